Source: an optimization exercise on an open RTL-to-GDS flow (aim: a short achievable clock period and few clock cycles). Production flows keep margins and buffers that such runs may drop. At most, simulation tests tie the RTL to the original design; equivalence was not proved. Runs are listed by start time; runs that overlapped did not see each other's results, and the first one shown may already differ from the original design. Not every run is shown, and edits may drop behaviour that the tests do not exercise. Only the layout flow was run in runs 2 to 4; the RTL was not checked for function there. Power is estimated from default activity; no workload was simulated.

==> flow/run.sh <==
#!/bin/bash
# synth_recipe.tcl (not shown) runs the flow's synth.tcl, then flattens the netlist and writes it again
# the make line also repeats each setting of config.mk as NAME=value (left out here)
make -C /OpenROAD-flow-scripts/flow DESIGN_CONFIG=/design/flow/config.mk WORK_HOME=/design/flow/orfs CLKGATE_MAP_FILE= SYNTH_SCRIPT=/design/flow/synth_recipe.tcl finish
==> flow/config.mk <==
export PLATFORM = sky130hd
export DESIGN_NAME = TopLevel
export DESIGN_NICKNAME = TopLevel
export VERILOG_FILES = /design/flow/design.v
export SDC_FILE = /design/flow/constraint.sdc
export NUM_CORES = 4
export LEC_CHECK = 0
export CAP_MARGIN = 20
export CORE_MARGIN = 2
export CORE_UTILIZATION = 40
export SLEW_MARGIN = 20
==> flow/constraint.sdc <==
create_clock -name core_clock -period 11.0 [get_ports {clk}]
set_input_delay 2.2000 -clock core_clock [delete_from_list [all_inputs] [get_ports {clk}]]
set_output_delay 2.2000 -clock core_clock [all_outputs]
set_load 0.01 [all_outputs]
==> flow/design.v <==
module MUX(sw, input0, input1, out);
    parameter n = 32;
    input sw;
    input [n-1:0] input0, input1;
    output [n-1:0] out;
    assign out = (~sw)? input0:input1;
endmodule  
module adder(in0,in1,out);
parameter n = 32;
input [n-1:0] in0,in1; 
output [n-1:0] out;
assign out = in0 + in1;
endmodule
module register ( clk, rst, ld,r_in,r_out);
	parameter n = 32;
	input clk, rst, ld;
    	input [n-1:0] r_in;
   	 output reg [n-1:0] r_out;
	always@(posedge clk, negedge rst)begin
		if(~rst)
			r_out <= 0;
		else if(ld == 1'b1)
				r_out <= r_in;
	end
 endmodule
module registerf (flush, clk, rst, ld,r_in,r_out);
	parameter n = 32;
	input flush, clk, rst, ld;
    	input [n-1:0] r_in;
   	 output reg [n-1:0] r_out;
	always@(posedge clk, negedge rst)begin
		if(~rst)
			r_out <= 0;
        else if(flush)
			r_out <= 0;
		else if(ld == 1'b1)
				r_out <= r_in;
	end
 endmodule
module PCReg (
    input freeze,clk,rst,
    input [31:0] in,
    output [31:0] out
);
    register #(32) pcreg (clk, rst, ~freeze,in, out);
endmodule
module IF(
	input rst, clk, freeze, Branch_taken,
	input [31:0] BranchAddress,
	output [31:0] PC, Instruction,
	output [31:0] imem_addr,
	input [31:0] imem_rdata
);
	wire [31:0] pcin, pcout;
	MUX #(32) m1(Branch_taken,PC,BranchAddress,pcin);
	PCReg p1(freeze & ~Branch_taken,clk,rst,pcin,pcout);
	adder a1 (32'd4,pcout,PC);
	assign imem_addr = pcout;
	assign Instruction = imem_rdata;
endmodule
module IF_Reg(
	input rst, clk, freeze,flush,
	input [31:0] PC_in, Instruction_in,
	output [31:0] PC, Instruction
);
registerf instr(flush,clk, rst,~freeze,Instruction_in, Instruction);
registerf regif(flush,clk, rst, ~freeze,PC_in, PC);
endmodule
module register_file(read_reg1,read_reg2,read_data1,read_data2,write_reg,write_data,regwrite,clk);
input [3:0] read_reg1,read_reg2,write_reg;
input [31:0]write_data;
input regwrite,clk;
output [31:0]read_data1,read_data2;
reg [31:0]R[15:0];
wire wr = regwrite & (write_reg != 4'b0);
assign read_data1=(wr && write_reg==read_reg1)? write_data : R[read_reg1];
assign read_data2=(wr && write_reg==read_reg2)? write_data : R[read_reg2];
always@ (posedge clk)begin 
    R[0]<=32'b0;
    if(wr)
        R[write_reg]<=write_data;
end
endmodule
module ControlUnit (input S_in, 
    input [1:0] mode, 
    input [3:0] Op_code, 
    output reg [3:0] Execute_Command, 
    output reg mem_read, mem_write, WB_enable, B, S_out); 
parameter [3:0]  MOV = 4'b1101, MVN = 4'b1111, ADD = 4'b0100, 
                 ADC = 4'b0101, SUB = 4'b0010, SBC = 4'b0110, 
                 AND = 4'b0000, ORR = 4'b1100, EOR = 4'b0001, 
                 CMP = 4'b1010, TST = 4'b1000, LDR = 4'b0100, 
                 STR = 4'b0100, NOP = 4'b0000; 
always @(Op_code, mode, S_in) begin 
   {Execute_Command, mem_read, mem_write, WB_enable, B} = 8'b0;S_out = S_in; 
    case (mode) 
        2'b00: begin
             case (Op_code) 
                MOV: begin Execute_Command = 4'b0001; WB_enable = 1'b1; S_out = S_in;end 
                MVN: begin Execute_Command = 4'b1001; WB_enable = 1'b1; S_out = S_in;end 
                ADD: begin Execute_Command = 4'b0010; WB_enable = 1'b1; S_out = S_in;end
                ADC: begin Execute_Command = 4'b0011; WB_enable = 1'b1; S_out = S_in;end
                SUB: begin Execute_Command = 4'b0100; WB_enable = 1'b1; S_out = S_in;end
                SBC: begin Execute_Command = 4'b0101; WB_enable = 1'b1; S_out = S_in;end
                AND: begin Execute_Command = 4'b0110; WB_enable = 1'b1; S_out = S_in;end
                ORR: begin Execute_Command = 4'b0111; WB_enable = 1'b1; S_out = S_in;end
                EOR: begin Execute_Command = 4'b1000; WB_enable = 1'b1; S_out = S_in;end
                CMP: begin Execute_Command = 4'b0100; S_out = 1'b1; end
                TST: begin Execute_Command = 4'b0110; S_out = 1'b1; end 
                default: begin {Execute_Command, mem_read, mem_write, WB_enable, B} = 8'b0; S_out = S_in; end
            endcase
        end
        2'b01: begin
            S_out = 1'b0;
            if (Op_code == LDR) begin
                if (S_in) begin mem_read = 1'b1; Execute_Command = 4'b0010; WB_enable = 1'b1; end
                else begin mem_write = 1'b1; Execute_Command = 4'b0010; end
            end
        end 
        2'b10: begin B = 1'b1; S_out = 1'b0; end
        2'b11: begin S_out = 1'b0; end 
    endcase
end
endmodule
module ConditionCheck(input [3:0] Cond, input Z, C , N, V, output reg CondFlag);  
parameter [3:0] EQ = 4'b0000,NE=4'b0001,CS_HS=4'b0010,
                CC_LO=4'b0011,MI=4'b0100,PL=4'b0101,
                VS=4'b0110, VC=4'b0111 , HI=4'b1000,
                LS=4'b1001,GE=4'b1010,LT=4'b1011,
                GT=4'b1100,LE=4'b1101,AL=4'b1110, NOP=4'b1111;
always @(Cond,Z,C,N,V) begin 
    case (Cond) 
    EQ: CondFlag = Z ? 1'b1 : 1'b0;
    NE: CondFlag = ~Z ? 1'b1 : 1'b0; 
    CS_HS: CondFlag = C ? 1'b1 : 1'b0; 
    CC_LO: CondFlag = ~C ? 1'b1 : 1'b0; 
    MI: CondFlag = N ? 1'b1 : 1'b0; 
    PL: CondFlag = ~N ? 1'b1 : 1'b0; 
    VS: CondFlag = V ? 1'b1 : 1'b0; 
    VC: CondFlag= ~V ? 1'b1 : 1'b0; 
    HI: CondFlag= (C&~Z) ? 1'b1 : 1'b0; 
    LS: CondFlag= (~C|Z) ? 1'b1 : 1'b0; 
    GE: CondFlag= ((N&V)|(~N&~V)) ? 1'b1 : 1'b0; 
    LT: CondFlag= ((N&~V)|(~N&V)) ? 1'b1 : 1'b0; 
    GT: CondFlag= ((~Z&(N|V))|(~N&~V)) ? 1'b1 : 1'b0; 
    LE: CondFlag= ((Z|(N&~V))|(~N&V)) ? 1'b1 : 1'b0; 
    AL: CondFlag=1'b1; NOP: CondFlag=1'b0; 
    default:CondFlag=1'b0; 
    endcase 
end 
endmodule
module ID (
	input clk,rst,
	input [31:0] Instruction,
	input [31:0] Result_WB,
	input WB_enable_rf,
	input [3:0] Dest_WB,
	input hazard,
	input [3:0] SR,
	input [31:0] PC_in,
	output [31:0] PC,
	output WB_enable,mem_read,mem_write,B,S_out,
	output [3:0] Execute_Command,
	output [31:0] Val_Rn, Value_Rm,
	output imm,
	output [11:0] Shift_operand,
	output [23:0] Signed_imm_24,
	output [3:0] Dest,
	output [3:0] src1,src2,
	output Two_src,
	output [3:0] Op_code
);
wire [3:0] Cond=Instruction[31:28], read_reg1,read_reg2;
wire CondFlag;
wire S_in;
wire mux1_sl = (~CondFlag) | hazard;
wire WB_enable_c,mem_read_c,mem_write_c,B_c,S_out_c;
wire [3:0] Execute_Command_c;
wire [3:0] mux2_out;
wire [1:0] mode;
assign mode = Instruction[27:26];
assign imm = Instruction[25];
assign Op_code = Instruction[24:21];
assign S_in = Instruction [20];
assign read_reg1 = Instruction[19:16];
assign Dest = Instruction[15:12];
assign Shift_operand = Instruction[11:0];
assign read_reg2 = Instruction[3:0];
assign Signed_imm_24 = Instruction[23:0];
assign PC=PC_in;
assign Two_src = ~imm | mem_write_c;
assign src1 = read_reg1;
assign src2 = mux2_out;
register_file rf(read_reg1,mux2_out,Val_Rn,Value_Rm,Dest_WB,Result_WB,WB_enable_rf,clk);
ControlUnit cu(S_in, mode, Op_code, Execute_Command_c, mem_read_c, mem_write_c, WB_enable_c, B_c, S_out_c);
ConditionCheck cch(Cond, SR[1], SR[2] , SR[0], SR[3], CondFlag);
MUX #(9) mx1(mux1_sl,{WB_enable_c,mem_read_c,mem_write_c,Execute_Command_c,B_c,S_out_c},9'b0,{WB_enable,mem_read,mem_write,Execute_Command,B,S_out});
MUX #(4) mx2(mem_write_c, read_reg2, Dest, mux2_out);
endmodule
module ID_Reg (
	input c_in,flush,clk,rst,  
	input [31:0] PC_in,
	input [31:0] Val_Rn_in, Val_Rm_in,
	input [3:0] op_code_in, Execute_Command_in,
	input Two_src_in, imm_in , WB_enable_in ,mem_read_in,mem_write_in,B_in,S_in,
	input [3:0] src1_in,src2_in,Dest_in,
	input [23:0] Signed_imm_24_in,
	input [11:0] Shift_operand_in,
	output [11:0] Shift_operand_out,
	output [23:0] Signed_imm_24_out,
	output [3:0] src1_out,src2_out,Dest_out,
	output c_in_out, Two_src_out, imm_out,  WB_enable_out ,mem_read_out ,mem_write_out ,B_out ,S_out ,
	output [3:0] op_code_out , Execute_Command_out,
	output [31:0] PC,
	output [31:0] Val_Rn_out, Val_Rm_out
);
registerf pc_id(flush,clk, rst, 1'b1, PC_in,PC);
registerf Val_Rn_id(flush,clk, rst, 1'b1, Val_Rn_in,Val_Rn_out);
registerf Val_Rm_id(flush,clk, rst, 1'b1, Val_Rm_in,Val_Rm_out);
registerf #(4) opcode_id(flush,clk, rst, 1'b1, op_code_in,op_code_out);
registerf #(4) Execute_Command_id(flush,clk, rst, 1'b1, Execute_Command_in,Execute_Command_out);
registerf #(8) onebits(flush,clk, rst, 1'b1 , {c_in,Two_src_in, imm_in , WB_enable_in ,mem_read_in,mem_write_in,B_in,S_in},{c_in_out,Two_src_out, imm_out,  WB_enable_out ,mem_read_out ,mem_write_out ,B_out ,S_out});
registerf #(4) src1_id(flush,clk, rst, 1'b1, src1_in,src1_out);
registerf #(4) src2_id(flush,clk, rst, 1'b1, src2_in,src2_out);
registerf #(4) Dest_id(flush,clk, rst, 1'b1, Dest_in,Dest_out);
registerf #(24) Signed_imm_24_id(flush,clk, rst, 1'b1, Signed_imm_24_in,Signed_imm_24_out);
registerf #(12) Shift_operand_id(flush,clk, rst, 1'b1, Shift_operand_in,Shift_operand_out);
endmodule
module HazzardUnit(input [3:0] MEM_Dest, EXE_Dest, Src1, Src2, input MEM_WB_En, EXE_WB_En, Two_src, output reg hazzard); 
    always @(MEM_Dest, EXE_Dest, Src1, Src2, MEM_WB_En, EXE_WB_En, Two_src) begin 
        if ((Src1 == EXE_Dest) && (EXE_WB_En)) hazzard = 1;
        else if ((Src1 == MEM_Dest) && (MEM_WB_En)) hazzard = 1;
        else if ((Src2 == EXE_Dest) && (EXE_WB_En) && (Two_src)) hazzard = 1;
        else if ((Src2 == MEM_Dest) && (MEM_WB_En) && (Two_src)) hazzard = 1;
        else hazzard = 0;
end 
endmodule
module Val2_Generate(
                    input rw_en,
                    input I,
                    input signed [31:0] Val_RM,
                    input [11:0] imm,
                    input [11:0] shift_operand,
                    output reg [31:0] Val2
);
    always @(rw_en, Val_RM, imm, shift_operand, I) begin
        if (rw_en) begin
            Val2 = {20'b0, shift_operand};
        end
        else if(I)begin
            case(shift_operand[11:8])
            4'd0: Val2 = {24'd0, shift_operand[7:0]};
            4'd1: Val2 = {shift_operand[1:0], 24'd0, shift_operand[7:2]};
            4'd2: Val2 = {shift_operand[3:0], 24'd0, shift_operand[7:4]};
            4'd3: Val2 = {shift_operand[5:0], 24'd0, shift_operand[7:6]};
            4'd4: Val2 = {shift_operand[7:0], 24'd0};
            4'd5: Val2 = {2'd0, shift_operand[7:0], 22'd0};
            4'd6: Val2 = {4'd0, shift_operand[7:0], 20'd0};
            4'd7: Val2 = {6'd0,shift_operand[7:0], 18'd0};
            4'd8: Val2 = {8'd0, shift_operand[7:0], 16'd0};
            4'd9: Val2 = {10'd0, shift_operand[7:0], 14'd0};
            4'd10: Val2 = {12'd0, shift_operand[7:0], 12'd0};
            4'd11: Val2 = {14'd0, shift_operand[7:0], 10'd0};
            4'd12: Val2 = {16'd0, shift_operand[7:0], 8'd0};
            4'd13: Val2 = {18'd0, shift_operand[7:0], 6'd0};
            4'd14: Val2 = {20'd0, shift_operand[7:0], 4'd0};
            4'd15: Val2 = {22'd0, shift_operand[7:0], 2'd0};
            endcase
         end
        else begin 
            case (shift_operand[6:5])
                2'b00: Val2 = Val_RM << shift_operand[11:7];
                2'b01: Val2 = Val_RM >> shift_operand[11:7];
                2'b10: Val2 = Val_RM >>> shift_operand[11:7];
                2'b11: Val2 = (Val_RM >> shift_operand[11:7]) | (Val_RM << (6'd32 - shift_operand[11:7]));
            endcase
        end
    end
endmodule
module ALU (input [3:0] ALU_cmd,input [31:0] Val1,Val2,input C_in, output reg [31:0] ALU_out, output reg N_out, output reg Z_out, output reg C_out, output reg V_out);
parameter [3:0] MOV=4'b0001,MVN=4'b1001,ADD=4'b0010,ADC=4'b0011,SUB=4'b0100,AND=4'b0110,SBC=4'b0101,
                ORR=4'b0111,EOR=4'b1000,CMP=4'b0100,TST=4'b0110,LDR=4'b0010,STR=4'b0010;
always @(ALU_cmd,Val1,Val2,C_in) begin
    C_out = C_in;
    case (ALU_cmd)
    MOV:  ALU_out = Val2;
    MVN:  ALU_out = ~Val2;
    ADD:  {C_out, ALU_out} = Val1+Val2;
    ADC:  {C_out, ALU_out} = Val1+Val2+C_in;
    SUB:  {C_out, ALU_out} = Val1-Val2;
    SBC:  {C_out, ALU_out} = Val1-Val2-(!C_in);
    AND:  ALU_out = Val1&Val2;
    ORR:  ALU_out = Val1|Val2;
    EOR:  ALU_out = Val1^Val2;
        default: begin ALU_out=32'b0; C_out=1'b0; end
    endcase
    V_out = ALU_out[31]^C_out;
    N_out = ALU_out[31];
    if (ALU_out == 32'b0 & C_out == 0)
        Z_out = 1;
    else
        Z_out =0;
end
endmodule
module EXE(input mem_write, mem_read,I,C_in,
	   input [3:0] ALU_cmd,
	   input signed [31:0] Val_RM,
	   input [31:0] Val1,
	   input [23:0] signed_imm_24,
	   input [11:0] shift_operand,
	   input [31:0] PC,
           output N_out,Z_out,C_out,V_out,
	   output [31:0] Branch_address,
	   output [31:0] ALU_out
);
wire rw_en;
wire [31:0] Val2;
wire [11:0] imm;
assign rw_en = mem_write | mem_read;
assign imm = signed_imm_24[23:12];
Val2_Generate v2g(rw_en,I,Val_RM,imm,shift_operand,Val2);
ALU alu(ALU_cmd,Val1,Val2,C_in,ALU_out,N_out,Z_out,C_out,V_out);
adder #(32) add(PC,{signed_imm_24[23], signed_imm_24[23],
                    signed_imm_24[23], signed_imm_24[23],
                    signed_imm_24[23], signed_imm_24[23],
                    signed_imm_24, 2'b00},Branch_address);
endmodule
module StatusReg(clk, rst, ld,r_in,r_out);
  input clk, rst, ld;
  input [3:0] r_in;
  output reg [3:0] r_out;
  always@(posedge clk, negedge rst)begin
    if(~rst)
r_out <= 0;
    else if(ld == 1'b1)
r_out <= r_in;
    end
 endmodule
module EXE_Reg(
	input clk,rst , WB_en_in , MEM_R_EN_in , MEM_W_EN_in,
	input [31:0] ALU_result_in , ST_val_in, 
	input [3:0] Dest_in,
	output WB_en_out,  MEM_R_EN_out , MEM_W_EN_out,
	output [31:0] ALU_result_out , ST_val_out, 
	output [3:0] Dest_out
);
	register ALU_result_exe(clk, rst, 1'b1, ALU_result_in,ALU_result_out);
	register ST_val_exe(clk, rst, 1'b1, ST_val_in,ST_val_out);
	register #(4) dest_exe(clk, rst, 1'b1, Dest_in,Dest_out);
	register #(3) onebits_exe (clk, rst, 1'b1,  {WB_en_in , MEM_R_EN_in , MEM_W_EN_in},{WB_en_out,  MEM_R_EN_out , MEM_W_EN_out});
endmodule
module MEM(
	input clk,rst ,wb_in , MEM_R_EN , MEM_W_EN , 
	input [31:0] alu_res , Value_Rm,
	input [3:0] Dest,
	output wb_in_out , MEM_R_EN_out , 
	output [31:0] alu_res_out , mem_res,
	output [3:0] Dest_out,
	output [31:0] dmem_addr, dmem_wdata,
	output dmem_we, dmem_re,
	input [31:0] dmem_rdata
);
	assign Dest_out = Dest;
	assign alu_res_out = alu_res;
	assign MEM_R_EN_out = MEM_R_EN;
	assign wb_in_out = wb_in;
	assign dmem_addr = alu_res;
	assign dmem_wdata = Value_Rm;
	assign dmem_we = MEM_W_EN;
	assign dmem_re = MEM_R_EN;
	assign mem_res = MEM_R_EN ? dmem_rdata : 32'b0;
endmodule
module MEM_Reg(
	input clk,rst,
	input WB_en_in , MEM_R_EN_in ,
	input [31:0] ALU_result_in , MEM_Result_in , 
	input [3:0] Dest_in,
	output WB_en_out , MEM_R_EN_out ,
	output [31:0] ALU_result_out , MEM_Result_out , 
	output [3:0] Dest_out
);
	register ALU_result_mem(clk, rst, 1'b1, ALU_result_in,ALU_result_out);
	register MEM_Result_mem(clk, rst, 1'b1, MEM_Result_in,MEM_Result_out);
	register #(4) dest_exe(clk, rst, 1'b1, Dest_in,Dest_out);
	register #(2) onebits_exe (clk, rst, 1'b1,  {WB_en_in , MEM_R_EN_in },{WB_en_out,  MEM_R_EN_out }); 
endmodule
module WB(
	input MEM_R_EN, 
	input Wb_en,
	input [3:0] Dest,
	input [31:0] ALU_result, MEM_Result,
	output [31:0] out,
	output [3:0] WB_Dest,
	output Wb_Wb_en
);
	MUX #(32) mx_wb (MEM_R_EN,ALU_result,MEM_Result,out);
	assign WB_Dest = Dest;
	assign Wb_Wb_en = Wb_en;
endmodule
module TopLevel(
	input rst,clk,
	output [31:0] imem_addr,
	input [31:0] imem_rdata,
	output [31:0] dmem_addr, dmem_wdata,
	output dmem_we, dmem_re,
	input [31:0] dmem_rdata,
	output wb_en,
	output [3:0] wb_dest,
	output [31:0] wb_data
);
    wire   WB_enable_rf, hazard;
	wire [31:0] BranchAddress;
	wire [31:0] PC_IF, Instruction_IF, PC_IFReg,PC_IDReg, PC_ID,Val_Rn, Value_Rm, Instruction_ID;
	wire [31:0] Result_WB;
	wire [3:0] Dest_WB ,SR, SR_cur;
	wire WB_enable,mem_read,mem_write,B,S_out,imm,Two_src;
	wire [3:0] Execute_Command,Dest,src1,src2;
	wire [11:0] Shift_operand;
	wire [23:0] Signed_imm_24;
	wire [3:0] op_code_in;
	wire [11:0] Shift_operand_idreg;
	wire [23:0] Signed_imm_24_idreg;
	wire [3:0] src1_idreg,src2_idreg,Dest_idreg;
	wire c_in_idreg, Two_src_idreg, imm_idreg,  WB_enable_idreg ,mem_read_idreg ,mem_write_idreg ,B_idreg ,S_idreg ;
	wire [3:0] op_code_idreg , Execute_Command_idreg;
	wire [31:0] Val_Rn_idreg, Val_Rm_idreg;
	wire N_out, Z_out, C_out, V_out;
	wire [31:0] ALU_result_exe;
	wire WB_en_exereg, MEM_R_EN_exereg, MEM_W_EN_exereg;
	wire [31:0] ALU_result_exereg, ST_val_exereg;
	wire [3:0] Dest_exereg;
	wire WB_en_mem, MEM_R_EN_mem;
	wire [31:0] ALU_result_mem, MEM_Result_mem;
	wire [3:0] Dest_mem;
	wire WB_en_memreg, MEM_R_EN_memreg;
	wire [31:0] ALU_result_memreg, MEM_Result_memreg;
	wire [3:0] Dest_memreg;
	assign SR_cur = S_idreg ? {V_out,C_out,Z_out,N_out} : SR;
	IF if_inst(rst, clk, hazard, B_idreg, BranchAddress, PC_IF, Instruction_IF, imem_addr, imem_rdata);
	IF_Reg ifreg(rst, clk, hazard, B_idreg, PC_IF, Instruction_IF, PC_IFReg, Instruction_ID);
	ID id(clk, rst, Instruction_ID, Result_WB,WB_enable_rf,Dest_WB,hazard,SR_cur,PC_IFReg,PC_ID,WB_enable,
        mem_read,mem_write,B,S_out,Execute_Command,Val_Rn, Value_Rm,imm,Shift_operand, Signed_imm_24,Dest, src1,src2,Two_src,op_code_in);	
    ID_Reg idreg(SR_cur[2],B_idreg,clk, rst, PC_ID, Val_Rn, Value_Rm, op_code_in, Execute_Command, Two_src, imm , WB_enable , mem_read, mem_write, B, S_out, src1, src2, Dest, Signed_imm_24, Shift_operand, Shift_operand_idreg, Signed_imm_24_idreg, src1_idreg, src2_idreg, Dest_idreg, c_in_idreg,Two_src_idreg, imm_idreg,  WB_enable_idreg ,mem_read_idreg ,mem_write_idreg ,B_idreg ,S_idreg , op_code_idreg , Execute_Command_idreg, PC_IDReg, Val_Rn_idreg, Val_Rm_idreg);
    HazzardUnit haz(Dest_exereg, Dest_idreg, src1, src2, WB_en_exereg, WB_enable_idreg, Two_src, hazard);
    EXE exe(mem_write_idreg,mem_read_idreg,imm_idreg,c_in_idreg,Execute_Command_idreg,Val_Rm_idreg,Val_Rn_idreg,Signed_imm_24_idreg,
		Shift_operand_idreg,PC_IDReg,N_out,Z_out,C_out,V_out,BranchAddress,ALU_result_exe);
	StatusReg sr(clk, rst, S_idreg,{V_out,C_out,Z_out,N_out},SR);
    EXE_Reg exereg(clk , rst , WB_enable_idreg , mem_read_idreg , mem_write_idreg, ALU_result_exe , Val_Rm_idreg, Dest_idreg, WB_en_exereg, MEM_R_EN_exereg , MEM_W_EN_exereg, ALU_result_exereg , ST_val_exereg, Dest_exereg);
    MEM mem(clk,rst, WB_en_exereg , MEM_R_EN_exereg , MEM_W_EN_exereg , ALU_result_exereg , ST_val_exereg, Dest_exereg, WB_en_mem , MEM_R_EN_mem , ALU_result_mem , MEM_Result_mem, Dest_mem,
        dmem_addr, dmem_wdata, dmem_we, dmem_re, dmem_rdata);
    MEM_Reg memreg(clk,rst, WB_en_mem , MEM_R_EN_mem , ALU_result_mem , MEM_Result_mem ,  Dest_mem, WB_en_memreg , MEM_R_EN_memreg , ALU_result_memreg , MEM_Result_memreg , Dest_memreg);
    WB writeback(MEM_R_EN_memreg, WB_en_memreg, Dest_memreg, ALU_result_memreg, MEM_Result_memreg, Result_WB, Dest_WB, WB_enable_rf);
	assign wb_en = WB_enable_rf & (Dest_WB != 4'b0);
	assign wb_dest = Dest_WB;
	assign wb_data = Result_WB;
endmodule
==> results of run 1 <==
==> sequential cells by signal (all words and copies together) (netlist names), 32 cells and up <==
register and count:
exereg.ALU_result_exe.r_out 32, ifreg.regif.r_out 32, ifreg.instr.r_out 32, memreg.ALU_result_mem.r_out 32, if_inst.p1.pcreg.r_out 32, id.rf.R 512, memreg.MEM_Result_mem.r_out 32, exereg.ST_val_exe.r_out 32
idreg.pc_id.r_out 32, idreg.Val_Rn_id.r_out 32, idreg.Val_Rm_id.r_out 32
==> worst max path at each step <==
stage | from | to | slack [ns] | cells after the start
2_1_floorplan | idreg.Signed_imm_24_id.r_out[8]$_DFF_PN0_ | idreg.onebits.r_out[1]$_DFF_PN0_ | 1.88 | 33
3_3_place_gp | idreg.Signed_imm_24_id.r_out[9]$_DFF_PN0_ | idreg.onebits.r_out[1]$_DFF_PN0_ | 0.39 | 24
3_5_place_dp | idreg.Signed_imm_24_id.r_out[8]$_DFF_PN0_ | idreg.onebits.r_out[1]$_DFF_PN0_ | 0.34 | 25
4_1_cts | idreg.Signed_imm_24_id.r_out[8]$_DFF_PN0_ | idreg.onebits.r_out[1]$_DFF_PN0_ | 0.29 | 25
5_1_grt | idreg.Signed_imm_24_id.r_out[8]$_DFF_PN0_ | idreg.onebits.r_out[1]$_DFF_PN0_ | 0.13 | 27
6_report | idreg.Signed_imm_24_id.r_out[8]$_DFF_PN0_ | idreg.onebits.r_out[1]$_DFF_PN0_ | 0.37 | 25
==> cells by family after synthesis <==
logic type / Yosys count / synth area share [%]
compound gates: 1055 / 13.3
buf+inv: 533 / 3.96
flops: 884 / 43.8
simple gates: 1408 / 12.8
fa+ha+maj: 135 / 3.07
xor+xnor: 197 / 3.12
mux: 640 / 20.0
other cells: 1 / 0.00675
==> cell type report <==
type / count / area (sq um)
Sequential cell: 884 / 24400
Clock inverter: 56 / 692
Fill cell: 12500 / 74100
Clock buffer: 128 / 2700
Tap cell: 1794 / 2240
Antenna cell: 2 / 5.00
Inverter: 138 / 518
Multi-Input combinational cell: 3467 / 29400
Timing Repair Buffer: 400 / 3600
==> metal layers <==
metal	global-route usage, %	wire length, microns
met1	42.3	91600
met2	49.0	103000
met3	7.15	20700
met4	14.1	11300
met5	0	61
==> layout by cell type, fill, tap and decap left out, types with 42 or more instances in the layout <==
cell type / instances
xor2_1: 74
nand2_1: 338
mux2i_1: 184
mux2_2: 85
a211oi_1: 105
nand3_1: 92
xnor2_1: 121
edfxtp_1: 480
mux4_2: 366
clkbuf_16: 100
a21oi_1: 218
nor3_1: 77
nand2b_1: 42
and3_1: 47
a22oi_1: 43
nor2_1: 379
clkdlybuf4s50_1: 199
ha_1: 131
inv_1: 132
o21ai_0: 161
buf_4: 193
dfrtp_1: 360
nor2b_1: 85
o211ai_1: 58
and2_1: 88
==> metrics by stage <==
stage	utilization, %	setup WS [ns]	area, sq um	std cells
detailed placement	43.7	0.341	60100	6683
floorplan	-	1.88	55700	4884
global placement	43.7	0.393	60100	6683
CTS	46.1	0.292	63500	6867
finish	46.2	0.372	63500	6869
global route	46.2	0.134	63500	6867
==> worst max-delay path, stage by stage, from the launching register on <==
cell and delay, ns:
dfrtp_4 0.80, buf_4 0.47, nand2b_1 0.49, o22ai_1 0.14
nor2_1 0.34, o22ai_1 0.22, or3_1 0.40, a211o_1 0.44
inv_1 0.17, ha_1 0.30, o21bai_1 0.30, nor4b_2 0.68
nor2_1 0.23, a221o_1 0.46, nor3_2 0.38, a21oi_1 0.12
or4_4 0.56, or4b_1 0.59, nor4_2 0.52, or4b_1 0.57
nor4_1 0.58, nand4b_1 0.30, or3_4 0.43, and4b_1 0.20
or3b_1 0.57, nor4b_4 0.27
==> results.ini, run 1 <==
[clock_tree]
cts_root_buf = clkbuf_16
cts_sinks = 884
holdBufCountCts = 0
worstSkewPairLatency_ns = 0.73
htree_levels = 3
cts_resized = 0
cts_tree = built
cts_buffers = 97
post_cts_buffers = 0
clk_pin_slew_worst_paths_ns = 0.06
clockBufferDepth = 3

[routing]
first_pass_iters = 6
drt-wirelength-per-cell_microns = 33.0
viasPerCell = 6.52
ant_nets = 0
remaining_drc_errors = 0
routed_wl_microns = 227000
drtIter0Drc = 5838
vias = 44800

[floorplan]
io_pins = 201
initial_core_util_pct = 40.4
die_h_microns = 377
dieArea_sq_mm = 0.142
rows = 136
die_w_microns = 377
core_sq_mm = 0.138

[worst_setup_path]
start_kind = register
critPathRequiredTime_ns = 11.64
critPathMaxFanout = 36
path_class = register to register
reg2reg_to = idreg.onebits.r_out[1]$_DFF_PN0_
reg2reg_depth = 25
cp_data_arrival_time_ns = 11.27
cp-end-kind = register
rr_startpoint = idreg.Signed_imm_24_id.r_out[8]$_DFF_PN0_
regToRegSetupSlack_ns = 0.37

[synthesis]
syn_inst = 4853
synth.most_common_cell = edfxtp_1
synth-edff-count = 480
synth_area_sq_mm = 0.0556
yosys-top-cells-count = edfxtp_1 (480), nor2_1 (394), dfrtp_1 (372), mux4_2 (366), nand2_1 (340)
avgSynthCellArea_sq_um = 11.5
synth.distinct_cells = 116
async_flop_share_pct = 42.1
yosys_warnings = 17
yosysTopAreaCell = edfxtp_1
synth.area.top_cells = edfxtp_1 (26%), dfrtp_1 (17%), mux4_2 (15%)
synth_flop_cell = edfxtp_1
netlist.area_leader.share_pct = 25.9
ys_seq_elements = 884
yosysSeqAreaShare_pct = 43.8

[timing]
slew_headroom_pct = 20.1
finalSetupViolCount = 0
finalHoldViolations = 0
drv_slew = 0
period_needed_ns = 10.63
timing.hold.ws_ns = 0.374
finClkSkew_ns = 0.0434
tns_ns = 0
post-route-period-util_pct = 96.6
rsz0062_at_grt = no
tightest_slew_ns = 1.18
fmax_mhz = 94.1

[global_route]
grt_use_total_pct = 31.6
grt_max_degree = 211
grt_pass1_vias = 44000
antenna_found_initial = 14
overflow = 0
grt_first_pass_wirelength_microns = 325000

[placement]
post-dp-hpwl_microns = 159000
portBuffers = 200
gp_congestion = 1.05

[hold_path]
hold_path_class = register to register
hold_depth = 0
hold_end = memreg.ALU_result_mem.r_out[4]$_DFF_PN0_
worstHoldStart = exereg.ALU_result_exe.r_out[4]$_DFF_PN0_

[finish]
finalNetCount = 5188
area_growth_pct = 14.3
drive_gt1_share_pct = 18.6

[run_status]
status = no timing/DRC/antenna violations

[job]
drv_cap = 0

Testbench counts, summed over its fixed seeds: cycles 30,468.
Power of run 1 is not shown: the default activity estimate is doubtful for this run.
==> run 2: changes to the inputs <==
==> flow/design.v (replaced) <==
module TopLevel(
	input rst,clk,
	output [31:0] imem_addr,
	input [31:0] imem_rdata,
	output [31:0] dmem_addr, dmem_wdata,
	output dmem_we, dmem_re,
	input [31:0] dmem_rdata,
	output wb_en,
	output [3:0] wb_dest,
	output [31:0] wb_data
);
	function condpass(input [3:0] c, input n, input z, input cf, input v);
		case (c)
			4'b0000: condpass = z;
			4'b0001: condpass = ~z;
			4'b0010: condpass = cf;
			4'b0011: condpass = ~cf;
			4'b0100: condpass = n;
			4'b0101: condpass = ~n;
			4'b0110: condpass = v;
			4'b0111: condpass = ~v;
			4'b1000: condpass = cf & ~z;
			4'b1001: condpass = ~cf | z;
			4'b1010: condpass = n == v;
			4'b1011: condpass = n != v;
			4'b1100: condpass = (~z & (n | v)) | (~n & ~v);
			4'b1101: condpass = z | (n != v);
			4'b1110: condpass = 1'b1;
			default: condpass = 1'b0;
		endcase
	endfunction
	reg [31:0] pc;
	reg        d_valid;
	reg [31:0] d_ir, d_pcp4;
	reg        de_valid;        
	reg [3:0]  de_cond;
	reg        de_wr, de_ld, de_st, de_setf, de_br, de_pred;
	reg [3:0]  de_rd;
	reg [31:0] de_A, de_B, de_sd, de_alt;
	reg        de_fwdA, de_fwdB, de_fwdS;
	reg        de_sub, de_cin_c, de_cin_1;
	reg        de_r_add, de_r_and, de_r_orr, de_r_eor, de_r_mov, de_r_mvn;
	reg        de_c_add, de_c_keep;
	reg        fN, fZ, fC, fV;
	reg        em_wen, em_load, em_store;
	reg [3:0]  em_rd;
	reg [31:0] em_result, em_sd;
	reg        wb_en_r;
	reg [3:0]  wb_dest_r;
	reg [31:0] wb_data_r;
	reg [31:0] R [1:15];
	wire condE = condpass(de_cond, fN, fZ, fC, fV);
	wire doE = de_valid & condE;
	wire [31:0] A = de_fwdA ? em_result : de_A;
	wire [31:0] B = de_fwdB ? em_result : de_B;
	wire [31:0] SD = de_fwdS ? em_result : de_sd;
	wire cin = de_cin_c ? fC : de_cin_1;
	wire [32:0] sum = {1'b0, A} + {1'b0, B ^ {32{de_sub}}} + {32'b0, cin};
	wire [31:0] res = ({32{de_r_add}} & sum[31:0]) |
	                  ({32{de_r_and}} & (A & B)) |
	                  ({32{de_r_orr}} & (A | B)) |
	                  ({32{de_r_eor}} & (A ^ B)) |
	                  ({32{de_r_mov}} & B) |
	                  ({32{de_r_mvn}} & ~B);
	wire coutE = (de_c_add & (sum[32] ^ de_sub)) | (de_c_keep & fC);
	wire nE = res[31];
	wire zE = (res == 32'b0) & ~coutE;
	wire vE = nE ^ coutE;
	wire mispredict = de_valid & de_br & (condE != de_pred);
	wire [3:0] cond = d_ir[31:28];
	wire [1:0] mode = d_ir[27:26];
	wire       I    = d_ir[25];
	wire [3:0] op   = d_ir[24:21];
	wire       S    = d_ir[20];
	wire [3:0] rn   = d_ir[19:16];
	wire [3:0] rd   = d_ir[15:12];
	wire [3:0] rm   = d_ir[3:0];
	wire [4:0] shamt = d_ir[11:7];
	wire [1:0] shtyp = d_ir[6:5];
	wire dp = mode == 2'b00;
	wire o_mov = op == 4'b1101, o_mvn = op == 4'b1111, o_add = op == 4'b0100, o_adc = op == 4'b0101;
	wire o_sub = op == 4'b0010, o_sbc = op == 4'b0110, o_and = op == 4'b0000, o_orr = op == 4'b1100;
	wire o_eor = op == 4'b0001, o_cmp = op == 4'b1010, o_tst = op == 4'b1000;
	wire o_wr  = o_mov | o_mvn | o_add | o_adc | o_sub | o_sbc | o_and | o_orr | o_eor;
	wire o_two = o_add | o_adc | o_sub | o_sbc | o_and | o_orr | o_eor | o_cmp | o_tst;
	wire mem  = mode == 2'b01 && op == 4'b0100;
	wire ld   = mem & S;
	wire st   = mem & ~S;
	wire br   = mode == 2'b10;
	wire wr_d   = ((dp & o_wr) | ld) & (rd != 4'b0);
	wire setf_d = dp & (S | o_cmp | o_tst);
	wire use_rn = ((dp & o_two) | mem) & (rn != 4'b0);
	wire use_rm = dp & (o_wr | o_two) & ~I & (rm != 4'b0);
	wire use_sd = st & (rd != 4'b0);
	wire shifted = shamt != 5'b0;
	wire e_wr = doE & de_wr;
	wire e_ld = doE & de_ld;
	wire hitE_rn = e_wr & (de_rd == rn);
	wire hitE_rm = e_wr & (de_rd == rm);
	wire hitE_rd = e_wr & (de_rd == rd);
	wire hitM_rn = em_wen & (em_rd == rn);
	wire hitM_rm = em_wen & (em_rd == rm);
	wire hitM_rd = em_wen & (em_rd == rd);
	wire stall = d_valid & (
		(e_ld & ((use_rn & hitE_rn) | (use_rm & hitE_rm) | (use_sd & hitE_rd))) |
		(use_rm & shifted & (hitE_rm | (hitM_rm & em_load))));
	wire [31:0] mval = em_load ? dmem_rdata : em_result;
	wire [31:0] rf_rn = (rn == 4'b0) ? 32'b0 : R[rn];
	wire [31:0] rf_rm = (rm == 4'b0) ? 32'b0 : R[rm];
	wire [31:0] rf_rd = (rd == 4'b0) ? 32'b0 : R[rd];
	wire [31:0] a_val  = hitM_rn ? mval : rf_rn;
	wire [31:0] sd_val = hitM_rd ? mval : rf_rd;
	wire [31:0] rm_base = (hitM_rm & ~em_load) ? em_result : rf_rm;
	reg [31:0] sh_val;
	always @(*) begin
		case (shtyp)
			2'b00: sh_val = rm_base << shamt;
			2'b01: sh_val = rm_base >> shamt;
			2'b10: sh_val = $signed(rm_base) >>> shamt;
			default: sh_val = (rm_base >> shamt) | (rm_base << (6'd32 - {1'b0, shamt}));
		endcase
	end
	wire [63:0] rot2 = {24'b0, d_ir[7:0], 24'b0, d_ir[7:0]} >> {d_ir[11:8], 1'b0};
	wire [31:0] b_val = mem ? {20'b0, d_ir[11:0]} :
	                    I ? rot2[31:0] :
	                    (hitM_rm & em_load) ? dmem_rdata : sh_val;
	wire flags_final = ~(de_valid & de_setf);
	wire condD = condpass(cond, fN, fZ, fC, fV);
	wire pred = flags_final ? condD : ((cond == 4'b1110) | ((cond != 4'b1111) & d_ir[23]));
	wire [31:0] target = d_pcp4 + {{6{d_ir[23]}}, d_ir[23:0], 2'b00};
	wire redirect = d_valid & br & pred;
	assign imem_addr = pc;
	wire [31:0] pc_p4 = pc + 32'd4;
	always @(posedge clk or negedge rst) begin
		if (~rst) begin
			pc <= 32'b0;
			d_valid <= 1'b0;
		end else if (mispredict) begin
			pc <= de_alt;
			d_valid <= 1'b0;
		end else if (redirect) begin
			pc <= target;
			d_valid <= 1'b0;
		end else if (~stall) begin
			pc <= pc_p4;
			d_valid <= 1'b1;
		end
	end
	always @(posedge clk) begin
		if (~stall | mispredict | redirect) begin
			d_ir <= imem_rdata;
			d_pcp4 <= pc_p4;
		end
	end
	always @(posedge clk or negedge rst) begin
		if (~rst) begin
			de_valid <= 1'b0;
		end else begin
			de_valid <= d_valid & ~stall & ~mispredict & (dp | mem | br) & (cond != 4'b1111);
		end
	end
	always @(posedge clk) begin
		de_cond <= cond;
		de_wr <= wr_d;
		de_ld <= ld;
		de_st <= st;
		de_setf <= setf_d;
		de_br <= br;
		de_pred <= pred;
		de_rd <= rd;
		de_A <= a_val;
		de_B <= b_val;
		de_sd <= sd_val;
		de_alt <= pred ? d_pcp4 : target;
		de_fwdA <= use_rn & hitE_rn;
		de_fwdB <= use_rm & hitE_rm;
		de_fwdS <= use_sd & hitE_rd;
		de_sub <= dp & (o_sub | o_sbc | o_cmp);
		de_cin_c <= dp & (o_adc | o_sbc);
		de_cin_1 <= dp & (o_sub | o_cmp);
		de_r_add <= mem | (dp & (o_add | o_adc | o_sub | o_sbc | o_cmp));
		de_r_and <= dp & (o_and | o_tst);
		de_r_orr <= dp & o_orr;
		de_r_eor <= dp & o_eor;
		de_r_mov <= dp & o_mov;
		de_r_mvn <= dp & o_mvn;
		de_c_add <= dp & (o_add | o_adc | o_sub | o_sbc | o_cmp);
		de_c_keep <= dp & (o_mov | o_mvn | o_and | o_orr | o_eor | o_tst);
	end
	always @(posedge clk or negedge rst) begin
		if (~rst) begin
			em_wen <= 1'b0;
			em_load <= 1'b0;
			em_store <= 1'b0;
			fN <= 1'b0; fZ <= 1'b0; fC <= 1'b0; fV <= 1'b0;
		end else begin
			em_wen <= doE & de_wr;
			em_load <= doE & de_ld;
			em_store <= doE & de_st;
			if (doE & de_setf) begin
				fN <= nE; fZ <= zE; fC <= coutE; fV <= vE;
			end
		end
	end
	always @(posedge clk) begin
		em_rd <= de_rd;
		em_result <= res;
		em_sd <= SD;
	end
	assign dmem_addr = em_result;
	assign dmem_wdata = em_sd;
	assign dmem_we = em_store;
	assign dmem_re = em_load;
	always @(posedge clk) begin
		if (em_wen) R[em_rd] <= mval;
	end
	always @(posedge clk or negedge rst) begin
		if (~rst) wb_en_r <= 1'b0;
		else wb_en_r <= em_wen;
	end
	always @(posedge clk) begin
		wb_dest_r <= em_rd;
		wb_data_r <= mval;
	end
	assign wb_en = wb_en_r;
	assign wb_dest = wb_dest_r;
	assign wb_data = wb_data_r;
endmodule
==> run 2 against run 1 <==
  * Still clean on timing, DRC and antenna
  * Non-clock buffer count is 55 lower
  * Register-to-register slack better by 4.9 ns
  * Synthesized cell count fell by 5.3%
  * Global-route usage rose by 1.7 points
  * Fmax grew 86%
  * First-iteration DRC count up 4.4%
  * Final area fell by 4.9%
  * Critical path depth decreased by 16
  * Worst hold slack got worse by 0.00052 ns
  * Highest routed layer unchanged
==> results.ini, run 2 <==
[finish]
layout_commonest_cell = edfxtp_1
largest_reg_flops = 480  ; -6.3%
area_growth_pct = 13.7
fillerInstances = 12100  ; -3.0%
layout_common_cells = edfxtp_1 (544), mux4_2 (379), nor2_1 (320), mux2i_1 (291), nand2_1 (291)
multiInputGateArea_sq_mm = 0.0282  ; -4.1%
finalInstanceArea_sq_mm = 0.0604  ; -4.9%
drive_gt1_share_pct = 18.7  ; +0.064 points
finalNetCount = 4886  ; -5.8%
regMostFlops = R
register_area_sq_mm = 0.0229  ; -6.2%

[timing]
rsz0062_at_grt = no
tns_ns = 0  ; unchanged
period_needed_ns = 5.71  ; -4.92 ns
finalHoldViolations = 0  ; unchanged
slew_headroom_pct = 18.1  ; -2.0 points
finalSetupViolCount = 0  ; unchanged
tightest_slew_ns = 1.23  ; +0.0443 ns
finClkSkew_ns = 0.0359  ; -0.00750 ns
post-route-period-util_pct = 51.9  ; -45 points
fmax_mhz = 175  ; +86%
drv_slew = 0  ; unchanged

[routing]
drtIter0Drc = 6094  ; +4.4%
first_pass_iters = 6  ; unchanged
ant_nets = 0  ; unchanged
remaining_drc_errors = 0  ; unchanged
routed_wl_microns = 230000  ; +1.2%
viasPerCell = 6.65  ; +1.9%
vias = 43400  ; -3.1%
drt-wirelength-per-cell_microns = 35.2  ; +6.5%

[synthesis]
ys_seq_elements = 858  ; -2.9%
synth.area.top_cells = edfxtp_1 (31%), mux4_2 (16%), dfxtp_1 (10%)
netlist.area_leader.share_pct = 30.7  ; +4.8 points
yosysTopAreaCell = edfxtp_1
synth.distinct_cells = 107  ; -7.8%
avgSynthCellArea_sq_um = 11.6  ; +1.0%
synth-edff-count = 544  ; +13%
yosys-top-cells-count = edfxtp_1 (544), mux4_2 (379), nor2_1 (338), mux2i_1 (291), nand2_1 (291)
async_flop_share_pct = 4.90  ; -37 points
synth_flop_cell = edfxtp_1
yosysSeqAreaShare_pct = 42.9  ; -0.90 points
synth_area_sq_mm = 0.0532  ; -4.3%
yosys_warnings = 1  ; -16
synth.most_common_cell = edfxtp_1
syn_inst = 4596  ; -5.3%

[worst_setup_path]
reg2reg_depth = 9  ; -64%
cp_data_arrival_time_ns = 6.32  ; -4.95 ns
regToRegSetupSlack_ns = 5.29  ; +4.92 ns
reg2reg_to = de_B[27]$_SDFF_PP0_
critPathMaxFanout = 89  ; +150%
start_kind = register
path_class = register to register
critPathRequiredTime_ns = 11.61  ; -0.03 ns
cp-end-kind = register

[floorplan]
die_h_microns = 369  ; -2.2%
core_sq_mm = 0.132  ; -4.3%
dieArea_sq_mm = 0.136  ; -4.3%
initial_core_util_pct = 40.4  ; about the same
die_w_microns = 369  ; -2.2%
io_pins = 201  ; unchanged
rows = 133  ; -2.2%

[power_and_ir_drop]
p_sw_mw = 3.50
power_density_mw_per_mm2 = 171
switching_share_pct = 33.9
p_total_mw = 10.3
leakage_nw = 21.9
vdd_drop_max_mv = 0.120
seqPwrFrac_pct = 39.9
power.share.clock_pct = 32.2
combPwrFrac_pct = 27.9
intPower_mw = 6.82

[global_route]
grt_use_total_pct = 33.3  ; +1.7 points
grt_max_degree = 91  ; -57%
antenna_found_initial = 14  ; unchanged
grt_use_met2_pct = 49.3  ; +0.36 points
use_met1_pct = 46.3  ; +4.0 points
overflow = 0  ; unchanged
top_usage_layer = met2
grt_first_pass_wirelength_microns = 323000  ; -0.79%
grtUsageMet3_pct = 8.55  ; +1.4 points
grt_pass1_vias = 41600  ; -5.5%

[clock_tree]
worstSkewPairLatency_ns = 0.75  ; +0.02 ns
holdBufCountCts = 0  ; unchanged
clk_pin_slew_worst_paths_ns = 0.06  ; about the same
cts_buffers = 97  ; unchanged
post_cts_buffers = 0  ; unchanged
cts_sinks = 858  ; -2.9%
cts_tree = built
cts_root_buf = clkbuf_16
clockBufferDepth = 3  ; unchanged
htree_levels = 3  ; unchanged
cts_resized = 0  ; unchanged

[placement]
place_area_sq_mm = 0.0572  ; -4.9%
post-dp-hpwl_microns = 161000  ; +1.4%
portBuffers = 200  ; unchanged
gp_congestion = 1.09  ; +3.5%

[run_status]
status = no timing/DRC/antenna violations

[hold_path]
worstHoldStart = d_pcp4[0]$_DFFE_PN_
hold_end = de_alt[0]$_DFF_P_
hold_path_class = register to register
hold_depth = 0  ; unchanged

[job]
drv_cap = 0  ; unchanged

-- run 2: changes by cell type after synthesis, sizes merged, moves of 76 or more --
| cell | previous run | this run |
|---|---|---|
| dfrtp | 372 | 42 |
| dfxtp | 32 | 272 |
| inv | 135 | 215 |
| mux2i | 188 | 292 |
| nor2b | 86 | 9 |
| o22ai | 30 | 106 |
-- run 2: cells by family after synthesis --
logic type | share of synthesized area, %
simple gates | 8.73
fa+ha+maj | 3.15
compound gates | 15.1
mux | 23.6
flops | 42.9
buf+inv | 4.48
xor+xnor | 2.04
-- run 2: area by class of cell --
type | count | share of cell area (%)
Tap cell | 1755 | 3.63
Clock inverter | 49 | 0.834
Sequential cell | 858 | 37.8
Multi-Input combinational cell | 3169 | 46.6
Inverter | 217 | 1.35
Antenna cell | 2 | 0.00828
Timing Repair Buffer | 345 | 5.15
Clock buffer | 134 | 4.57
-- run 2: stage by stage --
step | setup slack [ns] | hold WS [ns] | utilization (%) | std cells
CTS | 5.48 | 0.380 | 45.9 | 6527
global placement | 5.53 | 0.353 | 43.4 | 6343
detailed placement | 5.50 | 0.366 | 43.4 | 6344
floorplan | 6.47 | 0.326 | - | 4596
global route | 5.21 | 0.395 | 45.9 | 6527
finish | 5.29 | 0.373 | 45.9 | 6529
-- run 2: worst max path at each step --
stage / cells after the start / startpoint / to
after detailed placement: 16 / de_fwdB$_DFF_P_ / fZ$_DFFE_PN0P_
after global routing: 10 / register / de_B[28]$_SDFF_PP0_
final: 9 / register / de_B[27]$_SDFF_PP0_
after global placement: 10 / register / de_B[28]$_SDFF_PP0_
after CTS: 16 / de_fwdB$_DFF_P_ / fZ$_DFFE_PN0P_
after floorplan: 11 / d_ir[9]$_DFFE_PN_ / d_ir[0]$_DFFE_PN_
-- run 2: worst max-delay path, cell delays in order (launching register included) --
cell,delay [ns]
dfxtp_4,0.91
buf_12,0.58
mux2i_1,0.17
a211oi_1,0.40
o311ai_0,0.27
o221ai_1,0.93
o22ai_1,0.23
a221oi_1,0.91
a221oi_1,0.45
o32ai_1,0.52
-- run 2: power by group through the flow --
stage,logic [mW],clock network [mW],registers (mW)
after floorplan,1.78,0,4.05
after global placement,2.78,0,4.17
after detailed placement,2.80,0,4.17
after CTS,2.81,3.37,4.11
after global routing,3.08,3.49,4.15
final,2.88,3.32,4.11
-- run 2: per-layer routing --
| metal | vias up | routed length, microns |
|---|---|---|
| met2 | 2693 | 99700 |
| li1 | 18200 | - |
| met1 | 22000 | 95300 |
| met5 | - | 34 |
| met3 | 487 | 24300 |
| met4 | 6 | 10300 |
==> run 3: changes to the inputs <==
--- a/flow/design.v
+++ b/flow/design.v
@@ -31,7 +31,8 @@
 	endfunction
 	reg [31:0] pc;
 	reg        d_valid;
-	reg [31:0] d_ir, d_pcp4;
+	reg [31:0] d_ir, d_pcp4, d_tgt;
+	reg        d_fpred;      
 	reg        de_valid;        
 	reg [3:0]  de_cond;
 	reg        de_wr, de_ld, de_st, de_setf, de_br, de_pred;
@@ -64,7 +65,21 @@
 	                  ({32{de_r_mvn}} & ~B);
 	wire coutE = (de_c_add & (sum[32] ^ de_sub)) | (de_c_keep & fC);
 	wire nE = res[31];
-	wire zE = (res == 32'b0) & ~coutE;
+	wire [31:0] Bs = B ^ {32{de_sub}};
+	wire a0 = A == 32'b0;
+	wire b0 = B == 32'b0;
+	wire b1 = B == 32'hFFFFFFFF;
+	wire aeqb = A == B;
+	wire and0 = (A & B) == 32'b0;
+	wire [31:0] sx = A ^ Bs;
+	wire [31:0] so = A | Bs;
+	wire sum0 = sx == {so[30:0], cin};
+	wire allz = a0 & (Bs == 32'b0) & ~cin;
+	wire zadd = de_sub ? (sum0 & ~allz) : (sum0 & allz);
+	wire zE = (de_c_add & zadd) |
+	          (~fC & ((de_r_and & and0) | (de_r_orr & a0 & b0) | (de_r_eor & aeqb) |
+	                  (de_r_mov & b0) | (de_r_mvn & b1))) |
+	          ~(de_c_add | de_c_keep);
 	wire vE = nE ^ coutE;
 	wire mispredict = de_valid & de_br & (condE != de_pred);
 	wire [3:0] cond = d_ir[31:28];
@@ -124,13 +139,22 @@
 	wire [31:0] b_val = mem ? {20'b0, d_ir[11:0]} :
 	                    I ? rot2[31:0] :
 	                    (hitM_rm & em_load) ? dmem_rdata : sh_val;
-	wire flags_final = ~(de_valid & de_setf);
+	wire e_setf = doE & de_setf;
+	wire zD = e_setf ? zE : fZ;
 	wire condD = condpass(cond, fN, fZ, fC, fV);
-	wire pred = flags_final ? condD : ((cond == 4'b1110) | ((cond != 4'b1111) & d_ir[23]));
-	wire [31:0] target = d_pcp4 + {{6{d_ir[23]}}, d_ir[23:0], 2'b00};
-	wire redirect = d_valid & br & pred;
+	wire zcond = cond[3:1] == 3'b000;
+	wire known = ~e_setf | zcond;
+	wire takenD = e_setf ? (zD ^ cond[0]) : condD;
+	wire spred = (cond == 4'b1110) | ((cond != 4'b1111) & d_ir[23]);
+	wire pred = known ? takenD : spred;
+	wire redirect = d_valid & br & (pred != d_fpred);
+	wire [31:0] target = d_tgt;
 	assign imem_addr = pc;
 	wire [31:0] pc_p4 = pc + 32'd4;
+	wire [3:0] fc = imem_rdata[31:28];
+	wire f_br = imem_rdata[27:26] == 2'b10;
+	wire f_pred = f_br & ((fc == 4'b1110) | ((fc != 4'b1111) & imem_rdata[23]));
+	wire [31:0] f_tgt = pc_p4 + {{6{imem_rdata[23]}}, imem_rdata[23:0], 2'b00};
 	always @(posedge clk or negedge rst) begin
 		if (~rst) begin
 			pc <= 32'b0;
@@ -139,10 +163,10 @@
 			pc <= de_alt;
 			d_valid <= 1'b0;
 		end else if (redirect) begin
-			pc <= target;
+			pc <= pred ? target : d_pcp4;
 			d_valid <= 1'b0;
 		end else if (~stall) begin
-			pc <= pc_p4;
+			pc <= f_pred ? f_tgt : pc_p4;
 			d_valid <= 1'b1;
 		end
 	end
@@ -150,6 +174,8 @@
 		if (~stall | mispredict | redirect) begin
 			d_ir <= imem_rdata;
 			d_pcp4 <= pc_p4;
+			d_tgt <= f_tgt;
+			d_fpred <= f_pred;
 		end
 	end
 	always @(posedge clk or negedge rst) begin
==> flow/flow/run.sh (new file) <==
#!/bin/bash
# Standard synthesis and layout, with repair_timing asked to leave extra setup slack so that it
# optimises the design's paths below the clock period (the SDC is the standard flow's, unchanged).
set -euo pipefail
bash standard.sh finish SETUP_SLACK_MARGIN=7.5 > standard.log 2>&1
==> flow/standard.sh (new file) <==
#!/bin/bash
# synth_recipe.tcl (not shown) runs the flow's synth.tcl, then flattens the netlist and writes it again
# the make line also repeats each setting of config.mk as NAME=value (left out here)
make -C /OpenROAD-flow-scripts/flow DESIGN_CONFIG=/design/flow/config.mk WORK_HOME=/design/flow/orfs CLKGATE_MAP_FILE= SYNTH_SCRIPT=/design/flow/synth_recipe.tcl "${@:-finish}"
removed: flow/run.sh
==> run 3 against run 2 <==
  * Critical endpoint is now fN$_DFFE_PN0P_
  * Via count is 12% higher
  * Count of clock-buffer cells in the layout is 9 higher
  * Sequential share of layout area fell by 5.5 points
  * Synthesized cell count rose by 5.3%
  * Combinational power is 75% higher
  * Critical path type unchanged
  * Final cell count up 13%
  * Critical path depth grew 6
  * Worst setup slack improved by 1.1 ns
  * Fmax grew 23%
  * Die area grew 3.8%
  * Still clean on timing, DRC and antenna
  * Final area is 23% higher
  * Sequential power up 5.8%
==> results.ini, run 3 <==
[run_status]
status = no timing/DRC/antenna violations

[job]
drv_cap = 0  ; unchanged

[power_and_ir_drop]
vdd_drop_max_mv = 0.169  ; +41%
power_density_mw_per_mm2 = 175  ; +2.4%
leakage_nw = 28.0  ; +27%

[floorplan]
dieArea_sq_mm = 0.141  ; +3.8%
initial_core_util_pct = 40.2  ; -0.14 points
die_h_microns = 376  ; +1.9%
rows = 136  ; +2.3%
die_w_microns = 376  ; +1.9%
core_sq_mm = 0.137  ; +4.2%
io_pins = 201  ; unchanged

[synthesis]
synth.area.top_cells = edfxtp_1 (31%), mux4_2 (15%), dfxtp_1 (9.9%)
yosys_warnings = 1  ; unchanged
synth.distinct_cells = 88  ; -18%
yosysSeqAreaShare_pct = 43.0  ; +0.099 points
yosysTopAreaCell = edfxtp_1
syn_inst = 4841  ; +5.3%
synth-edff-count = 575  ; +5.7%
async_flop_share_pct = 4.72  ; -0.17 points
netlist.area_leader.share_pct = 31.3  ; +0.55 points
synth.most_common_cell = edfxtp_1
synth_flop_cell = edfxtp_1
yosys-top-cells-count = edfxtp_1 (575), mux4_2 (366), mux2i_1 (349), nor2_1 (334), nand2_1 (289)
ys_seq_elements = 889  ; +3.6%
synth_area_sq_mm = 0.0552  ; +3.8%
avgSynthCellArea_sq_um = 11.4  ; -1.4%

[routing]
viasPerCell = 6.59  ; -0.93%
vias = 48500  ; +12%
remaining_drc_errors = 0  ; unchanged
ant_nets = 0  ; unchanged
first_pass_iters = 8  ; +2
routed_wl_microns = 256000  ; +11%
drt-wirelength-per-cell_microns = 34.8  ; -1.2%
drtIter0Drc = 7458  ; +22%

[clock_tree]
cts_sinks = 889  ; +3.6%
cts_root_buf = clkbuf_16
clockBufferDepth = 3  ; unchanged
worstSkewPairLatency_ns = 0.77  ; +0.02 ns
holdBufCountCts = 0  ; unchanged
clk_pin_slew_worst_paths_ns = 0.07  ; about the same
cts_buffers = 100  ; +3.1%
htree_levels = 3  ; unchanged
cts_tree = built

[finish]
area_growth_pct = 34.1
finalNetCount = 5711  ; +17%
register_area_sq_mm = 0.0240  ; +4.8%
fillerInstances = 11400  ; -6.0%
layout_common_cells = edfxtp_1 (575), buf_4 (466), mux4_2 (366), nor2_1 (291), nand2_1 (274)
regMostFlops = R
multiInputGateArea_sq_mm = 0.0344  ; +22%
largest_reg_flops = 480  ; unchanged
fin_util_pct = 53.9  ; +8.1 points
drive_gt1_share_pct = 40.3  ; +22 points
layout_commonest_cell = edfxtp_1

[worst_setup_path]
cp-end-kind = register
path_class = register to register
crit_start = de_fwdA$_DFF_P_
critPathMaxFanout = 9  ; -90%
critPathRequiredTime_ns = 11.55  ; -0.06 ns
rr_startpoint = de_fwdA$_DFF_P_
cp_slowest_cell = or4b_4
critPathMaxStageDelay_ns = 0.56  ; -0.37 ns
worstPathCellList = buf_12, buf_8, mux2i_2, inv_1, ha_1, o21a_1, o21ai_1, o311ai_4, a221oi_2, o221ai_2, or4b_4, a31oi_4, xnor2_4, a211o_1, a21boi_0
cp_data_arrival_time_ns = 5.19  ; -1.13 ns
regToRegSetupSlack_ns = 6.36  ; +1.07 ns
start_kind = register

[timing]
tns_ns = 0  ; unchanged
finalSetupViolCount = 0  ; unchanged
timing.final.ws_setup_ns = 6.36  ; +1.07 ns
slew_headroom_pct = 16.4  ; -1.7 points
rsz0062_at_grt = yes
timing.hold.ws_ns = 0.395  ; +0.0216 ns
fmax_mhz = 216  ; +23%
drv_slew = 0  ; unchanged
post-route-period-util_pct = 42.2  ; -9.7 points
finalHoldViolations = 0  ; unchanged
finClkSkew_ns = 0.0760  ; +0.0401 ns
period_needed_ns = 4.64  ; -1.07 ns
tightest_slew_ns = 1.24  ; +0.0130 ns

[global_route]
grtUsageMet3_pct = 8.60  ; +0.043 points
grt_use_total_pct = 35.2  ; +1.9 points
grt_use_met2_pct = 51.3  ; +2.0 points
antenna_found_initial = 8  ; -6
top_usage_layer = met2
grt_pass1_vias = 45900  ; +10%
overflow = 0  ; unchanged
grt_max_degree = 95  ; +4.4%
grt_first_pass_wirelength_microns = 354000  ; +9.5%
use_met1_pct = 48.2  ; +1.9 points

[hold_path]
worstHoldStart = d_pcp4[1]$_DFFE_PP_
hold_path_class = register to register

[placement]
post-dp-hpwl_microns = 163000  ; +1.6%
gp_congestion = 1.03  ; -4.9%
portBuffers = 200  ; unchanged
place_worst_setup_slack_ns = 4.63  ; -0.868 ns

==> run 3: logic make-up (layout without fill, tap and decap cells) <==
family                     after synthesis  count (layout)  share of synthesized area (%)
AOI/OAI and AO/OA                     1048            1048                           12.5
xor gates and xnor gates               171             172                           2.73
adders and majority gates              163             163                           3.73
buffers and inverters                  583            1311                           4.22
DFF                                    889             889                           43.0
muxes                                  842             842                           23.9
other                                    0               1                              0
and+or+nand+nor                       1145            1145                           9.94
==> run 3: metal layers <==
| metal | vias up | wire length (microns) |
|---|---|---|
| met5 | - | 46 |
| met4 | 8 | 16800 |
| met3 | 723 | 30500 |
| met2 | 3450 | 109000 |
| met1 | 24300 | 99900 |
| li1 | 20000 | - |
==> run 3: repair_timing <==
| item | in CTS | in global routing |
|---|---|---|
| pin swaps | 169 | 157 |
| gates resized for setup | 1577 | 318 |
| setup buffers | 392 | 157 |
| cloned | 17 | 7 |
| setup endpoints to repair | 478 | 457 |
==> run 3: path summary, 6_finish.rpt <==
kind                                      to  cells after the start
max                           fN$_DFFE_PN0P_                     15
min                        de_alt[1]$_DFF_P_                      0
max reg2reg                   fN$_DFFE_PN0P_                     15
min reg2reg                de_alt[1]$_DFF_P_                      0
max in group asynchronous     fC$_DFFE_PN0P_                      2
min in group asynchronous  pc[3]$_DFFE_PN0P_                      2
==> run 3: where the power goes <==
part           switching (mW)  internal [mW]  leakage [nW]
Sequential              0.326           4.03          8.21
Clock                    1.52           2.04          1.70
Combinational            2.68           2.35          18.0
Total                    4.53           8.42          28.0
==> run 3: critical path: cells and delay by family (launching register included) <==
family / cells / cell delay (ns)
buffers and inverters: 3 / 0.48
muxes: 1 / 0.48
xor gates and xnor gates: 1 / 0.16
adders and majority gates: 1 / 0.32
AOI/OAI and AO/OA: 8 / 2.06
DFF: 1 / 0.38
and+or+nand+nor: 1 / 0.56
==> run 3: area by class of cell <==
| class | count | area share [%] |
|---|---|---|
| Timing Repair inverter | 1 | 0.0118 |
| Tap cell | 1794 | 3.03 |
| Timing Repair Buffer | 907 | 12.2 |
| Clock buffer | 143 | 3.95 |
| Clock inverter | 47 | 0.787 |
| Inverter | 213 | 1.11 |
| Sequential cell | 889 | 32.4 |
| Antenna cell | 1 | 0.00338 |
| Multi-Input combinational cell | 3370 | 46.5 |
==> run 3: metrics by stage <==
stage | instance area [sq um] | power (mW) | instances
finish | 74100 | 12.9 | 7365
global route | 74100 | 13.3 | 7364
CTS | 71100 | 12.4 | 7200
detailed placement | 59800 | 7.80 | 6601
global placement | 59800 | 7.79 | 6600
floorplan | 56000 | 6.52 | 4841
==> run 4: changes to the inputs <==
--- a/flow/design.v
+++ b/flow/design.v
@@ -1,3 +1,32 @@
+module ks_add #(parameter N = 32) (
+	input  [N-1:0] a, b,
+	input          cin,
+	output [N-1:0] s,
+	output         cout
+);
+	localparam L = $clog2(N);
+	wire [N-1:0] p0 = a ^ b;
+	wire [N-1:0] g [0:L];
+	wire [N-1:0] p [0:L];
+	assign g[0] = (a & b) | {{(N-1){1'b0}}, p0[0] & cin};
+	assign p[0] = p0;
+	genvar k, i;
+	generate
+		for (k = 0; k < L; k = k + 1) begin : lvl
+			for (i = 0; i < N; i = i + 1) begin : bt
+				if (i >= (1 << k)) begin : comb
+					assign g[k+1][i] = g[k][i] | (p[k][i] & g[k][i - (1 << k)]);
+					assign p[k+1][i] = p[k][i] & p[k][i - (1 << k)];
+				end else begin : thru
+					assign g[k+1][i] = g[k][i];
+					assign p[k+1][i] = p[k][i];
+				end
+			end
+		end
+	endgenerate
+	assign s = p0 ^ {g[L][N-2:0], cin};
+	assign cout = g[L][N-1];
+endmodule
 module TopLevel(
 	input rst,clk,
 	output [31:0] imem_addr,
@@ -29,15 +58,20 @@
 			default: condpass = 1'b0;
 		endcase
 	endfunction
+	function [15:1] onehot(input [3:0] r);
+		integer k;
+		for (k = 1; k < 16; k = k + 1) onehot[k] = r == k;
+	endfunction
 	reg [31:0] pc;
 	reg        d_valid;
 	reg [31:0] d_ir, d_pcp4, d_tgt;
 	reg        d_fpred;      
-	reg        de_valid;        
+	reg [15:1] d_rn_oh, d_rm_oh, d_rd_oh;
+	reg        de_valid;     
 	reg [3:0]  de_cond;
 	reg        de_wr, de_ld, de_st, de_setf, de_br, de_pred;
 	reg [3:0]  de_rd;
-	reg [31:0] de_A, de_B, de_sd, de_alt;
+	reg [31:0] de_A, de_B, de_sd, de_pcp4, de_tgt;
 	reg        de_fwdA, de_fwdB, de_fwdS;
 	reg        de_sub, de_cin_c, de_cin_1;
 	reg        de_r_add, de_r_and, de_r_orr, de_r_eor, de_r_mov, de_r_mvn;
@@ -56,16 +90,18 @@
 	wire [31:0] B = de_fwdB ? em_result : de_B;
 	wire [31:0] SD = de_fwdS ? em_result : de_sd;
 	wire cin = de_cin_c ? fC : de_cin_1;
-	wire [32:0] sum = {1'b0, A} + {1'b0, B ^ {32{de_sub}}} + {32'b0, cin};
-	wire [31:0] res = ({32{de_r_add}} & sum[31:0]) |
+	wire [31:0] Bs = B ^ {32{de_sub}};
+	wire [31:0] sum;
+	wire carry;
+	ks_add #(32) alu_add(.a(A), .b(Bs), .cin(cin), .s(sum), .cout(carry));
+	wire [31:0] res = ({32{de_r_add}} & sum) |
 	                  ({32{de_r_and}} & (A & B)) |
 	                  ({32{de_r_orr}} & (A | B)) |
 	                  ({32{de_r_eor}} & (A ^ B)) |
 	                  ({32{de_r_mov}} & B) |
 	                  ({32{de_r_mvn}} & ~B);
-	wire coutE = (de_c_add & (sum[32] ^ de_sub)) | (de_c_keep & fC);
+	wire coutE = (de_c_add & (carry ^ de_sub)) | (de_c_keep & fC);
 	wire nE = res[31];
-	wire [31:0] Bs = B ^ {32{de_sub}};
 	wire a0 = A == 32'b0;
 	wire b0 = B == 32'b0;
 	wire b1 = B == 32'hFFFFFFFF;
@@ -75,13 +111,14 @@
 	wire [31:0] so = A | Bs;
 	wire sum0 = sx == {so[30:0], cin};
 	wire allz = a0 & (Bs == 32'b0) & ~cin;
-	wire zadd = de_sub ? (sum0 & ~allz) : (sum0 & allz);
+	wire zadd = de_sub ? (sum0 & ~allz) : allz;
 	wire zE = (de_c_add & zadd) |
 	          (~fC & ((de_r_and & and0) | (de_r_orr & a0 & b0) | (de_r_eor & aeqb) |
 	                  (de_r_mov & b0) | (de_r_mvn & b1))) |
 	          ~(de_c_add | de_c_keep);
 	wire vE = nE ^ coutE;
 	wire mispredict = de_valid & de_br & (condE != de_pred);
+	wire [31:0] e_alt = de_pred ? de_pcp4 : de_tgt;
 	wire [3:0] cond = d_ir[31:28];
 	wire [1:0] mode = d_ir[27:26];
 	wire       I    = d_ir[25];
@@ -119,71 +156,74 @@
 	wire stall = d_valid & (
 		(e_ld & ((use_rn & hitE_rn) | (use_rm & hitE_rm) | (use_sd & hitE_rd))) |
 		(use_rm & shifted & (hitE_rm | (hitM_rm & em_load))));
+	reg [31:0] rf_rn, rf_rm, rf_rd;
+	integer k;
+	always @(*) begin
+		rf_rn = 32'b0; rf_rm = 32'b0; rf_rd = 32'b0;
+		for (k = 1; k < 16; k = k + 1) begin
+			rf_rn = rf_rn | ({32{d_rn_oh[k]}} & R[k]);
+			rf_rm = rf_rm | ({32{d_rm_oh[k]}} & R[k]);
+			rf_rd = rf_rd | ({32{d_rd_oh[k]}} & R[k]);
+		end
+	end
 	wire [31:0] mval = em_load ? dmem_rdata : em_result;
-	wire [31:0] rf_rn = (rn == 4'b0) ? 32'b0 : R[rn];
-	wire [31:0] rf_rm = (rm == 4'b0) ? 32'b0 : R[rm];
-	wire [31:0] rf_rd = (rd == 4'b0) ? 32'b0 : R[rd];
 	wire [31:0] a_val  = hitM_rn ? mval : rf_rn;
 	wire [31:0] sd_val = hitM_rd ? mval : rf_rd;
 	wire [31:0] rm_base = (hitM_rm & ~em_load) ? em_result : rf_rm;
-	reg [31:0] sh_val;
-	always @(*) begin
-		case (shtyp)
-			2'b00: sh_val = rm_base << shamt;
-			2'b01: sh_val = rm_base >> shamt;
-			2'b10: sh_val = $signed(rm_base) >>> shamt;
-			default: sh_val = (rm_base >> shamt) | (rm_base << (6'd32 - {1'b0, shamt}));
-		endcase
-	end
+	wire [31:0] sh_lsl = rm_base << shamt;
+	wire [31:0] sh_lsr = rm_base >> shamt;
+	wire [31:0] sh_asr = $signed(rm_base) >>> shamt;
+	wire [63:0] sh_rr  = {rm_base, rm_base} >> shamt;
+	wire [31:0] sh_val = shtyp == 2'b00 ? sh_lsl :
+	                     shtyp == 2'b01 ? sh_lsr :
+	                     shtyp == 2'b10 ? sh_asr : sh_rr[31:0];
 	wire [63:0] rot2 = {24'b0, d_ir[7:0], 24'b0, d_ir[7:0]} >> {d_ir[11:8], 1'b0};
-	wire [31:0] b_val = mem ? {20'b0, d_ir[11:0]} :
-	                    I ? rot2[31:0] :
-	                    (hitM_rm & em_load) ? dmem_rdata : sh_val;
+	wire [31:0] b_other = mem ? {20'b0, d_ir[11:0]} : I ? rot2[31:0] : dmem_rdata;
+	wire b_sh = dp & ~I & ~(hitM_rm & em_load);
+	wire [31:0] b_val = b_sh ? sh_val : b_other;
 	wire e_setf = doE & de_setf;
-	wire zD = e_setf ? zE : fZ;
 	wire condD = condpass(cond, fN, fZ, fC, fV);
 	wire zcond = cond[3:1] == 3'b000;
 	wire known = ~e_setf | zcond;
-	wire takenD = e_setf ? (zD ^ cond[0]) : condD;
+	wire takenD = e_setf ? (zE ^ cond[0]) : condD;
 	wire spred = (cond == 4'b1110) | ((cond != 4'b1111) & d_ir[23]);
 	wire pred = known ? takenD : spred;
-	wire redirect = d_valid & br & (pred != d_fpred);
-	wire [31:0] target = d_tgt;
+	wire redirect = d_valid & br & (pred != d_fpred) & ~mispredict;
+	wire [31:0] r_pc = d_fpred ? d_pcp4 : d_tgt;
 	assign imem_addr = pc;
-	wire [31:0] pc_p4 = pc + 32'd4;
+	wire [31:0] pc_p4;
+	ks_add #(30) pc_inc(.a(pc[31:2]), .b(30'b0), .cin(1'b1), .s(pc_p4[31:2]), .cout());
+	assign pc_p4[1:0] = 2'b00;
 	wire [3:0] fc = imem_rdata[31:28];
 	wire f_br = imem_rdata[27:26] == 2'b10;
 	wire f_pred = f_br & ((fc == 4'b1110) | ((fc != 4'b1111) & imem_rdata[23]));
-	wire [31:0] f_tgt = pc_p4 + {{6{imem_rdata[23]}}, imem_rdata[23:0], 2'b00};
+	wire [31:0] f_tgt;
+	ks_add #(30) tgt_add(.a(pc[31:2]), .b({{6{imem_rdata[23]}}, imem_rdata[23:0]}), .cin(1'b1),
+	                     .s(f_tgt[31:2]), .cout());
+	assign f_tgt[1:0] = 2'b00;
+	wire [31:0] pc_early = mispredict ? e_alt : stall ? pc : f_pred ? f_tgt : pc_p4;
+	wire [31:0] pc_next = redirect ? r_pc : pc_early;
+	always @(posedge clk) begin
+		pc <= rst ? pc_next : 32'b0;
+	end
 	always @(posedge clk or negedge rst) begin
-		if (~rst) begin
-			pc <= 32'b0;
-			d_valid <= 1'b0;
-		end else if (mispredict) begin
-			pc <= de_alt;
-			d_valid <= 1'b0;
-		end else if (redirect) begin
-			pc <= pred ? target : d_pcp4;
-			d_valid <= 1'b0;
-		end else if (~stall) begin
-			pc <= f_pred ? f_tgt : pc_p4;
-			d_valid <= 1'b1;
-		end
-	end
-	always @(posedge clk) begin
-		if (~stall | mispredict | redirect) begin
+		if (~rst) d_valid <= 1'b0;
+		else d_valid <= ~mispredict & ~redirect;
+	end
+	always @(posedge clk) begin
+		if (~stall | mispredict) begin
 			d_ir <= imem_rdata;
 			d_pcp4 <= pc_p4;
 			d_tgt <= f_tgt;
 			d_fpred <= f_pred;
+			d_rn_oh <= onehot(imem_rdata[19:16]);
+			d_rm_oh <= onehot(imem_rdata[3:0]);
+			d_rd_oh <= onehot(imem_rdata[15:12]);
 		end
 	end
 	always @(posedge clk or negedge rst) begin
-		if (~rst) begin
-			de_valid <= 1'b0;
-		end else begin
-			de_valid <= d_valid & ~stall & ~mispredict & (dp | mem | br) & (cond != 4'b1111);
-		end
+		if (~rst) de_valid <= 1'b0;
+		else de_valid <= d_valid & ~stall & ~mispredict & (dp | mem | br) & (cond != 4'b1111);
 	end
 	always @(posedge clk) begin
 		de_cond <= cond;
@@ -197,7 +237,8 @@
 		de_A <= a_val;
 		de_B <= b_val;
 		de_sd <= sd_val;
-		de_alt <= pred ? d_pcp4 : target;
+		de_pcp4 <= d_pcp4;
+		de_tgt <= d_tgt;
 		de_fwdA <= use_rn & hitE_rn;
 		de_fwdB <= use_rm & hitE_rm;
 		de_fwdS <= use_sd & hitE_rd;
@@ -215,20 +256,15 @@
 	end
 	always @(posedge clk or negedge rst) begin
 		if (~rst) begin
-			em_wen <= 1'b0;
-			em_load <= 1'b0;
-			em_store <= 1'b0;
 			fN <= 1'b0; fZ <= 1'b0; fC <= 1'b0; fV <= 1'b0;
-		end else begin
-			em_wen <= doE & de_wr;
-			em_load <= doE & de_ld;
-			em_store <= doE & de_st;
-			if (doE & de_setf) begin
-				fN <= nE; fZ <= zE; fC <= coutE; fV <= vE;
-			end
-		end
-	end
-	always @(posedge clk) begin
+		end else if (doE & de_setf) begin
+			fN <= nE; fZ <= zE; fC <= coutE; fV <= vE;
+		end
+	end
+	always @(posedge clk) begin
+		em_wen <= rst & doE & de_wr;
+		em_load <= rst & doE & de_ld;
+		em_store <= rst & doE & de_st;
 		em_rd <= de_rd;
 		em_result <= res;
 		em_sd <= SD;
@@ -238,13 +274,10 @@
 	assign dmem_we = em_store;
 	assign dmem_re = em_load;
 	always @(posedge clk) begin
-		if (em_wen) R[em_rd] <= mval;
-	end
-	always @(posedge clk or negedge rst) begin
-		if (~rst) wb_en_r <= 1'b0;
-		else wb_en_r <= em_wen;
-	end
-	always @(posedge clk) begin
+		if (em_wen & rst) R[em_rd] <= mval;
+	end
+	always @(posedge clk) begin
+		wb_en_r <= rst & em_wen;
 		wb_dest_r <= em_rd;
 		wb_data_r <= mval;
 	end
==> flow/flow/run.sh (replaced) <==
#!/bin/bash
# Standard layout with two changes in how it is made: synthesis leaves adders as plain logic for
# ABC (no full/half adder cell extraction), and repair_timing is asked to leave extra setup slack so
# that it optimises paths below the clock period. The SDC is the standard flow's, unchanged.
set -euo pipefail
bash standard.sh finish ADDER_MAP_FILE= SETUP_SLACK_MARGIN=7.5 > standard.log 2>&1
==> run 4 against run 3 <==
  * Still clean
  * Fmax fell by 2.0%
  * Worst hold slack lost 0.025 ns
  * Via count is 11% higher
  * Largest power group is now registers
==> results.ini, run 4 <==
[worst_setup_path]
reg2reg_depth = 19  ; +4
start_kind = register
rr_startpoint = de_fwdA$_DFF_P_
path_class = register to register
critPathMaxFanout = 8  ; -1
regToRegSetupSlack_ns = 6.27  ; -0.09 ns
reg2reg_to = pc[18]$_SDFFE_PN0P_
cp_data_arrival_time_ns = 5.36  ; +0.17 ns
cp-end-kind = register
critPathRequiredTime_ns = 11.63  ; +0.08 ns

[finish]
largest_reg_flops = 480  ; unchanged
fillerInstances = 11700  ; +2.4%
finalInstanceArea_sq_mm = 0.0690  ; -6.9%
finalNetCount = 5707  ; -0.070%
multiInputGateArea_sq_mm = 0.0294  ; -15%
layout_commonest_cell = edfxtp_1
layout_common_cells = edfxtp_1 (618), a22oi_1 (409), buf_4 (370), nand2_1 (325), nor2_1 (300)
drive_gt1_share_pct = 29.3  ; -11 points
regMostFlops = R
register_area_sq_mm = 0.0254  ; +6.0%
area_growth_pct = 29.6

[global_route]
grt_pass1_vias = 50500  ; +9.9%
grt_max_degree = 85  ; -11%
grt_first_pass_wirelength_microns = 388000  ; +9.7%
antenna_found_initial = 20  ; +12
overflow = 0  ; unchanged
grt_use_total_pct = 40.0  ; +4.8 points

[floorplan]
rows = 133  ; -2.2%
die_w_microns = 369  ; -1.8%
die_h_microns = 369  ; -1.8%
core_sq_mm = 0.132  ; -4.0%
dieArea_sq_mm = 0.136  ; -3.6%
initial_core_util_pct = 40.4  ; +0.16 points
io_pins = 201  ; unchanged

[hold_path]
hold_end = de_tgt[20]$_DFF_P_
hold_depth = 0  ; unchanged
hold_path_class = register to register
worstHoldStart = d_tgt[20]$_DFFE_PP_

[timing]
period_needed_ns = 4.73  ; +0.0937 ns
tns_ns = 0  ; unchanged
fmax_mhz = 211  ; -2.0%
tightest_slew_ns = 1.17  ; -0.0757 ns
finalSetupViolCount = 0  ; unchanged
drv_slew = 0  ; unchanged
rsz0062_at_grt = yes
slew_headroom_pct = 22.3  ; +5.9 points
finalHoldViolations = 0  ; unchanged
post-route-period-util_pct = 43.0  ; +0.85 points
finClkSkew_ns = 0.0539  ; -0.0221 ns

[placement]
place_area_sq_mm = 0.0573  ; -4.3%
portBuffers = 198  ; -1.0%
gp_congestion = 1.03  ; -0.72%
post-dp-hpwl_microns = 160000  ; -1.9%

[routing]
vias = 53700  ; +11%
first_pass_iters = 12  ; +4
drtIter0Drc = 10100  ; +35%
routed_wl_microns = 284000  ; +11%
drt-wirelength-per-cell_microns = 37.9  ; +9.0%
viasPerCell = 7.17  ; +8.8%
remaining_drc_errors = 0  ; unchanged
ant_nets = 0  ; unchanged

[synthesis]
synth.most_common_cell = edfxtp_1
yosysTopAreaCell = edfxtp_1
synth.area.top_cells = edfxtp_1 (35%), dfxtp_1 (12%), a22oi_1 (5.9%)
syn_inst = 5211  ; +7.6%
async_flop_share_pct = 0.634  ; -4.1 points
synth_area_sq_mm = 0.0532  ; -3.7%
synth.distinct_cells = 96  ; +9.1%
yosys_warnings = 3  ; +2
synth_flop_cell = edfxtp_1
yosysSeqAreaShare_pct = 47.3  ; +4.2 points
yosys-top-cells-count = edfxtp_1 (618), a22oi_1 (415), clkbuf_1 (370), nand2_1 (338), nor2_1 (335)
netlist.area_leader.share_pct = 34.9  ; +3.6 points
avgSynthCellArea_sq_um = 10.2  ; -10%
ys_seq_elements = 946  ; +6.4%
synth-edff-count = 618  ; +7.5%

[clock_tree]
cts_buffers = 101  ; +1.0%
clk_pin_slew_worst_paths_ns = 0.07  ; about the same
cts_tree = built
htree_levels = 3  ; unchanged
cts_sinks = 946  ; +6.4%
worstSkewPairLatency_ns = 0.77  ; about the same
cts_root_buf = clkbuf_16
clockBufferDepth = 3  ; unchanged

[power_and_ir_drop]
leakage_nw = 24.7  ; -12%
power_density_mw_per_mm2 = 166  ; -4.9%
vdd_drop_max_mv = 0.143  ; -15%

[job]
drv_cap = 0  ; unchanged

[run_status]
status = no timing/DRC/antenna violations

run 4: changes by cell type in the layout (fill, tap and decap cells not counted), moves of 66 or more:
cell      delta
a22o_1      +91
a22oi_1    +377
buf_4       -96
ha_1       -117
xnor2_1     +86
nand3_1     +92
mux2i_1     -89
a221oi_1    +80
nor3_1      +66
mux4_2     -342
a222oi_1   +100
inv_1      -122
run 4: cell families (layout without fill, tap and decap cells):
logic type	Yosys count	count (layout)	synth area share, %
AOI/OAI and AO/OA	1560	1562	21.4
xor gates and xnor gates	299	299	4.95
adders and majority gates	39	39	0.734
buffers and inverters	551	1063	4.05
DFF	946	946	47.3
muxes	431	431	9.12
other	1	10	0.00705
and+or+nand+nor	1384	1384	12.4
run 4: layout make-up:
cell class | count | share of cell area, %
Clock inverter | 53 | 0.922
Sequential cell | 946 | 36.8
Inverter | 94 | 0.564
Clock buffer | 135 | 4.19
Timing Repair Buffer | 781 | 11.7
Multi-Input combinational cell | 3717 | 42.6
Antenna cell | 8 | 0.0290
Tap cell | 1755 | 3.18
run 4: repair_timing:
item                       in CTS  in global routing
buffers inserted              333                 77
resized for setup            1389                253
gates cloned                   34                  4
pin swaps                     203                140
hold buffers                    0                  0
setup endpoints to repair     451                399
run 4: worst max-delay path, stage by stage (launching register included):
cell and delay [ns]:
dfxtp_4 0.36, buf_12 0.14, buf_12 0.13, buf_16 0.13, mux2i_4 0.19, o32a_1 0.35, a211oi_4 0.35, o221ai_1 0.18
a2111o_1 0.37, or4_4 0.57, o31ai_4 0.23, buf_12 0.17, xor2_4 0.18, a21o_4 0.16, buf_12 0.10, mux2i_4 0.35
buf_6 0.18, buf_16 0.17, nor4_4 0.05, o221a_2 0.26
run 4: layer usage:
| metal | track usage (%) | wire [microns] | share of wire [%] |
|---|---|---|---|
| met1 | 52.2 | 101000 | 36 |
| met2 | 55.0 | 112000 | 39 |
| met3 | 16.3 | 48100 | 17 |
| met4 | 23.6 | 22100 | 7.8 |
| met5 | 1.21 | 294 | 0.10 |
run 4: stage by stage:
step           hold WS (ns)  setup slack [ns]  utilization (%)  cells  total power, mW
6_report              0.370              6.27             52.3   7489             11.5
5_1_grt               0.376              6.24             52.3   7483             11.8
4_1_cts               0.367              6.43             50.9   7400             11.1
3_5_place_dp          0.353              4.40             43.4   6845             6.94
3_3_place_gp          0.350              4.40             43.4   6845             6.94
2_1_floorplan         0.330              5.93                -   5212             5.92
run 4: worst max-delay path by stage:
| stage | startpoint | to | slack, ns |
|---|---|---|---|
| 3_5_place_dp | de_fwdA$_DFF_P_ | pc[12]$_SDFFE_PN0P_ | 4.40 |
| 4_1_cts | de_fwdA$_DFF_P_ | pc[22]$_SDFFE_PN0P_ | 6.43 |
| 6_report | de_fwdA$_DFF_P_ | pc[18]$_SDFFE_PN0P_ | 6.27 |
| 5_1_grt | de_fwdA$_DFF_P_ | pc[7]$_SDFFE_PN0P_ | 6.24 |
| 2_1_floorplan | imem_rdata[1] | pc[24]$_SDFFE_PN0P_ | 5.93 |
| 3_3_place_gp | de_fwdA$_DFF_P_ | pc[2]$_SDFFE_PN0P_ | 4.40 |
run 4: power breakdown:
part	leakage [nW]	internal [mW]	switching [mW]
logic	14.2	1.38	1.99
clock network	1.73	2.12	1.55
registers	8.77	4.16	0.275
==> run 5: changes to the inputs <==
--- a/flow/design.v
+++ b/flow/design.v
@@ -1,10 +1,9 @@
-module ks_add #(parameter N = 32) (
+module ks_add #(parameter N = 32, parameter L = 5) (
 	input  [N-1:0] a, b,
 	input          cin,
 	output [N-1:0] s,
 	output         cout
 );
-	localparam L = $clog2(N);
 	wire [N-1:0] p0 = a ^ b;
 	wire [N-1:0] g [0:L];
 	wire [N-1:0] p [0:L];
@@ -27,6 +26,40 @@
 	assign s = p0 ^ {g[L][N-2:0], cin};
 	assign cout = g[L][N-1];
 endmodule
+module inc30 (
+	input  [29:0] a,
+	output [29:0] s
+);
+	wire [29:0] p [0:5];
+	assign p[0] = a;
+	genvar k, i;
+	generate
+		for (k = 0; k < 5; k = k + 1) begin : lvl
+			for (i = 0; i < 30; i = i + 1) begin : bt
+				if (i >= (1 << k)) begin : comb
+					assign p[k+1][i] = p[k][i] & p[k][i - (1 << k)];
+				end else begin : thru
+					assign p[k+1][i] = p[k][i];
+				end
+			end
+		end
+	endgenerate
+	assign s = a ^ {p[5][28:0], 1'b1};
+endmodule
+module shifter (
+	input  [31:0] v,
+	input  [4:0]  n,
+	input  [1:0]  typ,
+	output [31:0] r
+);
+	wire [31:0] sh_lsl = v << n;
+	wire [31:0] sh_lsr = v >> n;
+	wire [31:0] sh_asr = sh_lsr | ({32{v[31]}} & ~(32'hFFFFFFFF >> n));
+	wire [63:0] sh_rr  = {v, v} >> n;
+	assign r = typ == 2'b00 ? sh_lsl :
+	           typ == 2'b01 ? sh_lsr :
+	           typ == 2'b10 ? sh_asr : sh_rr[31:0];
+endmodule
 module TopLevel(
 	input rst,clk,
 	output [31:0] imem_addr,
@@ -170,33 +203,36 @@
 	wire [31:0] a_val  = hitM_rn ? mval : rf_rn;
 	wire [31:0] sd_val = hitM_rd ? mval : rf_rd;
 	wire [31:0] rm_base = (hitM_rm & ~em_load) ? em_result : rf_rm;
-	wire [31:0] sh_lsl = rm_base << shamt;
-	wire [31:0] sh_lsr = rm_base >> shamt;
-	wire [31:0] sh_asr = $signed(rm_base) >>> shamt;
-	wire [63:0] sh_rr  = {rm_base, rm_base} >> shamt;
-	wire [31:0] sh_val = shtyp == 2'b00 ? sh_lsl :
-	                     shtyp == 2'b01 ? sh_lsr :
-	                     shtyp == 2'b10 ? sh_asr : sh_rr[31:0];
+	wire [31:0] sh_val;
+	shifter rm_shift(.v(rm_base), .n(shamt), .typ(shtyp), .r(sh_val));
 	wire [63:0] rot2 = {24'b0, d_ir[7:0], 24'b0, d_ir[7:0]} >> {d_ir[11:8], 1'b0};
 	wire [31:0] b_other = mem ? {20'b0, d_ir[11:0]} : I ? rot2[31:0] : dmem_rdata;
 	wire b_sh = dp & ~I & ~(hitM_rm & em_load);
 	wire [31:0] b_val = b_sh ? sh_val : b_other;
 	wire e_setf = doE & de_setf;
 	wire condD = condpass(cond, fN, fZ, fC, fV);
-	wire zcond = cond[3:1] == 3'b000;
-	wire known = ~e_setf | zcond;
-	wire takenD = e_setf ? (zE ^ cond[0]) : condD;
-	wire spred = (cond == 4'b1110) | ((cond != 4'b1111) & d_ir[23]);
-	wire pred = known ? takenD : spred;
+	wire pred = e_setf ? d_fpred : condD;
 	wire redirect = d_valid & br & (pred != d_fpred) & ~mispredict;
 	wire [31:0] r_pc = d_fpred ? d_pcp4 : d_tgt;
+	wire d_runs = (cond == 4'b1110) | (~e_setf & condD);
+	wire d_keepf = ~d_valid | ~setf_d | (~e_setf & ~condD);
+	wire [31:0] a_fast = hitM_rn ? em_result : rf_rn;
+	wire [31:0] b_fast = I ? rot2[31:0] : rm_base;
+	wire zpre_ok = d_valid & dp & (o_sub | o_cmp) & d_runs & (I | ~shifted) &
+	               ~(use_rn & hitE_rn) & ~(use_rm & hitE_rm) &
+	               ~(em_load & ((use_rn & hitM_rn) | (use_rm & hitM_rm)));
+	wire zpre = a_fast == b_fast;
 	assign imem_addr = pc;
 	wire [31:0] pc_p4;
-	ks_add #(30) pc_inc(.a(pc[31:2]), .b(30'b0), .cin(1'b1), .s(pc_p4[31:2]), .cout());
+	inc30 pc_inc(.a(pc[31:2]), .s(pc_p4[31:2]));
 	assign pc_p4[1:0] = 2'b00;
 	wire [3:0] fc = imem_rdata[31:28];
 	wire f_br = imem_rdata[27:26] == 2'b10;
-	wire f_pred = f_br & ((fc == 4'b1110) | ((fc != 4'b1111) & imem_rdata[23]));
+	wire f_static = (fc == 4'b1110) | ((fc != 4'b1111) & imem_rdata[23]);
+	wire f_flags = condpass(fc, fN, fZ, fC, fV);
+	wire f_zc = fc[3:1] == 3'b000;
+	wire f_taken = (zpre_ok & f_zc) ? (zpre ^ fc[0]) : (d_keepf & ~e_setf) ? f_flags : f_static;
+	wire f_pred = f_br & f_taken;
 	wire [31:0] f_tgt;
 	ks_add #(30) tgt_add(.a(pc[31:2]), .b({{6{imem_rdata[23]}}, imem_rdata[23:0]}), .cin(1'b1),
 	                     .s(f_tgt[31:2]), .cout());
--- a/flow/config.mk
+++ b/flow/config.mk
@@ -9,3 +9,5 @@
 export CORE_MARGIN = 2
 export CORE_UTILIZATION = 40
 export SLEW_MARGIN = 20
+export SYNTH_HIERARCHICAL = 1
+export SYNTH_MINIMUM_KEEP_SIZE = 0
==> run 5 against run 4 <==
  * Wire length shrank 0.16%
  * Fmax rose by 8.3%
  * Non-clock buffer count increased by 124
  * Sequential share of layout area fell by 1.2 points
  * Critical endpoint is now pc[4]$_SDFFE_PN0P_
  * Largest cell class unchanged
  * Largest power group unchanged
==> results.ini, run 5 <==
[run_status]
status = no timing/DRC/antenna violations

[timing]
timing.hold.ws_ns = 0.360  ; -0.00955 ns
finalSetupViolCount = 0  ; unchanged
rsz0062_at_grt = yes
fmax_mhz = 229  ; +8.3%
finalHoldViolations = 0  ; unchanged
period_needed_ns = 4.37  ; -0.364 ns
tns_ns = 0  ; unchanged
slew_headroom_pct = 11.8  ; -11 points
drv_slew = 0  ; unchanged
post-route-period-util_pct = 39.7  ; -3.3 points
tightest_slew_ns = 1.31  ; +0.146 ns
finClkSkew_ns = 0.0705  ; +0.0166 ns

[worst_setup_path]
path_class = register to register
worstPathCellList = buf_4, a22oi_1, and3_1, nand4_1, mux2i_2, or3b_1, a2111o_1, nor4_4, nand4_1, nor3b_4, buf_12, clkbuf_16, or4bb_1, a31oi_1
crit_start = d_rn_oh[13]$_DFFE_PP_
cp_slowest_cell = or4bb_1
critPathMaxStageDelay_ns = 0.47  ; -0.10 ns
cp_data_arrival_time_ns = 5.00  ; -0.36 ns
cp_common_cell = nand4_1
reg2reg_depth = 14  ; -5
start_kind = register
cp-endpoint = pc[4]$_SDFFE_PN0P_
regToRegSetupSlack_ns = 6.63  ; +0.36 ns
critPathMaxFanout = 32  ; +24
reg2reg_to = pc[4]$_SDFFE_PN0P_
rr_startpoint = d_rn_oh[13]$_DFFE_PP_
critPathRequiredTime_ns = 11.64  ; about the same
cp-end-kind = register

[synthesis]
avgSynthCellArea_sq_um = 10.4  ; +2.3%
syn_inst = 5172  ; -0.75%
synth_area_sq_mm = 0.0540  ; +1.5%
yosys_warnings = 10  ; +7

[placement]
post-dp-hpwl_microns = 159000  ; -0.54%
place_area_sq_mm = 0.0585  ; +2.2%
gp_congestion = 1.04  ; +0.93%
portBuffers = 198  ; unchanged
place_inst = 6934  ; +1.3%

[power_and_ir_drop]
p_total_mw = 11.7  ; +2.2%
leakage_nw = 25.9  ; +4.8%
vdd_drop_max_mv = 0.122  ; -14%
power_density_mw_per_mm2 = 164  ; -1.2%

[routing]
drtIter0Drc = 11300  ; +12%
drt-wirelength-per-cell_microns = 36.9  ; -2.5%
viasPerCell = 7.21  ; +0.63%
ant_nets = 0  ; unchanged
vias = 55300  ; +3.0%
first_pass_iters = 12  ; unchanged
routed_wl_microns = 283000  ; -0.16%
remaining_drc_errors = 0  ; unchanged

[clock_tree]
cts_root_buf = clkbuf_16
worstSkewPairLatency_ns = 0.78  ; about the same
htree_levels = 3  ; unchanged
cts_buffers = 103  ; +2.0%
holdBufCountCts = 0  ; unchanged
clockBufferDepth = 3  ; unchanged
cts_sinks = 946  ; unchanged
clk_pin_slew_worst_paths_ns = 0.06  ; about the same
cts_tree = built

[floorplan]
initial_core_util_pct = 40.4  ; about the same
die_h_microns = 371  ; +0.74%
core_sq_mm = 0.134  ; +1.5%
dieArea_sq_mm = 0.138  ; +1.5%
die_w_microns = 371  ; +0.74%
io_pins = 201  ; unchanged
rows = 134  ; +0.75%

[global_route]
grt_pass1_vias = 51500  ; +2.1%
grt_first_pass_wirelength_microns = 388000  ; about the same
use_met1_pct = 49.3  ; -3.0 points
overflow = 0  ; unchanged
grt_use_met2_pct = 55.0  ; about the same
top_usage_layer = met2
grt_use_total_pct = 39.3  ; -0.67 points
grt_max_degree = 76  ; -11%
antenna_found_initial = 18  ; -10%
grtUsageMet3_pct = 16.7  ; +0.42 points

[finish]
register_area_sq_mm = 0.0254  ; about the same
finalInstanceArea_sq_mm = 0.0713  ; +3.4%
multiInputGateArea_sq_mm = 0.0303  ; +3.0%
drive_gt1_share_pct = 32.1  ; +2.8 points
layout_common_cells = edfxtp_1 (618), buf_4 (472), a22oi_1 (461), nand2_1 (300), nor2_1 (267)
layout_commonest_cell = edfxtp_1
stdcell_count = 7668  ; +2.4%
largest_reg_flops = 480  ; unchanged
area_growth_pct = 32.1
fillerInstances = 11500  ; -1.3%
finalNetCount = 5859  ; +2.7%
regMostFlops = R

[job]
drv_cap = 0  ; unchanged

[hold_path]
hold_path_class = register to register

## run 5: repair_timing
item / in CTS / in global routing
gates resized for setup: 1471 / 275
cloned: 33 / 5
pin swaps: 216 / 129
buffers inserted: 387 / 97
setup endpoints to repair: 866 / 529
## run 5: routing by layer
metal / vias to the layer above / part of all wire [%]
li1: 21700 / -
met1: 26500 / 35
met2: 5520 / 40
met3: 1512 / 16
met4: 10 / 8.9
met5: - / 0.059
## run 5: worst min path at each step
stage | start | end | slack [ns] | depth (start not counted)
after floorplan | em_rd[0]$_DFF_P_ | wb_dest_r[0]$_DFF_P_ | 0.33 | 0
after global placement | d_pcp4[21]$_DFFE_PP_ | de_pcp4[21]$_DFF_P_ | 0.35 | 0
after detailed placement | d_pcp4[3]$_DFFE_PP_ | de_pcp4[3]$_DFF_P_ | 0.35 | 0
after CTS | d_pcp4[29]$_DFFE_PP_ | de_pcp4[29]$_DFF_P_ | 0.36 | 0
after global routing | d_tgt[22]$_DFFE_PP_ | de_tgt[22]$_DFF_P_ | 0.37 | 0
final | d_pcp4[3]$_DFFE_PP_ | de_pcp4[3]$_DFF_P_ | 0.36 | 0
## run 5: metrics by stage
step | worst slack [ns] | util (%)
finish | 6.63 | 53.3
global route | 6.60 | 53.3
CTS | 6.80 | 51.9
detailed placement | 5.21 | 43.7
global placement | 5.27 | 43.7
floorplan | 6.35 | -
## run 5: layout make-up
class / count / area share, %
clock buffers: 143 / 4.24
inverters: 130 / 0.763
diodes: 17 / 0.0596
well taps: 1768 / 3.10
clock inverters: 52 / 0.977
multi-input cells: 3707 / 42.4
repair buffers: 905 / 12.8
flip-flops and latches: 946 / 35.6
## run 5: where the power goes
| part | internal (mW) | leakage, nW | switching, mW | total, mW |
|---|---|---|---|---|
| Combinational | 1.47 | 15.2 | 2.10 | 3.57 |
| Clock | 2.20 | 1.82 | 1.58 | 3.78 |
| Sequential | 4.18 | 8.80 | 0.189 | 4.36 |
| Total | 7.85 | 25.9 | 3.87 | 11.7 |
## run 5: critical path, delay by kind of cell, from the launching register on
kind,cells,cell delay (ns)
buffers and inverters,3,0.70
DFF,1,0.35
AOI/OAI and AO/OA,3,0.86
muxes,1,0.28
and+or+nand+nor,7,2.04
Testbench counts for the RTL of run 5, summed over its fixed seeds: cycles 21,781.
==> run 6: changes to the inputs <==
--- a/flow/design.v
+++ b/flow/design.v
@@ -297,8 +297,11 @@
 			fN <= nE; fZ <= zE; fC <= coutE; fV <= vE;
 		end
 	end
+	always @(posedge clk or negedge rst) begin
+		if (~rst) em_wen <= 1'b0;
+		else em_wen <= doE & de_wr;
+	end
 	always @(posedge clk) begin
-		em_wen <= rst & doE & de_wr;
 		em_load <= rst & doE & de_ld;
 		em_store <= rst & doE & de_st;
 		em_rd <= de_rd;
@@ -310,7 +313,7 @@
 	assign dmem_we = em_store;
 	assign dmem_re = em_load;
 	always @(posedge clk) begin
-		if (em_wen & rst) R[em_rd] <= mval;
+		if (em_wen) R[em_rd] <= mval;
 	end
 	always @(posedge clk) begin
 		wb_en_r <= rst & em_wen;
==> flow/flow/run.sh (replaced) <==
#!/bin/bash
# Standard layout with changes in how it is made (the SDC is the standard flow's, unchanged):
#  - synthesis maps with ABC for delay without area recovery (flow/abc_speed.script, used
#    through a copy of the ORFS scripts folder), and leaves adders as plain logic for ABC;
#  - repair_timing is asked to leave extra setup slack so that it optimises paths below the
#    clock period.
set -euo pipefail
here=$(pwd)
rm -rf "$here/scripts_custom"
cp -r "$FLOW_HOME/scripts" "$here/scripts_custom"
cp "$here/flow/abc_speed.script" "$here/scripts_custom/abc_speed.script"
bash standard.sh finish SCRIPTS_DIR="$here/scripts_custom" ADDER_MAP_FILE= SETUP_SLACK_MARGIN=7.5 > standard.log 2>&1
==> flow/flow/abc_speed.script (new file) <==
&get -n
&st
&dch
&nf
&st
&syn2
&if -g -K 6
&synch2
&nf
&st
&syn2
&if -g -K 6
&synch2
&nf
&put
strash
dch
map -r
buffer -c
topo
stime -c
upsize -c
==> run 6 against run 5 <==
  * Global-route usage grew 3.5 points
  * Clock skew is 0.031 ns higher
  * Flip-flop and latch count unchanged
  * Final cell count is 85% higher
  * Area after synthesis grew 60%
  * First-iteration DRC count up 54%
  * Worst setup slack improved by 0.46 ns
  * Largest cell class unchanged
  * Largest power group is now combinational logic
  * Highest routed layer unchanged
==> results.ini, run 6 <==
[routing]
ant_nets = 0  ; unchanged
viasPerCell = 6.88  ; -4.7%
drtIter0Drc = 17300  ; +54%
remaining_drc_errors = 0  ; unchanged
top_layer = met5
wl_met1_microns = 174000  ; +78%
first_pass_iters = 8  ; -4
routed_wl_microns = 499000  ; +76%
dr_wl_met3_microns = 76500  ; +64%
drt-wirelength-per-cell_microns = 35.1  ; -5.0%
dr_wl_met2_microns = 198000  ; +75%
vias = 97800  ; +77%

[synthesis]
synth_area_sq_mm = 0.0863  ; +60%
syn_inst = 10800  ; +110%
yosys_warnings = 10  ; unchanged
avgSynthCellArea_sq_um = 8.01  ; -23%

[floorplan]
die_w_microns = 468  ; +26%
die_h_microns = 468  ; +26%
io_pins = 201  ; unchanged
core_sq_mm = 0.214  ; +60%
rows = 170  ; +27%
dieArea_sq_mm = 0.219  ; +59%
initial_core_util_pct = 40.2  ; -0.14 points

[global_route]
grt_max_degree = 101  ; +33%
grt_pass1_vias = 87500  ; +70%
grt_first_pass_wirelength_microns = 673000  ; +73%
overflow = 0  ; unchanged
antenna_found_initial = 53  ; +35
grt_use_total_pct = 42.8  ; +3.5 points

[worst_setup_path]
critPathRequiredTime_ns = 11.69  ; +0.05 ns
start_kind = register
path_class = register to register
cp-end-kind = register
cp_data_arrival_time_ns = 4.60  ; -0.40 ns
critPathMaxFanout = 66  ; +110%

[clock_tree]
worstSkewPairLatency_ns = 0.87  ; +0.09 ns
holdBufCountCts = 0  ; unchanged
cts_tree = built
htree_levels = 3  ; unchanged
clk_pin_slew_worst_paths_ns = 0.06  ; about the same
cts_buffers = 109  ; +5.8%
clockBufferDepth = 3  ; unchanged
cts_root_buf = clkbuf_16
cts_sinks = 946  ; unchanged

[finish]
drive_gt1_share_pct = 27.7  ; -4.4 points
finalNetCount = 11300  ; +93%
layout_commonest_cell = nand2_1
largest_reg_flops = 480  ; unchanged
area_growth_pct = 17.9
stdcell_count = 14200  ; +85%
regMostFlops = R
layout_common_cells = nand2_1 (2,545), nand3_1 (1,048), nand4_1 (845), buf_4 (649), edfxtp_1 (618)

[power_and_ir_drop]
vdd_drop_max_mv = 0.127  ; +3.6%
p_total_mw = 13.3  ; +14%
leakage_nw = 40.8  ; +58%
power_density_mw_per_mm2 = 131  ; -20%

[timing]
finalHoldViolations = 0  ; unchanged
slew_headroom_pct = 7.55  ; -4.2 points
fmax_mhz = 256  ; +12%
finClkSkew_ns = 0.101  ; +0.0309 ns
post-route-period-util_pct = 35.6  ; -4.2 points
tightest_slew_ns = 1.38  ; +0.0707 ns
rsz0062_at_grt = yes
finalSetupViolCount = 0  ; unchanged
drv_slew = 0  ; unchanged
tns_ns = 0  ; unchanged
period_needed_ns = 3.91  ; -0.458 ns

[run_status]
status = no timing/DRC/antenna violations

[placement]
portBuffers = 198  ; unchanged
place_inst = 13200  ; +91%
post-dp-hpwl_microns = 302000  ; +89%
gp_congestion = 1.08  ; +4.1%

[hold_path]
hold_path_class = register to register

[job]
drv_cap = 0  ; unchanged

[run 6: worst paths after layout]
check                               startpoint                  to  slack (ns)  depth (start not counted)
setup / recovery            d_ir[10]$_DFFE_PP_     de_B[7]$_DFF_P_        7.09                         10
hold / removal             d_tgt[12]$_DFFE_PP_  de_tgt[12]$_DFF_P_        0.34                          0
setup reg to reg            d_ir[10]$_DFFE_PP_     de_B[7]$_DFF_P_        7.09                         10
hold reg to reg            d_tgt[12]$_DFFE_PP_  de_tgt[12]$_DFF_P_        0.34                          0
max in group asynchronous                  rst      fC$_DFFE_PN0P_        9.07                          2
min in group asynchronous                  rst   d_valid$_DFF_PN0_        1.43                          2
[run 6: through the flow]
stage	hold WS (ns)	cell area, sq um	utilization, %	worst slack (ns)
after floorplan	0.346	86500	-	6.96
after global placement	0.351	82500	38.5	5.16
after detailed placement	0.355	82600	38.5	5.07
after CTS	0.327	97300	45.4	7.36
after global routing	0.342	102000	47.4	7.23
final	0.342	102000	47.4	7.09
[run 6: repair_timing]
action	4_1_cts	5_1_grt
buffers inserted	463	162
gates cloned	79	21
endpoints found under the setup margin	390	298
pin swaps	268	342
resized for setup	2042	552
[run 6: power by group]
| group | internal (mW) | switching (mW) |
|---|---|---|
| registers | 4.09 | 0.237 |
| clock network | 2.24 | 1.74 |
| logic | 1.70 | 3.30 |
| total | 8.03 | 5.28 |
[run 6: cell type report]
type	instances	area, sq um
Clock buffer	156	3200
Sequential cell	946	25500
Fill cell	20800	113000
Antenna cell	38	95.1
Multi-Input combinational cell	8455	52800
Inverter	540	2100
Clock inverter	52	646
Tap cell	2838	3550
Timing Repair Buffer	1191	13800
Timing Repair inverter	1	8.76
[run 6: metal layers]
| layer | GRT usage [%] | vias up |
|---|---|---|
| met5 | 0 | - |
| met4 | 32.5 | 30 |
| met1 | 52.3 | 46200 |
| met2 | 60.3 | 8981 |
| li1 | - | 40000 |
| met3 | 16.7 | 2566 |
[run 6: worst max-delay path: stages, from the launching register on]
cell      delay [ns]
edfxtp_1        0.41
buf_12          0.19
buf_4           0.42
nor2_1          1.05
nand3_1         0.52
o211a_1         0.40
nand4_1         0.25
inv_1           0.08
nand3_1         0.09
nand2_1         0.07
a21oi_2         0.14
Testbench counts for the RTL of run 6, summed over its fixed seeds: cycles 21,781.
==> run 7: changes to the inputs <==
--- a/flow/design.v
+++ b/flow/design.v
@@ -96,6 +96,9 @@
 		for (k = 1; k < 16; k = k + 1) onehot[k] = r == k;
 	endfunction
 	reg [31:0] pc;
+	reg [31:0] pc_o;         
+	reg [31:0] em_addr_o;    
+	reg        em_load_o;    
 	reg        d_valid;
 	reg [31:0] d_ir, d_pcp4, d_tgt;
 	reg        d_fpred;      
@@ -222,7 +225,7 @@
 	               ~(use_rn & hitE_rn) & ~(use_rm & hitE_rm) &
 	               ~(em_load & ((use_rn & hitM_rn) | (use_rm & hitM_rm)));
 	wire zpre = a_fast == b_fast;
-	assign imem_addr = pc;
+	assign imem_addr = pc_o;
 	wire [31:0] pc_p4;
 	inc30 pc_inc(.a(pc[31:2]), .s(pc_p4[31:2]));
 	assign pc_p4[1:0] = 2'b00;
@@ -239,8 +242,12 @@
 	assign f_tgt[1:0] = 2'b00;
 	wire [31:0] pc_early = mispredict ? e_alt : stall ? pc : f_pred ? f_tgt : pc_p4;
 	wire [31:0] pc_next = redirect ? r_pc : pc_early;
+	always @(posedge clk or negedge rst) begin
+		if (~rst) pc <= 32'b0;
+		else pc <= pc_next;
+	end
 	always @(posedge clk) begin
-		pc <= rst ? pc_next : 32'b0;
+		pc_o <= rst ? pc_next : 32'b0;
 	end
 	always @(posedge clk or negedge rst) begin
 		if (~rst) d_valid <= 1'b0;
@@ -298,20 +305,26 @@
 		end
 	end
 	always @(posedge clk or negedge rst) begin
-		if (~rst) em_wen <= 1'b0;
-		else em_wen <= doE & de_wr;
+		if (~rst) begin
+			em_wen <= 1'b0;
+			em_load <= 1'b0;
+		end else begin
+			em_wen <= doE & de_wr;
+			em_load <= doE & de_ld;
+		end
 	end
 	always @(posedge clk) begin
-		em_load <= rst & doE & de_ld;
+		em_load_o <= rst & doE & de_ld;
+		em_addr_o <= rst ? res : 32'b0;
 		em_store <= rst & doE & de_st;
 		em_rd <= de_rd;
 		em_result <= res;
 		em_sd <= SD;
 	end
-	assign dmem_addr = em_result;
+	assign dmem_addr = em_addr_o;
 	assign dmem_wdata = em_sd;
 	assign dmem_we = em_store;
-	assign dmem_re = em_load;
+	assign dmem_re = em_load_o;
 	always @(posedge clk) begin
 		if (em_wen) R[em_rd] <= mval;
 	end
--- a/flow/config.mk
+++ b/flow/config.mk
@@ -7,7 +7,7 @@
 export LEC_CHECK = 0
 export CAP_MARGIN = 20
 export CORE_MARGIN = 2
-export CORE_UTILIZATION = 40
+export CORE_UTILIZATION = 35
 export SLEW_MARGIN = 20
 export SYNTH_HIERARCHICAL = 1
 export SYNTH_MINIMUM_KEEP_SIZE = 0
==> run 7 against run 6 <==
  * Final area is 1.3% higher
  * Critical path depth is 6 higher
  * Worst setup slack improved by 0.0012 ns
  * Combinational power increased by 18%
==> results.ini, run 7 <==
[power_and_ir_drop]
intPower_mw = 9.40  ; +17%
switching_share_pct = 40.5  ; +0.89 points
vdd_drop_max_mv = 0.186  ; +47%
combPwrFrac_pct = 37.5  ; about the same
leakage_nw = 40.6  ; -0.67%
seqPwrFrac_pct = 33.1  ; +0.6 points
power_density_mw_per_mm2 = 153  ; +17%
power.share.clock_pct = 29.4  ; -0.5 points
p_sw_mw = 6.41  ; +21%

[routing]
drtIter0Drc = 17000  ; -1.5%
viasPerCell = 6.62  ; -3.7%
drt-wirelength-per-cell_microns = 32.5  ; -7.4%
routed_wl_microns = 479000  ; -4.0%
vias = 97500  ; -0.24%
ant_nets = 0  ; unchanged
remaining_drc_errors = 0  ; unchanged
first_pass_iters = 10  ; +2

[timing]
finalHoldViolations = 0  ; unchanged
drv_slew = 0  ; unchanged
rsz0062_at_grt = yes
fmax_mhz = 256  ; about the same
post-route-period-util_pct = 35.5  ; about the same
timing.final.ws_setup_ns = 7.09  ; +0.00124 ns
slew_headroom_pct = 7.71  ; +0.15 points
tightest_slew_ns = 1.37  ; -0.0152 ns
finalSetupViolCount = 0  ; unchanged
tns_ns = 0  ; unchanged
finClkSkew_ns = 0.0655  ; -0.0359 ns
period_needed_ns = 3.91  ; -0.00124 ns

[worst_setup_path]
regToRegSetupSlack_ns = 7.09  ; about the same
cp_top_family = simple AND/OR/NAND/NOR gates
critPathMaxStageDelay_ns = 0.43  ; -0.62 ns
crit_buf_inv = 4  ; +1
cp_slowest_cell = edfxtp_1
reg2reg_to = pc_o[19]$_SDFF_PN0_
cp_data_arrival_time_ns = 4.65  ; +0.05 ns
path_class = register to register
cp-end-kind = register
critPathMaxFanout = 9  ; -86%
worstPathCellList = buf_12, or2b_4, o211ai_1, nand2_1, a22oi_2, nand4_1, nand2_1, nand4_1, nor2_4, nand4_4, buf_4, o21ai_4, buf_12, clkbuf_16, nand4_4, a311oi_2
reg2reg_depth = 16  ; +6
start_kind = register
rr_startpoint = d_ir[9]$_DFFE_PP_
critPathRequiredTime_ns = 11.74  ; +0.05 ns

[placement]
place_worst_setup_slack_ns = 5.51  ; +0.437 ns
post-dp-hpwl_microns = 294000  ; -2.4%
portBuffers = 200  ; +1.0%
place_inst = 13900  ; +4.8%
place_area_sq_mm = 0.0864  ; +4.6%
gp_congestion = 1.05  ; -2.5%

[synthesis]
yosys_warnings = 10  ; unchanged
synth_area_sq_mm = 0.0893  ; +3.5%
avgSynthCellArea_sq_um = 8.20  ; +2.3%
syn_inst = 10900  ; +1.1%

[global_route]
grt_max_degree = 112  ; +11%
antenna_found_initial = 37  ; -30%
grt_first_pass_wirelength_microns = 653000  ; -3.1%
grt_pass1_vias = 87100  ; -0.46%
overflow = 0  ; unchanged
grt_use_total_pct = 34.6  ; -8.2 points

[floorplan]
dieArea_sq_mm = 0.259  ; +18%
core_sq_mm = 0.254  ; +18%
rows = 185  ; +8.8%
die_h_microns = 509  ; +8.7%
die_w_microns = 509  ; +8.7%
io_pins = 201  ; unchanged
initial_core_util_pct = 35.2  ; -5.1 points

[finish]
layout_common_cells = nand2_1 (2,300), nand4_1 (988), nand3_1 (896), edfxtp_1 (618), buf_4 (567)
finalInstanceArea_sq_mm = 0.103  ; +1.3%
largest_reg_flops = 480  ; unchanged
drive_gt1_share_pct = 26.4  ; -1.3 points
layout_commonest_cell = nand2_1
finalNetCount = 11300  ; -0.15%
stdcell_count = 14700  ; +3.6%
regMostFlops = R
area_growth_pct = 15.4

[clock_tree]
clk_pin_slew_worst_paths_ns = 0.07  ; about the same
htree_levels = 4  ; +1
cts_root_buf = clkbuf_16
worstSkewPairLatency_ns = 0.87  ; about the same
cts_buffers = 132  ; +21%
cts_tree = built
cts_sinks = 1013  ; +7.1%
clockBufferDepth = 3  ; unchanged

[hold_path]
hold_path_class = register to register
worstHoldStart = d_tgt[3]$_DFFE_PP_
hold_end = de_tgt[3]$_DFF_P_
hold_depth = 0  ; unchanged

[job]
drv_cap = 0  ; unchanged

[run_status]
status = no timing/DRC/antenna violations

## run 7: routing by layer
layer	routed length [microns]	GRT usage, %	part of all wire (%)
met5	463	0	0.097
met4	50000	26.6	10
met3	73000	12.1	15
met2	188000	48.6	39
met1	167000	43.0	35
## run 7: timing repair
action                                   CTS  global route
buffers inserted                         234           270
gates cloned                              47            26
endpoints found under the setup margin   461           325
hold buffers                               0             0
pin swaps                                148           320
resized for setup                       1605           658
## run 7: how the worst max path moves through the flow
stage / start / end / slack [ns] / cells after the start
finish: d_ir[9]$_DFFE_PP_ / pc_o[19]$_SDFF_PN0_ / 7.09 / 16
global route: d_ir[9]$_DFFE_PP_ / pc_o[30]$_SDFF_PN0_ / 7.05 / 16
CTS: imem_rdata[14] / pc_o[25]$_SDFF_PN0_ / 7.32 / 15
detailed placement: imem_rdata[3] / pc_o[25]$_SDFF_PN0_ / 5.51 / 14
global placement: imem_rdata[17] / pc_o[27]$_SDFF_PN0_ / 5.56 / 12
floorplan: d_ir[25]$_DFFE_PP_ / d_fpred$_DFFE_PP_ / 3.55 / 9
## run 7: layout make-up
cell class | count | area (sq um)
Antenna cell | 24 | 60.1
Clock buffer | 173 | 3750
Clock inverter | 71 | 837
Fill cell | 25500 | 151000
Inverter | 538 | 2080
Multi-Input combinational cell | 8491 | 53600
Sequential cell | 1013 | 26900
Tap cell | 3366 | 4210
Timing Repair Buffer | 1051 | 11600
## run 7: through the flow
step | hold slack, ns | utilization [%] | power [mW]
after floorplan | 0.346 | - | 8.54
after global routing | 0.366 | 40.6 | 16.3
after detailed placement | 0.375 | 34.0 | 10.0
after global placement | 0.373 | 34.0 | 10.0
final | 0.353 | 40.6 | 15.8
after CTS | 0.341 | 38.3 | 15.1
## run 7: worst register-to-register path: cells and delay by family (launching register included)
family / cells / cell delay, ns
buffers and inverters: 4 / 0.74
DFF: 1 / 0.43
and+or+nand+nor: 8 / 1.50
AOI/OAI and AO/OA: 4 / 1.13
## run 7: power groups by stage
stage          sequential [mW]  combinational [mW]  clock [mW]
3_3_place_gp              5.24                4.79           0
5_1_grt                   5.27                6.18        4.82
2_1_floorplan             4.94                3.60           0
4_1_cts                   5.19                5.25        4.67
3_5_place_dp              5.24                4.78           0
6_report                  5.23                5.93        4.65
Testbench counts for the RTL of run 7, summed over its fixed seeds: cycles 21,781.

[port drivers added, routing unchanged]
Ports are ideal in the flow. The routed layouts listed here were re-timed in OpenROAD. Step 1 (the two cells are an assumption about what drives the block):
set clk [get_ports {clk}]
set_driving_cell -lib_cell sky130_fd_sc_hd__clkbuf_16 $clk
set_driving_cell -lib_cell sky130_fd_sc_hd__buf_2 [delete_from_list [all_inputs] $clk]
Step 2, shift: input delay + t, output delay - t, t = (earliest + latest rising clock arrival at the registers) / 2. This alone moves slack from input paths to output paths. Three values: ideal, step 1, step 2; two values: the first two.
| run | shift t [ns] | slack for setup (ns) | hold slack, ns | worst setup path after step 2 |
|---|---|---|---|---|
| run 1 | 0.800 | 0.372 / 0.372 / 0.372 | 0.374 / 0.374 / 0.374 | register to register |
| run 2 | 0.812 | 5.291 / 5.291 / 5.291 | 0.373 / 0.373 / 0.373 | register to register |
| run 3 | 0.812 | 6.361 / 6.361 / 5.901 | 0.395 / 0.395 / 0.395 | input to register |
| run 4 | 0.831 | 6.267 / 6.267 / 5.580 | 0.370 / 0.370 / 0.370 | input to register |
| run 5 | 0.823 | 6.631 / 6.631 / 5.999 | 0.360 / 0.360 / 0.360 | input to register |
| run 6 | 0.908 | 7.089 / 7.089 / 6.387 | 0.342 / 0.342 / 0.342 | input to register |
| run 7 | 0.941 | 7.090 / 7.090 / 6.253 | 0.353 / 0.353 / 0.353 | input to register |
After both steps every run listed still meets setup and hold. The setup slack of run 7, which loses most, moves by 0.000 ns with the drivers and by -0.837 ns with both steps.
